This design comes from an exercise in tuning for small area and a short achievable clock period on the open sky130 flow, not from production work. Where RTL was checked, it was by simulation tests only, not by an equivalence proof against the original. The runs stand in the order in which they began. Some may have run side by side, so a run need not build on the results above it, and the first need not be the original design. Not every run is shown, and edits may drop behaviour that the tests do not exercise. For runs 1 and 2, only the layout was checked, not whether the RTL still works. No activity file was given, so power comes from the tool's default toggle rates.

--- design/flow/config.mk ---
export PLATFORM = sky130hd
export DESIGN_NAME = pipeline
export DESIGN_NICKNAME = pipeline
export VERILOG_FILES = /design/flow/design.v
export SDC_FILE = /design/flow/constraint.sdc
export NUM_CORES = 4
export LEC_CHECK = 0
export CAP_MARGIN = 20
export CORE_MARGIN = 2
export CORE_UTILIZATION = 35
export SLEW_MARGIN = 20
--- design/flow/constraint.sdc ---
create_clock -name core_clock -period 12.5 [get_ports {clk}]
set_input_delay 2.5000 -clock core_clock [delete_from_list [all_inputs] [get_ports {clk}]]
set_output_delay 2.5000 -clock core_clock [all_outputs]
set_load 0.01 [all_outputs]
--- design/flow/design.v ---
`timescale 1ns / 1ps
module mux
	#(
		parameter B=32  
	)
	(
		input wire select,
		input wire [B-1:0] item_a,
		input wire [B-1:0] item_b,
		output wire [B-1:0] signal
   );
	assign signal = ( select == 0 )? item_a : item_b;
endmodule
`timescale 1ns / 1ps
module mux4
	#(
		parameter B=32
	)
	(
		input wire [1:0] sel,
		input wire [B-1:0] item_a,
		input wire [B-1:0] item_b,
		input wire [B-1:0] item_c,
		input wire [B-1:0] item_d,
		output wire [B-1:0] signal
    );
	assign signal = 	(sel == 2'b00) ? item_a :
							(sel == 2'b01) ? item_b :
							(sel == 2'b10) ? item_c :
							(sel == 2'b11) ? item_d :
							32'b11111111_11111111_11111111_11111111;
endmodule
`timescale 1ns / 1ps
module adder
	#(
		parameter B=32  
	)
	(
		input wire [B-1:0] value1,
		input wire [B-1:0] value2,
		output wire [B-1:0] result
   );
	assign result = value1 + value2;
endmodule
`timescale 1ns / 1ps
module sig_extend
	#(
		parameter B=16
	)
	(
		input [B-1:0] reg_in,
		output [31:0] reg_out
    );
	assign reg_out = {{(32-B){reg_in[B-1]}}, reg_in};
endmodule
`timescale 1ns / 1ps
module shift_left
	#(
		parameter B=32
	)
	(
    	input [B-1:0] shift_in,
		output [B-1:0] shift_out
    );
	assign shift_out = (shift_in << 2);
endmodule
`timescale 1ns / 1ps
module alu #(parameter B = 32)
	(
	input wire signed [B-1:0] op1,
	input wire signed [B-1:0] op2,
	input wire [3:0] alu_control,
	output wire [B-1:0] result,
	output wire zero
	);
	assign result = 	(alu_control == 4'b0000) ? op1 + op2 :  
							(alu_control == 4'b0001) ? op1 - op2 :  
							(alu_control == 4'b0010) ? op1 & op2 :  
							(alu_control == 4'b0011) ? op1 | op2 :  
							(alu_control == 4'b0100) ? op1 ^ op2 :  
							(alu_control == 4'b0101) ? ~(op1 | op2) :  
							(alu_control == 4'b0110) ? op1 < op2 :  
							(alu_control == 4'b0111) ? op1 << op2[10:6] :  
							(alu_control == 4'b1000) ? op1 >> op2[10:6] :  
							(alu_control == 4'b1001) ? {$signed(op1) >>> op2[10:6]} :  
							(alu_control == 4'b1010) ? op2 << op1 :  
							(alu_control == 4'b1011) ? op2 >> op1 :  
							(alu_control == 4'b1100) ? {$signed(op2) >>> op1} :  
							(alu_control == 4'b1101) ? {op2[15:0],16'b00000000_00000000} :  
							32'b11111111_11111111_11111111_11111111;
	assign zero = (result == 0) ? 1'b1 : 1'b0;
endmodule
`timescale 1ns / 1ps
module alu_control(
	input [5:0] ALUOp,
	input [5:0] funct,
	output wire [3:0] ALUcontrolOut
	);
	assign ALUcontrolOut = 	(ALUOp == 6'b000100) ? 4'b0001 :  
									(ALUOp == 6'b000101) ? 4'b0001 :  
									(ALUOp == 6'b001000) ? 4'b0000 :  
									(ALUOp == 6'b001010) ? 4'b0110 :  
									(ALUOp == 6'b001100) ? 4'b0010 :  
									(ALUOp == 6'b001101) ? 4'b0011 :  
									(ALUOp == 6'b001110) ? 4'b0100 :  
									(ALUOp == 6'b001111) ? 4'b1101 :  
									(ALUOp == 6'b100000) ? 4'b0000 :  
									(ALUOp == 6'b100001) ? 4'b0000 :  
									(ALUOp == 6'b100011) ? 4'b0000 :  
									(ALUOp == 6'b100100) ? 4'b0000 :  
									(ALUOp == 6'b100101) ? 4'b0000 :  
									(ALUOp == 6'b100111) ? 4'b0000 :  
									(ALUOp == 6'b101000) ? 4'b0000 :  
									(ALUOp == 6'b101001) ? 4'b0000 :  
									(ALUOp == 6'b101011) ? 4'b0000 :  
									(ALUOp == 6'b000011) ? 4'b0000 :  
									(	(funct == 6'b100000) ? 4'b0000 :  
										(funct == 6'b100010) ? 4'b0001 :  
										(funct == 6'b100100) ? 4'b0010 :  
										(funct == 6'b100101) ? 4'b0011 :  
										(funct == 6'b100110) ? 4'b0100 :  
										(funct == 6'b100111) ? 4'b0101 :  
										(funct == 6'b101010) ? 4'b0110 :  
										(funct == 6'b000000) ? 4'b0111 :  
										(funct == 6'b000010) ? 4'b1000 :  
										(funct == 6'b000011) ? 4'b1001 :  
										(funct == 6'b000100) ? 4'b1010 :  
										(funct == 6'b000110) ? 4'b1011 :  
										(funct == 6'b000111) ? 4'b1100 :  
										(funct == 6'b001001) ? 4'b0000 :  
										4'b1111);  
endmodule
`timescale 1ns / 1ps
module control_unit
	#(
		parameter B=32 	 
	)
	(
		input wire [5:0] opcode,
		input wire [5:0] func,
		output wire wb_RegWrite_out,
		output wire wb_MemtoReg_out,
		output wire m_Jump_out,
		output wire m_Branch_out,
		output wire m_BranchNot_out,
		output wire m_MemWrite_out,
		output wire ex_RegDst_out,
		output wire [5:0] ex_ALUOp_out,
		output wire ex_ALUSrc_out,
		output wire jr_jalr_out
    );
		wire [7:0] ex_ctrl_sgnl;    
		wire [4:0] mem_ctrl_sgnl;	 
		wire [1:0] wb_ctrl_sgnl;	 
		wire jr_jalr_sgnl;
		assign ex_ctrl_sgnl = 	
										(opcode == 6'b000_100) ? 8'b00010000 :  
										(opcode == 6'b000_101) ? 8'b00010100 :  
										(opcode == 6'b001_000) ? 8'b00100001 :  
										(opcode == 6'b001_010) ? 8'b00101001 :  
										(opcode == 6'b001_100) ? 8'b00110001 :  
										(opcode == 6'b001_101) ? 8'b00110101 :  
										(opcode == 6'b001_110) ? 8'b00111001 :  
										(opcode == 6'b001_111) ? 8'b00111101 :  
										(opcode == 6'b100_000) ? 8'b10000001 :  
										(opcode == 6'b100_001) ? 8'b10000101 :  
										(opcode == 6'b100_011) ? 8'b10001101 :  
										(opcode == 6'b100_100) ? 8'b10010001 :  
										(opcode == 6'b100_101) ? 8'b10010101 :  
										(opcode == 6'b100_111) ? 8'b10011101 :  
										(opcode == 6'b101_000) ? 8'b10100001 :  
										(opcode == 6'b101_001) ? 8'b10100101 :  
										(opcode == 6'b101_011) ? 8'b10101101 :  
										(opcode == 6'b000_010) ? 8'b00001010 :  
										(opcode == 6'b000_011) ? 8'b00001110 :  
										(	(func == 6'b000000) ? 8'b00000011 :  
											(func == 6'b000010) ? 8'b00000011 :  
											(func == 6'b000011) ? 8'b00000011 :  
											8'b00000010);
		assign mem_ctrl_sgnl = 	(opcode == 6'b000_000) ? (	(func == 6'b001000) ? 5'b00001 :	 
																			(func == 6'b001001) ? 5'b00001 :	 
																		  5'b00000) :  
										(opcode == 6'b000_100) ? 5'b00100 :  
										(opcode == 6'b000_101) ? 5'b00010 :  
										(opcode == 6'b001_000) ? 5'b00000 :  
										(opcode == 6'b001_010) ? 5'b00000 :  
										(opcode == 6'b001_100) ? 5'b00000 :  
										(opcode == 6'b001_101) ? 5'b00000 :  
										(opcode == 6'b001_110) ? 5'b00000 :  
										(opcode == 6'b001_111) ? 5'b00000 :  
										(opcode == 6'b100_000) ? 5'b10000 :  
										(opcode == 6'b100_001) ? 5'b10000 :  
										(opcode == 6'b100_011) ? 5'b10000 :  
										(opcode == 6'b100_100) ? 5'b10000 :  
										(opcode == 6'b100_101) ? 5'b10000 :  
										(opcode == 6'b100_111) ? 5'b10000 :  
										(opcode == 6'b101_000) ? 5'b01000 :  
										(opcode == 6'b101_001) ? 5'b01000 :  
										(opcode == 6'b101_011) ? 5'b01000 :  
										(opcode == 6'b000_010) ? 5'b00001 :  
										(opcode == 6'b000_011) ? 5'b00001 :  
										5'b00000;
		assign wb_ctrl_sgnl = 	(opcode == 6'b000_000) ? ((func == 6'b001000) ? 2'b00 :  
																		  2'b01) : 
										(opcode == 6'b000_100) ? 2'b00 :  
										(opcode == 6'b000_101) ? 2'b00 :  
										(opcode == 6'b001_000) ? 2'b01 :  
										(opcode == 6'b001_010) ? 2'b01 :  
										(opcode == 6'b001_100) ? 2'b01 :  
										(opcode == 6'b001_101) ? 2'b01 :  
										(opcode == 6'b001_110) ? 2'b01 :  
										(opcode == 6'b001_111) ? 2'b01 :  
										(opcode == 6'b100_000) ? 2'b11 :  
										(opcode == 6'b100_001) ? 2'b11 :  
										(opcode == 6'b100_011) ? 2'b11 :  
										(opcode == 6'b100_100) ? 2'b11 :  
										(opcode == 6'b100_101) ? 2'b11 :  
										(opcode == 6'b100_111) ? 2'b11 :  
										(opcode == 6'b101_000) ? 2'b00 :  
										(opcode == 6'b101_001) ? 2'b00 :  
										(opcode == 6'b101_011) ? 2'b00 :  
										(opcode == 6'b000_010) ? 2'b00 :  
										(opcode == 6'b000_011) ? 2'b01 :  
										2'b00;
		assign jr_jalr_sgnl = 	(opcode == 6'b000_000) ? ((func == 6'b001000) ? 1'b1 :	 
																		  (func == 6'b001001) ? 1'b1 :	 
																		  1'b0) :
										1'b0;
		assign ex_ALUOp_out = ex_ctrl_sgnl[7:2];
		assign ex_RegDst_out = ex_ctrl_sgnl[1];
		assign ex_ALUSrc_out = ex_ctrl_sgnl[0];
		assign m_MemWrite_out = mem_ctrl_sgnl[3];
		assign m_Branch_out = mem_ctrl_sgnl[2];
		assign m_BranchNot_out = mem_ctrl_sgnl[1];
		assign m_Jump_out = mem_ctrl_sgnl[0]; 
		assign wb_RegWrite_out = wb_ctrl_sgnl[0];
		assign wb_MemtoReg_out = wb_ctrl_sgnl[1];
		assign jr_jalr_out = jr_jalr_sgnl;
endmodule
`timescale 1ns / 1ps
module registers_memory
	#(
	parameter B=32,  
				 W=5	  
	)
	(
		input wire clk,	 
		input wire reset,
		input wire wr_en,	 
		input wire [W-1:0] w_addr, r_addr1, r_addr2,
		input wire [B-1:0] w_data,
		output wire [B-1:0] r_data1, r_data2,
		output wire [B-1:0] reg_0,
		output wire [B-1:0] reg_1,
		output wire [B-1:0] reg_2,
		output wire [B-1:0] reg_3,
		output wire [B-1:0] reg_4,
		output wire [B-1:0] reg_5,
		output wire [B-1:0] reg_6,
		output wire [B-1:0] reg_7,
		output wire [B-1:0] reg_8,
		output wire [B-1:0] reg_9,
		output wire [B-1:0] reg_10,
		output wire [B-1:0] reg_11,
		output wire [B-1:0] reg_12,
		output wire [B-1:0] reg_13,
		output wire [B-1:0] reg_14,
		output wire [B-1:0] reg_15,
		output wire [B-1:0] reg_16,
		output wire [B-1:0] reg_17,
		output wire [B-1:0] reg_18,
		output wire [B-1:0] reg_19,
		output wire [B-1:0] reg_20,
		output wire [B-1:0] reg_21,
		output wire [B-1:0] reg_22,
		output wire [B-1:0] reg_23,
		output wire [B-1:0] reg_24,
		output wire [B-1:0] reg_25,
		output wire [B-1:0] reg_26,
		output wire [B-1:0] reg_27,
		output wire [B-1:0] reg_28,
		output wire [B-1:0] reg_29,
		output wire [B-1:0] reg_30,
		output wire [B-1:0] reg_31
   );
	reg [B-1:0] array_reg [0:31];
	integer i;
	always @(negedge clk)
	begin 		
			if (reset)
				begin
					for (i=0;i<32;i=i+1)
					begin
						array_reg[i] <= 0;
					end
				end
			else if (wr_en)
				array_reg[w_addr] <= w_data;
	end
	assign r_data1 = array_reg[r_addr1];
	assign r_data2 = array_reg[r_addr2];
	assign reg_0 = array_reg[0];
	assign reg_1 = array_reg[1];
	assign reg_2 = array_reg[2];
	assign reg_3 = array_reg[3];
	assign reg_4 = array_reg[4];
	assign reg_5 = array_reg[5];
	assign reg_6 = array_reg[6];
	assign reg_7 = array_reg[7];
	assign reg_8 = array_reg[8];
	assign reg_9 = array_reg[9];
	assign reg_10 = array_reg[10];
	assign reg_11 = array_reg[11];
	assign reg_12 = array_reg[12];
	assign reg_13 = array_reg[13];
	assign reg_14 = array_reg[14];
	assign reg_15 = array_reg[15];
	assign reg_16 = array_reg[16];
	assign reg_17 = array_reg[17];
	assign reg_18 = array_reg[18];
	assign reg_19 = array_reg[19];
	assign reg_20 = array_reg[20];
	assign reg_21 = array_reg[21];
	assign reg_22 = array_reg[22];
	assign reg_23 = array_reg[23];
	assign reg_24 = array_reg[24];
	assign reg_25 = array_reg[25];
	assign reg_26 = array_reg[26];
	assign reg_27 = array_reg[27];
	assign reg_28 = array_reg[28];
	assign reg_29 = array_reg[29];
	assign reg_30 = array_reg[30];
	assign reg_31 = array_reg[31];
endmodule
`timescale 1ns / 1ps
module instruction_decode
	#(
		parameter B=32, 	 
		parameter W=5		 
	)
	(
		input wire clk,
		input wire reset,
		input wire RegWrite,					 
		input wire [B-1:0] alu_result_EX,
		input wire ForwardAD,
		input wire ForwardBD,
		input wire [B-1:0] instruction,
		input wire [W-1:0] address_write,			 
		input wire [B-1:0] data_write,			 
		input wire [B-1:0] pc_incrementado,
		input wire [B-1:0] reg_muxes_b,		 
		output wire [B-1:0] reg_data1,					 
		output wire [B-1:0] reg_data2,					 
		output wire [B-1:0] sgn_extend_data_imm,		 
		output wire [W-1:0] rd,
		output wire [W-1:0] rt,
		output wire [W-1:0] rs,
		output wire [B-1:0] pc_jump,
		output wire [B-1:0] addResult_Pc_Branch_D,		 
		output wire wb_RegWrite_out,
		output wire wb_MemtoReg_out,
		output wire branch_out,
		output wire branch_taken_out,
		output wire jump_out,
		output wire m_MemWrite_out,
		output wire ex_RegDst_out,
		output wire [5:0] ex_ALUOp_out,
		output wire ex_ALUSrc_out,
		output wire [5:0] opcode_out,
		output wire [5:0] func_out,
		output wire [B-1:0] reg_0,
		output wire [B-1:0] reg_1,
		output wire [B-1:0] reg_2,
		output wire [B-1:0] reg_3,
		output wire [B-1:0] reg_4,
		output wire [B-1:0] reg_5,
		output wire [B-1:0] reg_6,
		output wire [B-1:0] reg_7,
		output wire [B-1:0] reg_8,
		output wire [B-1:0] reg_9,
		output wire [B-1:0] reg_10,
		output wire [B-1:0] reg_11,
		output wire [B-1:0] reg_12,
		output wire [B-1:0] reg_13,
		output wire [B-1:0] reg_14,
		output wire [B-1:0] reg_15,
		output wire [B-1:0] reg_16,
		output wire [B-1:0] reg_17,
		output wire [B-1:0] reg_18,
		output wire [B-1:0] reg_19,
		output wire [B-1:0] reg_20,
		output wire [B-1:0] reg_21,
		output wire [B-1:0] reg_22,
		output wire [B-1:0] reg_23,
		output wire [B-1:0] reg_24,
		output wire [B-1:0] reg_25,
		output wire [B-1:0] reg_26,
		output wire [B-1:0] reg_27,
		output wire [B-1:0] reg_28,
		output wire [B-1:0] reg_29,
		output wire [B-1:0] reg_30,
		output wire [B-1:0] reg_31
    );
	wire jump;
	wire jr_jalr_out;
	wire [B-1:0] data1;
	wire [B-1:0] data2;
	wire [B-1:0] mux_reg1_out;
	wire [B-1:0] mux_reg2_out;
	wire comparador;
	wire branch_signal;
	wire branchNot_signal;
	assign branch_out = branch_signal | branchNot_signal;
	assign opcode_out = instruction[31:26];
	assign func_out = instruction[5:0];
	control_unit cu ( 
						  .opcode(instruction[31:26]),
						  .func(instruction[5:0]),
						  .wb_RegWrite_out(wb_RegWrite_out),
						  .wb_MemtoReg_out(wb_MemtoReg_out),
						  .m_Jump_out(jump),
						  .m_Branch_out(branch_signal),
						  .m_BranchNot_out(branchNot_signal),
						  .m_MemWrite_out(m_MemWrite_out),
						  .ex_RegDst_out(ex_RegDst_out),
						  .ex_ALUOp_out(ex_ALUOp_out),
						  .ex_ALUSrc_out(ex_ALUSrc_out),
						  .jr_jalr_out(jr_jalr_out)
						  );
	registers_memory rb (.clk(clk),
								.reset(reset),
								.wr_en(RegWrite),
								.r_addr1(instruction[25:21]), 
								.r_addr2(instruction[20:16]), 
								.w_addr(address_write), .w_data(data_write), 
								.r_data1(data1), 
								.r_data2(data2),
								.reg_0(reg_0),
								.reg_1(reg_1),
								.reg_2(reg_2),
								.reg_3(reg_3),
								.reg_4(reg_4),
								.reg_5(reg_5),
								.reg_6(reg_6),
								.reg_7(reg_7),
								.reg_8(reg_8),
								.reg_9(reg_9),
								.reg_10(reg_10),
								.reg_11(reg_11),
								.reg_12(reg_12),
								.reg_13(reg_13),
								.reg_14(reg_14),
								.reg_15(reg_15),
								.reg_16(reg_16),
								.reg_17(reg_17),
								.reg_18(reg_18),
								.reg_19(reg_19),
								.reg_20(reg_20),
								.reg_21(reg_21),
								.reg_22(reg_22),
								.reg_23(reg_23),
								.reg_24(reg_24),
								.reg_25(reg_25),
								.reg_26(reg_26),
								.reg_27(reg_27),
								.reg_28(reg_28),
								.reg_29(reg_29),
								.reg_30(reg_30),
								.reg_31(reg_31)
								);
	sig_extend sig(.reg_in(instruction[15:0]), 		 
						.reg_out(sgn_extend_data_imm));	 
	assign rt = instruction[20:16];
	assign rs = instruction[25:21];
	wire [W-1:0] rdaux;
	assign rdaux = instruction[15:11];
	assign jump_out = jump;
	wire [B-1:0] pc_j;
	wire [B-1:0] shiftLeftOut;
	shift_left shiftModule(
    	.shift_in(instruction),
		.shift_out(shiftLeftOut)
    );
	assign pc_j = {pc_incrementado[31:28], shiftLeftOut[27:0]};
	wire Forward;	
	wire [31:0] jump_forwarded;
	assign Forward = (ForwardAD == 1'b1 | ForwardBD == 1'b1)? 1'b1:1'b0;
	mux jr_forwarded(
		.select(Forward),
		.item_a(data1),
		.item_b(alu_result_EX),  
		.signal(jump_forwarded)
	);
	mux j_or_jr(
		.select(jr_jalr_out),
		.item_a(pc_j),
		.item_b(jump_forwarded),  
		.signal(pc_jump)
	);
	mux pc_or_data1(
		.select(jump),
		.item_a(data1),
		.item_b(pc_incrementado),
		.signal(reg_data1)
	);
	mux four_or_data2(
		.select(jump),
		.item_a(data2),
		.item_b(32'b00000000_00000000_00000000_00000100),
		.signal(reg_data2)
	);
	wire sel;
	assign sel = jump&(~jr_jalr_out);
	mux #(5) rd_or_31(
		.select(sel),
		.item_a(rdaux),
		.item_b(5'b11111),  
		.signal(rd)
	);
	mux mux_reg_1(
		.select(ForwardAD),
		.item_a(reg_data1),
		.item_b(reg_muxes_b),
		.signal(mux_reg1_out)
	);
	mux mux_reg_2(
		.select(ForwardBD),
		.item_a(reg_data2),
		.item_b(reg_muxes_b),
		.signal(mux_reg2_out)
	);
	wire [B-1:0] shiftLeftOutBranch;
	shift_left shiftModuleBranch(
    	.shift_in(sgn_extend_data_imm),
		.shift_out(shiftLeftOutBranch)
    );
	adder #(32) adderModule(
		.value1(pc_incrementado),
		.value2(shiftLeftOutBranch),
		.result(addResult_Pc_Branch_D)
	);
	assign comparador = (mux_reg1_out == mux_reg2_out) ? 1'b1 : 1'b0;
	wire and_BEQ;
	assign and_BEQ = branch_signal & comparador;
	wire and_BNE; 
	assign and_BNE = branchNot_signal & (~comparador);
	assign branch_taken_out = (and_BEQ | and_BNE);  
endmodule
`timescale 1ns / 1ps
module Hazard_unit(
	input wire [4:0] RsE,			 
	input wire [4:0] RtE,			 
	input wire [4:0] WriteRegM,		
	input wire [4:0] WriteRegWB,
	input wire RegWriteM,	
	input wire RegWriteWB,
	output reg [1:0] ForwardAE,
	output reg [1:0] ForwardBE,
	input wire [4:0] RsD,	 
	input wire [4:0] RtD,	 
	input wire MemtoRegEX,	 
	output reg stallF,
	output reg stallD,
	output reg flushIDEX,
	input wire [5:0] Opcode,
	input wire [5:0] Func,
	output reg flushIFID,
	input wire [4:0] WriteRegEX,
	input wire MemtoRegM,
	input wire RegWriteE,
	input wire branch_ID,		
	input wire branch_taken_ID,
	output reg ForwardAD,
	output reg ForwardBD
   );
	reg lwstall;
	reg branchstall;
	always@(*)
	begin
	lwstall = ((RtE == RsD) | (RtE == RtD)) & MemtoRegEX;
	branchstall = (branch_ID & RegWriteE & (WriteRegEX == RsD | WriteRegEX == RtD)) | 
					  (branch_ID & MemtoRegM & (WriteRegM == RsD | WriteRegM == RtD));
	stallF = (lwstall | branchstall);
	stallD = (lwstall | branchstall);
	flushIDEX = (lwstall | branchstall);
	end
	always@(*)
	begin
		if ((RsE != 5'b00000) & (RsE == WriteRegM) & RegWriteM)
			ForwardAE = 2'b10;
		else if ((RsE != 5'b00000) & (RsE == WriteRegWB) & RegWriteWB)
			ForwardAE = 2'b01;
		else 
			ForwardAE = 2'b00;
		if ((RtE != 5'b00000) & (RtE == WriteRegM) & RegWriteM)
			ForwardBE = 2'b10;
		else if ((RtE != 5'b00000) & (RtE == WriteRegWB) & RegWriteWB)
			ForwardBE = 2'b01;
		else 
			ForwardBE = 2'b00;
	end
	always@(*)
	begin
		if ((Opcode == 6'b000010) |  
			(Opcode == 6'b000011) |  
			(((Opcode == 6'b000100) |(Opcode == 6'b000101)) & branch_taken_ID)|  
			(Opcode == 6'b000000 & Func == 6'b001000)  | 
			(Opcode == 6'b000000 & Func == 6'b001001) ) 
			flushIFID = 1'b1;
		else
			flushIFID = 1'b0;
		if (stallD == 1'b1)		 
			flushIFID = 1'b0;
	end
	always@(*)
	begin
		if ((RsD != 0) & (RsD == WriteRegM | WriteRegEX) & RegWriteM)
			ForwardAD = 1'b1;
		else 
			ForwardAD = 1'b0;
		if ((RtD != 0) & (RtD == WriteRegM | WriteRegEX) & RegWriteM)
			ForwardBD = 1'b1;
		else 
			ForwardBD = 1'b0;
	end
endmodule
`timescale 1ns / 1ps
module PC_counter
	#(
		parameter B=32  
	)
	(
	input wire clk,
	input wire reset,
	input wire ena,
	input wire disa,
	input wire [B-1:0] pc_branch,  
	input wire [B-1:0] pc_jump,
	input wire PCSrc, 				 
	input wire jump,
	output wire [B-1:0] pc_out,
	output wire [B-1:0] pc_incrementado
   );
	reg [B-1:0] pc;	 
	adder add (
		.value1(pc),
		.value2(4),
		.result(pc_incrementado)
		);
	always@(posedge clk)
			if (reset) 
				pc <= 0;		 
			else
				if (ena)
					begin
					if (disa == 1)
						pc <= pc; 
					else
						begin
							if (PCSrc == 1) pc <= pc_branch;
							else if (jump == 1) pc <= pc_jump;
							else pc <= pc_incrementado;			 
						end
					end
	assign pc_out = pc;
endmodule
`timescale 1ns / 1ps
module latch_IF_ID
	#(
	parameter B=32	 
   )
	(
	input wire clk,
	input wire reset,
	input wire ena,
	input wire disa,
	input wire flush,
	input wire [B-1:0]pc_incrementado_in,
	input wire [B-1:0]instruction_in,
	output reg [B-1:0]pc_incrementado_out,
	output reg [B-1:0]instruction_out
	);
	reg [B-1:0] instr_reg;
	reg [B-1:0] pc_next_reg;
	always @(posedge clk)
	begin
		if (reset)
			begin
			pc_incrementado_out <= 0;
			instruction_out <=0;
			end
		else
			if(ena)
				begin
				if(disa)
					begin
					pc_next_reg <= pc_next_reg;
					instr_reg <= instr_reg;
					end
				else if (flush)
					begin
					pc_incrementado_out <= pc_incrementado_out;
					instruction_out <= 0;
					end
				else
					begin
					instruction_out <= instruction_in;
					pc_incrementado_out <= pc_incrementado_in;
					end
				end
	end
endmodule
`timescale 1ns / 1ps
module latch_ID_EX
	#(
	parameter B=32,W=5
   )
	(
	input wire clk,
	input wire reset,
	input wire ena,
	input wire flush,
	input wire [B-1:0] pc_next_in,
	input wire [B-1:0] r_data1_in,
	input wire [B-1:0] r_data2_in,
	input wire [B-1:0] sign_ext_in,
	input wire [W-1:0] inst_25_21_in, 
	input wire [W-1:0] inst_20_16_in,
	input wire [W-1:0] inst_15_11_in,
	output wire [B-1:0] pc_next_out,
	output wire [B-1:0] r_data1_out,
	output wire [B-1:0] r_data2_out,
	output wire [B-1:0] sign_ext_out,
	output wire [W-1:0] inst_25_21_out, 
	output wire [W-1:0] inst_20_16_out,
	output wire [W-1:0] inst_15_11_out,
	input wire wb_RegWrite_in,
	input wire wb_MemtoReg_in,
	input wire m_MemWrite_in,
	input wire ex_RegDst_in,
	input wire [5:0] ex_ALUOp_in,
	input wire ex_ALUSrc_in,
	input wire [5:0] opcode_in,
	output wire wb_RegWrite_out,
	output wire wb_MemtoReg_out,
	output wire m_MemWrite_out,
	output wire ex_RegDst_out,
	output wire [5:0] ex_ALUOp_out,
	output wire ex_ALUSrc_out,
	output wire [5:0] opcode_out
	);
	reg [B-1:0] pc_next_reg;
	reg signed [B-1:0] r_data1_reg;
	reg signed [B-1:0] r_data2_reg;
	reg [B-1:0] sign_ext_reg;
	reg [W-1:0] inst_25_21_reg; 
	reg [W-1:0] inst_20_16_reg;
	reg [W-1:0] inst_15_11_reg;
	reg wb_RegWrite_reg;
	reg wb_MemtoReg_reg;
	reg m_MemWrite_reg;
	reg ex_RegDst_reg;
	reg [5:0] ex_ALUOp_reg;
	reg ex_ALUSrc_reg;
	reg [5:0] opcode_reg;
	always @(posedge clk)
	begin
		if (reset)
			begin
				pc_next_reg <= 0;
				r_data1_reg <= 0;
				r_data2_reg <= 0;
				sign_ext_reg <= 0;
				inst_25_21_reg <= 5'b00000; 
				inst_20_16_reg <= 5'b00000;
				inst_15_11_reg <= 5'b00000;
				wb_RegWrite_reg <= 0;
				wb_MemtoReg_reg <= 0;
				m_MemWrite_reg <= 0;
				ex_RegDst_reg <= 0;
				ex_ALUOp_reg <= 0;
				ex_ALUSrc_reg <= 0;
				opcode_reg <= 0;
			end
		else
			if(ena==1'b1)
				if (flush)
					begin
					pc_next_reg <= 0;
					r_data1_reg <= 0;
					r_data2_reg <= 0;
					sign_ext_reg <= 0;
					inst_25_21_reg <= 5'b00000; 
					inst_20_16_reg <= 5'b00000;
					inst_15_11_reg <= 5'b00000;
					wb_RegWrite_reg <= 0;
					wb_MemtoReg_reg <= 0;
					m_MemWrite_reg <= 0;
					ex_RegDst_reg <= 0;
					ex_ALUOp_reg <= 0;
					ex_ALUSrc_reg <= 0;
					opcode_reg <= 0;
					end
				else
					begin
					pc_next_reg <= pc_next_in;
					r_data1_reg <= r_data1_in;
					r_data2_reg <= r_data2_in;
					sign_ext_reg <= sign_ext_in;
					inst_25_21_reg <= inst_25_21_in; 
					inst_20_16_reg <= inst_20_16_in;
					inst_15_11_reg <= inst_15_11_in;
					wb_RegWrite_reg <= wb_RegWrite_in;
					wb_MemtoReg_reg <= wb_MemtoReg_in;
					m_MemWrite_reg <= m_MemWrite_in;
					ex_RegDst_reg <= ex_RegDst_in;
					ex_ALUOp_reg <= ex_ALUOp_in;
					ex_ALUSrc_reg <= ex_ALUSrc_in;
					opcode_reg <= opcode_in;
					end
	end
	assign pc_next_out = pc_next_reg;
	assign r_data1_out = r_data1_reg;
	assign r_data2_out = r_data2_reg;
	assign sign_ext_out = sign_ext_reg;
	assign inst_25_21_out = inst_25_21_reg; 
	assign inst_20_16_out = inst_20_16_reg;
	assign inst_15_11_out = inst_15_11_reg;
	assign wb_RegWrite_out = wb_RegWrite_reg;
	assign wb_MemtoReg_out = wb_MemtoReg_reg;
	assign m_MemWrite_out = m_MemWrite_reg;
	assign ex_RegDst_out = ex_RegDst_reg;
	assign ex_ALUOp_out = ex_ALUOp_reg;
	assign ex_ALUSrc_out = ex_ALUSrc_reg;
	assign opcode_out = opcode_reg;
endmodule
`timescale 1ns / 1ps
module latch_EX_MEM
	#(
	parameter B=32, W=5
   )
	(
	input wire clk,
	input wire reset,
	input wire ena,
	input wire [B-1:0] alu_result_in,
	input wire [B-1:0] r_data2_in,
	input wire [W-1:0] mux_RegDst_in,
	output wire [B-1:0]alu_result_out,
	output wire [B-1:0]r_data2_out,
	output wire [W-1:0]mux_RegDst_out,
	input wire wb_RegWrite_in,
	input wire wb_MemtoReg_in,
	input wire m_MemWrite_in,
	input [5:0] opcode_in,
	output wire wb_RegWrite_out,
	output wire wb_MemtoReg_out,
	output wire m_MemWrite_out,
	output wire [5:0] opcode_out
	);
	reg [B-1:0] alu_result_reg;
	reg [B-1:0] r_data2_reg;
	reg [W-1:0] mux_RegDst_reg;
	reg wb_RegWrite_reg;
	reg wb_MemtoReg_reg;
	reg m_MemWrite_reg;
	reg [5:0] opcode_reg;
	always @(posedge clk)
	begin
		if (reset)
		begin
			alu_result_reg <= 0;
			r_data2_reg <= 0;
			mux_RegDst_reg <= 0;
			wb_RegWrite_reg <= 0;
			wb_MemtoReg_reg <= 0;
			m_MemWrite_reg <= 0;
			opcode_reg <= 0;
		end
		else
			if(ena==1'b1)
			begin
				alu_result_reg <= alu_result_in;
				r_data2_reg <= r_data2_in;
				mux_RegDst_reg <= mux_RegDst_in;
				wb_RegWrite_reg <= wb_RegWrite_in;
				wb_MemtoReg_reg <= wb_MemtoReg_in;
				m_MemWrite_reg <= m_MemWrite_in;
				opcode_reg <= opcode_in;
			end
	end
	assign alu_result_out = alu_result_reg;
	assign r_data2_out = r_data2_reg;
	assign mux_RegDst_out = mux_RegDst_reg;
	assign wb_RegWrite_out = wb_RegWrite_reg;
	assign wb_MemtoReg_out = wb_MemtoReg_reg;
	assign m_MemWrite_out = m_MemWrite_reg;
	assign opcode_out = opcode_reg;
endmodule
`timescale 1ns / 1ps
module latch_MEM_WB
	#(
	parameter B=32, W=5
	)
	(
	input wire clk,
	input wire reset,
	input wire ena,
	input wire [B-1:0] read_data_in,
	input wire [B-1:0] alu_result_in,
	input wire [W-1:0] mux_RegDst_in,
	output wire [B-1:0] read_data_out,
	output wire [B-1:0] alu_result_out,
	output wire [W-1:0] mux_RegDst_out,
	input wire wb_RegWrite_in,
	input wire wb_MemtoReg_in,
	output wire wb_RegWrite_out,
	output wire wb_MemtoReg_out
   );
	reg [B-1:0]read_data_reg;
	reg [B-1:0]alu_result_reg;
	reg [W-1:0]mux_RegDst_reg;
	reg wb_RegWrite_reg;
	reg wb_MemtoReg_reg;
	always @(posedge clk)
	begin
		if (reset)
		begin
			read_data_reg <= 0;
			alu_result_reg <= 0;
			mux_RegDst_reg <= 0;
			wb_RegWrite_reg <= 0;
			wb_MemtoReg_reg <= 0;
		end
		else
			if(ena==1'b1)
			begin
				read_data_reg <= read_data_in;
				alu_result_reg <= alu_result_in;
				mux_RegDst_reg <= mux_RegDst_in;
				wb_RegWrite_reg <= wb_RegWrite_in;
				wb_MemtoReg_reg <= wb_MemtoReg_in;
			end
	end
	assign read_data_out = read_data_reg;
	assign alu_result_out = alu_result_reg;
	assign mux_RegDst_out = mux_RegDst_reg;
	assign wb_RegWrite_out = wb_RegWrite_reg;
	assign wb_MemtoReg_out = wb_MemtoReg_reg;
endmodule
`timescale 1ns / 1ps
module third_step(
		input wire aluSrc,		
		input wire [5:0] ALUOp,	
		input wire regDst,
		input wire [1:0] ForwardAE,
		input wire [1:0] ForwardBE,		
		input wire [31:0] reg1,
		input wire [31:0] reg2,
		input wire [31:0] signExtend,
		input wire [4:0] regDst1,
		input wire [4:0] regDst2,
		input wire [31:0] reg_muxes_b,
		input wire [31:0] reg_muxes_d,
		output wire [31:0] aluResult,
		output wire [31:0] reg2Out,
		output wire [4:0] muxRegDstOut
    );
	mux #(5) muxRegDst (
		.select(regDst),
		.item_a(regDst1), 
		.item_b(regDst2), 
		.signal(muxRegDstOut)
	);
	wire [31:0] ALUoperator1;
	mux4 mux_reg1
		(
			.sel(ForwardAE),
			.item_a(reg1),
			.item_b(reg_muxes_b),
			.item_c(reg_muxes_d),
			.item_d(32'b0),
			.signal(ALUoperator1)
		);
	wire [31:0] ALUoperator2;
	mux4 mux_reg2
		(
			.sel(ForwardBE),
			.item_a(reg2),
			.item_b(reg_muxes_b),
			.item_c(reg_muxes_d),
			.item_d(32'b0),
			.signal(ALUoperator2)
		);
	wire [31:0] muxAluSrc2Out;
	mux muxAluSrc2 (
		.select(aluSrc),
		.item_a(ALUoperator2), 
		.item_b(signExtend), 
		.signal(muxAluSrc2Out)
	);
	wire [3:0] ALUcontrolOut;
	alu_control aluControl (
		.ALUOp(ALUOp),  
		.funct(signExtend[5:0]),
		.ALUcontrolOut(ALUcontrolOut)
	);
	alu aluModule (
		.op1(ALUoperator1),
		.op2(muxAluSrc2Out),
		.alu_control(ALUcontrolOut),
		.result(aluResult),
		.zero()
	);
	wire [31:0] shiftLeftOut;
	assign reg2Out = ALUoperator2;
endmodule
`timescale 1ns / 1ps
module data_access
	#(
		parameter B=32,  
		parameter W=5	 
	)
	(
		input wire clk,
		input wire [B-1:0] addr_in,
		input wire [B-1:0] write_data,
		input wire [5:0] opcode,
		input wire mem_write,
		output wire [B-1:0] data_out,
		output wire [B-1:0] dmem_addr,
		output wire [B-1:0] dmem_wdata,
		output wire dmem_we,
		input wire [B-1:0] dmem_rdata
    );
		wire [3:0] we;
		assign we[3]=mem_write;
		assign we[2]=mem_write;
		assign we[1]=mem_write;
		assign we[0]=mem_write;
		wire [B-1:0] sb;
		wire [B-1:0] sh;
		sig_extend #(8) sb_sign
		(
			.reg_in(write_data[7:0]),
			.reg_out(sb)
		);
		sig_extend sh_sign
		(
			.reg_in(write_data[15:0]),
			.reg_out(sh)
		);
		wire [B-1:0] write_data_mem;
		mux4 mux_store 
		(
			.sel(opcode[1:0]),
			.item_a(sb),
			.item_b(sh),
			.item_c({B{1'b0}}),
			.item_d(write_data),
			.signal(write_data_mem)
		);
		wire [B-1:0] data_mem;
		assign dmem_addr = addr_in;
		assign dmem_wdata = write_data_mem;
		assign dmem_we = mem_write;
		assign data_mem = dmem_rdata;
		wire [B-1:0] lb;
		wire [B-1:0] lh;
		wire [B-1:0] lbu;
		wire [B-1:0] lhu;
		wire [B-1:0] l;
		wire [B-1:0] lu;
		sig_extend #(8) lb_sign
		(
			.reg_in(data_mem[7:0]),
			.reg_out(lb)
		);
		sig_extend lh_sign
		(
			.reg_in(data_mem[15:0]),
			.reg_out(lh)
		);
		assign lbu = {{(24){1'b0}}, data_mem[7:0]};
		assign lhu = {{(16){1'b0}}, data_mem[15:0]};
		mux4 mux_l
		(
			.sel(opcode[1:0]),
			.item_a(lb),
			.item_b(lh),
			.item_c({B{1'b0}}),
			.item_d(data_mem),
			.signal(l)
		);
		mux4 mux_lu
		(
			.sel(opcode[1:0]),
			.item_a(lbu),
			.item_b(lhu),
			.item_c({B{1'b0}}),
			.item_d(data_mem),
			.signal(lu)
		);
		mux mux_data_out
		(
			.select(opcode[2]),
			.item_a(l),
			.item_b(lu),
			.signal(data_out)
		);
endmodule
`timescale 1ns / 1ps
module write_back
	#(
	parameter B=32, D=5
	)
	(
	input wire[B-1:0]mem_data,
	input wire[B-1:0]ALU_data,
	input wire MemtoReg,
	output wire [B-1:0] data_out
   );
	mux wb_mux (
	.select(MemtoReg),
	.item_a(ALU_data),
	.item_b(mem_data),
	.signal(data_out)
	);
endmodule
`timescale 1ns / 1ps
module pipeline
	#(
		parameter B=32,  
		parameter W=5
	)
	(
		input wire clk,
		input wire reset,
		input wire ena,
		output wire [B-1:0] imem_addr,
		input wire [B-1:0] imem_data,
		output wire [B-1:0] dmem_addr,
		output wire [B-1:0] dmem_wdata,
		output wire dmem_we,
		input wire [B-1:0] dmem_rdata,
		output wire [B-1:0] reg_0,
		output wire [B-1:0] reg_1,
		output wire [B-1:0] reg_2,
		output wire [B-1:0] reg_3,
		output wire [B-1:0] reg_4,
		output wire [B-1:0] reg_5,
		output wire [B-1:0] reg_6,
		output wire [B-1:0] reg_7,
		output wire [B-1:0] reg_8,
		output wire [B-1:0] reg_9,
		output wire [B-1:0] reg_10,
		output wire [B-1:0] reg_11,
		output wire [B-1:0] reg_12,
		output wire [B-1:0] reg_13,
		output wire [B-1:0] reg_14,
		output wire [B-1:0] reg_15,
		output wire [B-1:0] reg_16,
		output wire [B-1:0] reg_17,
		output wire [B-1:0] reg_18,
		output wire [B-1:0] reg_19,
		output wire [B-1:0] reg_20,
		output wire [B-1:0] reg_21,
		output wire [B-1:0] reg_22,
		output wire [B-1:0] reg_23,
		output wire [B-1:0] reg_24,
		output wire [B-1:0] reg_25,
		output wire [B-1:0] reg_26,
		output wire [B-1:0] reg_27,
		output wire [B-1:0] reg_28,
		output wire [B-1:0] reg_29,
		output wire [B-1:0] reg_30,
		output wire [B-1:0] reg_31
    );
   wire [W-1:0] instruction_25_21_IDEX;  
   wire [W-1:0] instruction_20_16_IDEX;  
   wire wb_RegWrite_EXMEM;
   wire wb_RegWrite_MEMWB;
   wire [W-1:0] reg_dest_addr_MEMWB;
   wire [W-1:0] reg_dest_addr_EXMEM;
   wire [W-1:0] reg_dest_addr_EX;
	wire [W-1:0] instruction_25_21_ID;     
   wire [W-1:0] instruction_20_16_ID;     
	wire branch_ID;
	wire branch_taken_ID;
	wire wb_RegWrite_IDEX;
	wire wb_MemtoReg_EXMEM;
	wire wb_MemtoReg_IDEX;
   wire [5:0] opcode_ID;
	wire [5:0] func_ID;
   wire [1:0] ForwardAE_HZ;
   wire [1:0] ForwardBE_HZ;
   wire stallF_HZ;
   wire stallD_HZ;
   wire flushIDEX_HZ;
	wire flushIFID_HZ;
	wire ForwardAD_HZ;
	wire ForwardBD_HZ;
	Hazard_unit HU(
		 .RsE(instruction_25_21_IDEX),
		 .RtE(instruction_20_16_IDEX),
		 .RsD(instruction_25_21_ID),
		 .RtD(instruction_20_16_ID),
		 .WriteRegM(reg_dest_addr_EXMEM),
		 .WriteRegWB(reg_dest_addr_MEMWB),
		 .Opcode(opcode_ID),  
		 .Func(func_ID),
		 .branch_ID(branch_ID),
		 .branch_taken_ID(branch_taken_ID),
		 .WriteRegEX(reg_dest_addr_EX),
		 .MemtoRegM(wb_MemtoReg_EXMEM),
		 .RegWriteE(wb_RegWrite_IDEX),
		 .RegWriteM(wb_RegWrite_EXMEM),
		 .RegWriteWB(wb_RegWrite_MEMWB),
		 .MemtoRegEX(wb_MemtoReg_IDEX),
		 .ForwardAE(ForwardAE_HZ),
		 .ForwardBE(ForwardBE_HZ),
		 .stallF(stallF_HZ),
		 .stallD(stallD_HZ),
		 .flushIDEX(flushIDEX_HZ),
		 .flushIFID(flushIFID_HZ),
		 .ForwardAD(ForwardAD_HZ),
		 .ForwardBD(ForwardBD_HZ)
   );
	wire jump_ID;
	wire [B-1:0] pc_jump_ID;
	wire [B-1:0] pc_Branch_ID;
	wire [B-1:0] pc_incrementado_PC;  
	wire [B-1:0] pc_PC;					 
	PC_counter PC(
		.clk(clk),
		.reset(reset),
		.ena(ena),
		.disa(stallF_HZ),
		.pc_branch(pc_Branch_ID),  
		.pc_jump(pc_jump_ID),
		.PCSrc(branch_taken_ID), 				 
		.jump(jump_ID),
		.pc_out(pc_PC),					 
		.pc_incrementado(pc_incrementado_PC)	 
   );
	wire [B-1:0] instruction_IF;		 
	assign imem_addr = pc_PC;
	assign instruction_IF = imem_data;
	wire [B-1:0] pc_incrementado_IFID;
	wire [B-1:0] instruction_IFID;
	latch_IF_ID IF_ID(
		.clk(clk),
		.reset(reset),
		.ena(ena),
		.flush(flushIFID_HZ),  
		.disa(stallD_HZ),
		.pc_incrementado_in(pc_incrementado_PC),
		.instruction_in(instruction_IF),
		.pc_incrementado_out(pc_incrementado_IFID),
		.instruction_out(instruction_IFID)
	);
	wire [B-1:0] data_to_write_WB;
	wire [B-1:0] alu_result_EXMEM;  
	wire [B-1:0] alu_result_EX;
	wire [B-1:0] reg_data1_ID;
	wire [B-1:0] reg_data2_ID;
	wire [B-1:0] sgn_extend_ID;
	wire [W-1:0] instruction_15_11_ID;  
	wire wb_RegWrite_ID;
	wire wb_MemtoReg_ID;
	wire m_BranchNot_ID;
	wire m_MemRead_ID;
	wire m_MemWrite_ID;
	wire ex_RegDst_ID;
	wire [5:0] ex_ALUOp_ID;
	wire ex_ALUSrc_ID;
	instruction_decode ID(
		.clk(clk),
		.reset(reset),
		.RegWrite(wb_RegWrite_MEMWB),
		.ForwardAD(ForwardAD_HZ),
		.ForwardBD(ForwardBD_HZ),
		.alu_result_EX(alu_result_EX),
		.reg_muxes_b(alu_result_EXMEM),
		.instruction(instruction_IFID),
		.pc_incrementado(pc_incrementado_IFID),
		.address_write(reg_dest_addr_MEMWB),
		.data_write(data_to_write_WB),
		.wb_RegWrite_out(wb_RegWrite_ID),
		.wb_MemtoReg_out(wb_MemtoReg_ID),
		.jump_out(jump_ID),
		.branch_taken_out(branch_taken_ID),
		.branch_out(branch_ID),
		.m_MemWrite_out(m_MemWrite_ID),
		.ex_RegDst_out(ex_RegDst_ID),
		.ex_ALUOp_out(ex_ALUOp_ID),
		.ex_ALUSrc_out(ex_ALUSrc_ID),
		.opcode_out(opcode_ID),
		.func_out(func_ID),
		.reg_data1(reg_data1_ID),
		.reg_data2(reg_data2_ID),
		.sgn_extend_data_imm(sgn_extend_ID),
		.rd(instruction_15_11_ID),
		.rt(instruction_20_16_ID),
		.rs(instruction_25_21_ID),
		.pc_jump(pc_jump_ID),
		.addResult_Pc_Branch_D(pc_Branch_ID),
		.reg_0(reg_0),
		.reg_1(reg_1),
		.reg_2(reg_2),
		.reg_3(reg_3),
		.reg_4(reg_4),
		.reg_5(reg_5),
		.reg_6(reg_6),
		.reg_7(reg_7),
		.reg_8(reg_8),
		.reg_9(reg_9),
		.reg_10(reg_10),
		.reg_11(reg_11),
		.reg_12(reg_12),
		.reg_13(reg_13),
		.reg_14(reg_14),
		.reg_15(reg_15),
		.reg_16(reg_16),
		.reg_17(reg_17),
		.reg_18(reg_18),
		.reg_19(reg_19),
		.reg_20(reg_20),
		.reg_21(reg_21),
		.reg_22(reg_22),
		.reg_23(reg_23),
		.reg_24(reg_24),
		.reg_25(reg_25),
		.reg_26(reg_26),
		.reg_27(reg_27),
		.reg_28(reg_28),
		.reg_29(reg_29),
		.reg_30(reg_30),
		.reg_31(reg_31)
    );
	wire m_MemWrite_IDEX;
	wire ex_RegDst_IDEX;
	wire [5:0] ex_ALUOp_IDEX;
	wire ex_ALUSrc_IDEX;
	wire [5:0] opcode_IDEX;
	wire [B-1:0] pc_incrementado_IDEX;
	wire [B-1:0] reg_data1_IDEX;
	wire [B-1:0] reg_data2_IDEX;
	wire [B-1:0] sgn_extend_IDEX;
	wire [W-1:0] instruction_15_11_IDEX;
	latch_ID_EX ID_EX(
		.clk(clk),
		.reset(reset),
		.ena(ena),
		.flush(flushIDEX_HZ),
		.wb_RegWrite_in(wb_RegWrite_ID),
		.wb_MemtoReg_in(wb_MemtoReg_ID),
		.m_MemWrite_in(m_MemWrite_ID),
		.ex_RegDst_in(ex_RegDst_ID),
		.ex_ALUOp_in(ex_ALUOp_ID),
		.ex_ALUSrc_in(ex_ALUSrc_ID),
		.opcode_in(opcode_ID),
		.pc_next_in(pc_incrementado_IFID),
		.r_data1_in(reg_data1_ID),
		.r_data2_in(reg_data2_ID),
		.sign_ext_in(sgn_extend_ID),
		.inst_25_21_in(instruction_25_21_ID),
		.inst_20_16_in(instruction_20_16_ID),
		.inst_15_11_in(instruction_15_11_ID),
		.wb_RegWrite_out(wb_RegWrite_IDEX),
		.wb_MemtoReg_out(wb_MemtoReg_IDEX),
		.m_MemWrite_out(m_MemWrite_IDEX),
		.ex_RegDst_out(ex_RegDst_IDEX),
		.ex_ALUOp_out(ex_ALUOp_IDEX),
		.ex_ALUSrc_out(ex_ALUSrc_IDEX),
		.opcode_out(opcode_IDEX),
		.pc_next_out(pc_incrementado_IDEX),
		.r_data1_out(reg_data1_IDEX),
		.r_data2_out(reg_data2_IDEX),
		.sign_ext_out(sgn_extend_IDEX),
		.inst_25_21_out(instruction_25_21_IDEX),
		.inst_20_16_out(instruction_20_16_IDEX),
		.inst_15_11_out(instruction_15_11_IDEX)
	);
	wire zero_EX;
	wire [B-1:0] reg_data2_EX;
	third_step EX(
		.aluSrc(ex_ALUSrc_IDEX),
		.ALUOp(ex_ALUOp_IDEX),
		.regDst(ex_RegDst_IDEX),
		.reg1(reg_data1_IDEX),
		.reg2(reg_data2_IDEX),
		.signExtend(sgn_extend_IDEX),
		.regDst1(instruction_20_16_IDEX),
		.regDst2(instruction_15_11_IDEX),
		.reg_muxes_b(data_to_write_WB),
		.reg_muxes_d(alu_result_EXMEM),
		.ForwardAE(ForwardAE_HZ),
		.ForwardBE(ForwardBE_HZ),
		.aluResult(alu_result_EX),
		.reg2Out(reg_data2_EX),
		.muxRegDstOut(reg_dest_addr_EX)
    );
	wire [B-1:0] reg_data2_EXMEM;
	wire m_MemWrite_EXMEM;
	wire [5:0] opcode_EXMEM;
	latch_EX_MEM EX_MEM(
		.clk(clk),
		.reset(reset),
		.ena(ena),
		.alu_result_in(alu_result_EX),
		.r_data2_in(reg_data2_EX),
		.mux_RegDst_in(reg_dest_addr_EX),
		.wb_RegWrite_in(wb_RegWrite_IDEX),
		.wb_MemtoReg_in(wb_MemtoReg_IDEX),
		.m_MemWrite_in(m_MemWrite_IDEX),
		.opcode_in(opcode_IDEX),
		.alu_result_out(alu_result_EXMEM),
		.r_data2_out(reg_data2_EXMEM),
		.mux_RegDst_out(reg_dest_addr_EXMEM),
		.wb_RegWrite_out(wb_RegWrite_EXMEM),
		.wb_MemtoReg_out(wb_MemtoReg_EXMEM),
		.m_MemWrite_out(m_MemWrite_EXMEM),
		.opcode_out(opcode_EXMEM)
	);
	wire [B-1:0] data_MEM;
	data_access MEM(
		.clk(clk),
		.mem_write(m_MemWrite_EXMEM),
		.opcode(opcode_EXMEM),
		.addr_in(alu_result_EXMEM),
		.write_data(reg_data2_EXMEM),
		.data_out(data_MEM),
		.dmem_addr(dmem_addr),
		.dmem_wdata(dmem_wdata),
		.dmem_we(dmem_we),
		.dmem_rdata(dmem_rdata)
    );
	wire [B-1:0] data_MEMWB;
	wire [B-1:0] alu_result_MEMWB;
	wire wb_MemtoReg_MEMWB;
	latch_MEM_WB MEM_WB(
		.clk(clk),
		.reset(reset),
		.ena(ena),
		.read_data_in(data_MEM),
		.alu_result_in(alu_result_EXMEM),
		.mux_RegDst_in(reg_dest_addr_EXMEM),
		.wb_RegWrite_in(wb_RegWrite_EXMEM),
		.wb_MemtoReg_in(wb_MemtoReg_EXMEM),
		.read_data_out(data_MEMWB),
		.alu_result_out(alu_result_MEMWB),
		.mux_RegDst_out(reg_dest_addr_MEMWB),
		.wb_RegWrite_out(wb_RegWrite_MEMWB),
		.wb_MemtoReg_out(wb_MemtoReg_MEMWB)
	);
	write_back WB(
		.mem_data(data_MEMWB),
		.ALU_data(alu_result_MEMWB),
		.MemtoReg(wb_MemtoReg_MEMWB),
		.data_out(data_to_write_WB)
	);
endmodule
--- design/flow/run.sh ---
#!/bin/bash
# synth_recipe.tcl (not shown) runs the flow's synth.tcl, then flattens the netlist and writes it again
# the make line also repeats each setting of config.mk as NAME=value (left out here)
make -C /OpenROAD-flow-scripts/flow DESIGN_CONFIG=/design/flow/config.mk WORK_HOME=/design/flow/orfs CLKGATE_MAP_FILE= SYNTH_SCRIPT=/design/flow/synth_recipe.tcl finish
==> flow_summary.ini, run 1 <==
[cells_and_area]
layout-drive-gt1-share_pct = 14.5
largest_register_ffs = 1024
seq_area_um2 = 37800
layout-area-overhead-vs-synth_pct = 29.9
multi_input_area_um2 = 45800
layout.nets = 10600
num-fill-cells = 23500

[logic_synthesis]
yosysMostFrequentCell = nor2_1
synthCells = 8478
ys_seq_area_share_pct = 43.6
yosysWarnings = 7
synth_fp_nets = 8674
ys_ff_latch = 1374
synth_area_leader_cell = edfxtp_1
syn_area_um2 = 86500
ys_async_sr_fraction_pct = 0
synth_cell_types = 104
ys_top_cells_by_area = edfxtp_1, mux4_2, dfxtp_1
syn_area_per_cell_um2 = 10.2
synth_ff_type = edfxtp_1
synth_common_cells = nor2_1, edfxtp_1, clkbuf_1
synth.top_cell.area_share_pct = 35.5
synth_edf_count = 1024

[global_route]
antenna_found_initial = 39
grt_pass1_wl_mm = 802
grt_usage_pct = 47.3
grt_pass1_vias = 87600
grt_overflow = 0
grt_max_degree = 91

[power]
powerDensity_nw_per_um2 = 157
power_frac_comb_pct = 34.0
p_sw_share_pct = 43.0
vdd_drop_max_mv = 0.143
p_switching_mw = 7.59
power_frac_clock_pct = 35.0
seq_power_share_pct = 31.1
power_leakage_nw = 42.9
p_int_mw = 10.1
power_mw = 17.6

[floorplan]
die_w_um = 501
initial_core_util_pct = 35.2
num_rows = 182
coreArea_um2 = 246000
fp.dieArea_um2 = 251000
die_h_um = 501
ios = 1188

[sta]
finalSetupViolCount = 0
worst_slew_pin_slew_ns = 1.34
skew_ns = 0.0650
finalHoldViolCount = 0
layout_setup_ws_ns = 0.883
finalMaxSlewViolations = 0
grt_setup_unrepaired = no
slew_headroom_pct = 10.0
setup-tns-final_ns = 0
holdWs_ns = 0.474

[place]
gp_congestion = 1.08
detailed_place_hpwl_mm = 467
io_buffers = 1187
pre_cts_ws_ns = 1.08

[critical_path]
critical_path_class = reg2reg
start_kind = flop
path_cells = mux4_2, mux4_2, mux2i_1, o21ai_0, o22a_1, a21oi_1, a2bb2oi_1, nand3_1, a22o_1, a311o_2, buf_4, o21ai_0, nor3_1, a2111oi_0
cp_max_fo = 25
worst-path-buf-inv = 1
cp-end-kind = flop
path_delay_family = compound AO/OA/AOI/OAI gates
max_stage_delay_ns = 0.81
crit_slowest_cell = mux2i_1
crit_required_ns = 13.23
arrival_ns = 12.35

[detailed_routing]
ant_nets = 0
routed_wl_mm = 615
routedWlPerCell_um = 44.7
drc_errors = 0
vias = 92800
initialDrtViolationCount = 15200
via_per_inst = 6.74
first_pass_iters = 9

[clocking]
postCtsHoldBufs = 0
htreeDepth = 4
clock_sinks = 1374
cts.path.max_buffers = 3
cts_resized = 0
cts_root_buf = clkbuf_16
cts.clk_slew.worst_paths_ns = 0.07
postCtsSetupBuffers = 0
cts_tree = yes
cts_buffers = 153
clock_latency_ns = 0.85

[job]
maxCapViolCount = 0

[min_path]
hp-class = reg2reg

[run_status]
outcome = finished clean
[final cells by class]
| cell class | count | share of cell area, % |
|---|---|---|
| sequential | 1374 | 33.6 |
| multi-input combinational | 6128 | 40.8 |
| inverter | 142 | 0.478 |
| clock buffer | 165 | 3.49 |
| antenna | 20 | 0.0445 |
| timing repair buffer | 1584 | 13.5 |
| tap | 3220 | 3.59 |
| clock inverter | 1139 | 4.50 |
[cells in the final DEF (no fill, tap or decap), types with 42 or more instances in the layout]
master	instances
nor2_1	1661
clkdlybuf4s50_1	1185
inv_1	1177
edfxtp_1	1024
mux4_2	559
a21oi_1	461
nand2_1	415
buf_4	372
dfxtp_1	341
nand3_1	332
o21ai_0	313
nor3_1	181
mux2i_1	171
clkbuf_16	153
o22ai_1	151
ha_1	126
a22oi_1	123
a211oi_1	117
o211ai_1	105
xnor2_1	100
a221oi_1	87
a21o_1	84
a31oi_1	73
a22o_1	64
xor2_1	61
nor4_1	56
and3_1	44
a311oi_1	42
[worst reg2reg max path, cell delays in order (launching register included)]
cell       delay (ns)
edfxtp_1         0.44
mux4_2           0.58
mux4_2           0.49
mux2i_1          0.81
o21ai_0          0.40
o22a_1           0.30
a21oi_1          0.15
a2bb2oi_1        0.25
nand3_1          0.13
a22o_1           0.21
a311o_2          0.46
buf_4            0.28
o21ai_0          0.30
nor3_1           0.09
a2111oi_0        0.39
[cells by family after synthesis]
kind of cell	count (synthesis)	synth area share (%)
compound gates	2002	15.6
flops	1374	43.6
fa+ha+maj	130	1.90
xor+xnor	161	1.63
buf+inv	976	4.60
mux	801	17.4
simple gates	3034	15.2
[through the flow]
step	instances	cell area (µm²)	utilization (%)
floorplan	8478	86500	-
global placement	12400	103000	42.0
detailed placement	12400	103000	42.0
CTS	13800	112000	45.7
global route	13800	112000	45.7
finish	13800	112000	45.7
[power by group through the flow]
| stage | logic, mW | clock network [mW] | registers (mW) |
|---|---|---|---|
| 2_1_floorplan | 2.72 | 0.484 | 5.42 |
| 3_3_place_gp | 5.69 | 0.484 | 5.51 |
| 3_5_place_dp | 5.68 | 0.484 | 5.52 |
| 4_1_cts | 5.70 | 6.15 | 5.46 |
| 5_1_grt | 5.99 | 6.54 | 5.47 |
| 6_report | 5.99 | 6.17 | 5.48 |
[final timing paths]
check / start / end / slack (ns) / depth (start not counted)
worst max-delay path: ID.rb.array_reg[8][0] / PC.pc[2] / 0.88 / 14
worst min-delay path: ID_EX.inst_15_11_reg[3] / ID_EX.inst_15_11_reg[3] / 0.47 / 2
worst max register to register: ID.rb.array_reg[8][0] / PC.pc[2] / 0.88 / 14
worst min register to register: ID_EX.inst_15_11_reg[3] / ID_EX.inst_15_11_reg[3] / 0.47 / 2
[routing by layer]
layer  GRT usage, %  vias up  share of wire (%)
met1           51.8    46100                 32
met2           69.2     8384                 42
met5              0        -              0.024
li1               -    36000                  -
met3           19.3     2283                 14
met4           44.3       22                 12
==> run 2, diff against run 1 <==
==> design/flow/design.v (replaced) <==
`timescale 1ns / 1ps
module pipeline
	#(
		parameter B=32,
		parameter W=5
	)
	(
		input wire clk,
		input wire reset,
		input wire ena,
		output wire [B-1:0] imem_addr,
		input wire [B-1:0] imem_data,
		output wire [B-1:0] dmem_addr,
		output wire [B-1:0] dmem_wdata,
		output wire dmem_we,
		input wire [B-1:0] dmem_rdata,
		output wire [B-1:0] reg_0,
		output wire [B-1:0] reg_1,
		output wire [B-1:0] reg_2,
		output wire [B-1:0] reg_3,
		output wire [B-1:0] reg_4,
		output wire [B-1:0] reg_5,
		output wire [B-1:0] reg_6,
		output wire [B-1:0] reg_7,
		output wire [B-1:0] reg_8,
		output wire [B-1:0] reg_9,
		output wire [B-1:0] reg_10,
		output wire [B-1:0] reg_11,
		output wire [B-1:0] reg_12,
		output wire [B-1:0] reg_13,
		output wire [B-1:0] reg_14,
		output wire [B-1:0] reg_15,
		output wire [B-1:0] reg_16,
		output wire [B-1:0] reg_17,
		output wire [B-1:0] reg_18,
		output wire [B-1:0] reg_19,
		output wire [B-1:0] reg_20,
		output wire [B-1:0] reg_21,
		output wire [B-1:0] reg_22,
		output wire [B-1:0] reg_23,
		output wire [B-1:0] reg_24,
		output wire [B-1:0] reg_25,
		output wire [B-1:0] reg_26,
		output wire [B-1:0] reg_27,
		output wire [B-1:0] reg_28,
		output wire [B-1:0] reg_29,
		output wire [B-1:0] reg_30,
		output wire [B-1:0] reg_31
	);
	reg  [31:0] pc_reg;
	reg         pc_sel;           
	reg  [31:0] instr_D;
	reg  [31:0] r1_E, r2_E;
	reg  [15:0] imm_E;
	reg  [4:0]  rt_E, dest_E;
	reg         fA_E, fB_E;       
	reg         RegWrite_E, MemtoReg_E, MemWrite_E, ALUSrc_E;
	reg  [3:0]  aluc_E;           
	reg  [2:0]  op_E;             
	reg  [31:0] alu_M, sd_M;
	reg  [4:0]  dest_M;
	reg         RegWrite_M, MemtoReg_M, MemWrite_M;
	reg  [2:0]  op_M;
	reg  [31:0] rf [0:31];
	wire [31:0] pc = pc_sel ? alu_M : pc_reg;
	assign imem_addr = pc;
	wire [31:0] pc4 = pc + 32'd4;
	wire [5:0] op = instr_D[31:26];
	wire [5:0] fn = instr_D[5:0];
	wire [4:0] rs = instr_D[25:21];
	wire [4:0] rt = instr_D[20:16];
	wire [4:0] rdf = instr_D[15:11];
	wire isR     = (op == 6'b000000);
	wire is_j    = (op == 6'b000010);
	wire is_jal  = (op == 6'b000011);
	wire is_beq  = (op == 6'b000100);
	wire is_bne  = (op == 6'b000101);
	wire jr_jalr = isR & ((fn == 6'b001000) | (fn == 6'b001001));
	wire jump    = jr_jalr | is_j | is_jal;
	wire branch  = is_beq | is_bne;
	reg listed, ALUSrc_D, RegWrite_D, MemtoReg_D, MemWrite_D;
	always @* begin
		listed = 1'b1; ALUSrc_D = 1'b1; RegWrite_D = 1'b0; MemtoReg_D = 1'b0; MemWrite_D = 1'b0;
		case (op)
			6'h04, 6'h05:                      ALUSrc_D = 1'b0;
			6'h08, 6'h0A, 6'h0C, 6'h0D, 6'h0E, 6'h0F: RegWrite_D = 1'b1;
			6'h20, 6'h21, 6'h23, 6'h24, 6'h25, 6'h27: begin RegWrite_D = 1'b1; MemtoReg_D = 1'b1; end
			6'h28, 6'h29, 6'h2B:               MemWrite_D = 1'b1;
			6'h02:                             ALUSrc_D = 1'b0;
			6'h03:                     begin ALUSrc_D = 1'b0; RegWrite_D = 1'b1; end
			default: begin
				listed = 1'b0;
				ALUSrc_D = (fn == 6'h00) | (fn == 6'h02) | (fn == 6'h03);
				RegWrite_D = isR & (fn != 6'h08);
			end
		endcase
	end
	wire RegDst_D = listed ? (is_j | is_jal) : 1'b1;
	reg [3:0] aluc_D;
	always @* begin
		case (op)
			6'h04, 6'h05: aluc_D = 4'd1;
			6'h08:        aluc_D = 4'd0;
			6'h0A:        aluc_D = 4'd6;
			6'h0C:        aluc_D = 4'd2;
			6'h0D:        aluc_D = 4'd3;
			6'h0E:        aluc_D = 4'd4;
			6'h0F:        aluc_D = 4'd13;
			6'h20, 6'h21, 6'h23, 6'h24, 6'h25, 6'h27,
			6'h28, 6'h29, 6'h2B, 6'h03: aluc_D = 4'd0;
			default:
				case (fn)
					6'h20: aluc_D = 4'd0;
					6'h22: aluc_D = 4'd1;
					6'h24: aluc_D = 4'd2;
					6'h25: aluc_D = 4'd3;
					6'h26: aluc_D = 4'd4;
					6'h27: aluc_D = 4'd5;
					6'h2A: aluc_D = 4'd6;
					6'h00: aluc_D = 4'd7;
					6'h02: aluc_D = 4'd8;
					6'h03: aluc_D = 4'd9;
					6'h04: aluc_D = 4'd10;
					6'h06: aluc_D = 4'd11;
					6'h07: aluc_D = 4'd12;
					6'h09: aluc_D = 4'd0;
					default: aluc_D = 4'd15;
				endcase
		endcase
	end
	wire [31:0] data1 = rf[rs];
	wire [31:0] data2 = rf[rt];
	wire FAD = (rs != 5'd0) & ((rs == dest_M) | dest_E[0]) & RegWrite_M;
	wire FBD = (rt != 5'd0) & ((rt == dest_M) | dest_E[0]) & RegWrite_M;
	wire [31:0] cmpA = FAD ? alu_M : data1;
	wire [31:0] cmpB = FBD ? alu_M : data2;
	wire eq = (cmpA == cmpB);
	wire taken = (is_beq & eq) | (is_bne & ~eq);
	wire [31:0] se_D = {{16{instr_D[15]}}, instr_D[15:0]};
	wire [31:0] br_target = pc + {se_D[29:0], 2'b00};
	wire [31:0] pc_j = {pc[31:28], instr_D[25:0], 2'b00};
	wire lwstall = ((rt_E == rs) | (rt_E == rt)) & MemtoReg_E;
	wire branchstall = branch & ((RegWrite_E & ((dest_E == rs) | (dest_E == rt))) |
	                             (MemtoReg_M & ((dest_M == rs) | (dest_M == rt))));
	wire stall = lwstall | branchstall;
	wire flushIFID = ~stall & (jump | taken);
	wire [31:0] reg_data1 = jump ? pc : data1;
	wire [31:0] reg_data2 = jump ? 32'd4 : data2;
	wire [4:0]  rd_D = (jump & ~jr_jalr) ? 5'd31 : rdf;
	wire [4:0]  dest_D = RegDst_D ? rd_D : rt;
	wire [31:0] wd_M;
	wire pfA = (rs != 5'd0) & (rs == dest_M) & RegWrite_M;
	wire pfB = (rt != 5'd0) & (rt == dest_M) & RegWrite_M;
	wire fA_D = (rs != 5'd0) & (rs == dest_E) & RegWrite_E;
	wire fB_D = (rt != 5'd0) & (rt == dest_E) & RegWrite_E;
	wire [31:0] A = fA_E ? alu_M : r1_E;
	wire [31:0] Bv = fB_E ? alu_M : r2_E;
	wire [31:0] se_E = {{16{imm_E[15]}}, imm_E};
	wire [31:0] op2 = ALUSrc_E ? se_E : Bv;
	wire [3:0]  aluc = aluc_E ^ 4'b0111;
	wire do_sub = (aluc == 4'd1) | (aluc == 4'd6);
	wire [31:0] addb = do_sub ? ~op2 : op2;
	wire [31:0] sum = A + addb + {31'd0, do_sub};
	wire slt = (A[31] ^ op2[31]) ? A[31] : sum[31];
	wire sh_var   = (aluc == 4'd10) | (aluc == 4'd11) | (aluc == 4'd12);
	wire sh_left  = (aluc == 4'd7) | (aluc == 4'd10);
	wire sh_arith = (aluc == 4'd9) | (aluc == 4'd12);
	wire [31:0] sh_val = sh_var ? op2 : A;
	wire [4:0]  sh_amt = sh_var ? A[4:0] : op2[10:6];
	wire        sh_big = sh_var & (|A[31:5]);
	wire        sh_fill = sh_arith & sh_val[31];
	reg  [31:0] sh_in, sh_rev;
	integer k;
	always @* for (k = 0; k < 32; k = k + 1) sh_in[k] = sh_left ? sh_val[31-k] : sh_val[k];
	wire [63:0] sh_ext = {{32{sh_fill}}, sh_in};
	wire [31:0] sh_r0 = sh_ext[sh_amt +: 32];
	wire [31:0] sh_r = sh_big ? {32{sh_fill}} : sh_r0;
	always @* for (k = 0; k < 32; k = k + 1) sh_rev[k] = sh_left ? sh_r[31-k] : sh_r[k];
	reg [31:0] alu_E;
	always @* begin
		case (aluc)
			4'd0, 4'd1: alu_E = sum;
			4'd2:  alu_E = A & op2;
			4'd3:  alu_E = A | op2;
			4'd4:  alu_E = A ^ op2;
			4'd5:  alu_E = ~(A | op2);
			4'd6:  alu_E = {31'd0, slt};
			4'd7, 4'd8, 4'd9, 4'd10, 4'd11, 4'd12: alu_E = sh_rev;
			4'd13: alu_E = {op2[15:0], 16'd0};
			default: alu_E = 32'hFFFFFFFF;
		endcase
	end
	reg [31:0] sd_E;
	always @* begin
		case (op_E[1:0])
			2'b00: sd_E = {{24{Bv[7]}}, Bv[7:0]};
			2'b01: sd_E = {{16{Bv[15]}}, Bv[15:0]};
			2'b10: sd_E = 32'd0;
			default: sd_E = Bv;
		endcase
	end
	assign dmem_addr = alu_M;
	assign dmem_wdata = sd_M;
	assign dmem_we = MemWrite_M;
	reg [31:0] ld;
	always @* begin
		case (op_M[1:0])
			2'b00: ld = {{24{dmem_rdata[7] & ~op_M[2]}}, dmem_rdata[7:0]};
			2'b01: ld = {{16{dmem_rdata[15] & ~op_M[2]}}, dmem_rdata[15:0]};
			2'b10: ld = 32'd0;
			default: ld = dmem_rdata;
		endcase
	end
	assign wd_M = MemtoReg_M ? ld : alu_M;
	always @(posedge clk) begin
		if (reset) begin
			pc_reg <= 32'd0;
			pc_sel <= 1'b0;
		end else if (ena) begin
			if (stall) begin
				pc_reg <= pc;
				pc_sel <= 1'b0;
			end else if (taken) begin
				pc_reg <= br_target;
				pc_sel <= 1'b0;
			end else if (jump) begin
				pc_reg <= jr_jalr ? data1 : pc_j;
				pc_sel <= jr_jalr & (FAD | FBD);
			end else begin
				pc_reg <= pc4;
				pc_sel <= 1'b0;
			end
		end
	end
	always @(posedge clk) begin
		if (reset)
			instr_D <= 32'd0;
		else if (ena & ~stall)
			instr_D <= flushIFID ? 32'd0 : imem_data;
	end
	always @(posedge clk) begin
		if (reset | (ena & stall)) begin
			r1_E <= 32'd0; r2_E <= 32'd0; imm_E <= 16'd0;
			rt_E <= 5'd0; dest_E <= 5'd0; fA_E <= 1'b0; fB_E <= 1'b0;
			RegWrite_E <= 1'b0; MemtoReg_E <= 1'b0; MemWrite_E <= 1'b0; ALUSrc_E <= 1'b0;
			aluc_E <= 4'd0; op_E <= 3'd0;
		end else if (ena) begin
			r1_E <= pfA ? wd_M : reg_data1;
			r2_E <= pfB ? wd_M : reg_data2;
			imm_E <= instr_D[15:0];
			rt_E <= rt; dest_E <= dest_D; fA_E <= fA_D; fB_E <= fB_D;
			RegWrite_E <= RegWrite_D; MemtoReg_E <= MemtoReg_D; MemWrite_E <= MemWrite_D;
			ALUSrc_E <= ALUSrc_D; aluc_E <= aluc_D ^ 4'b0111; op_E <= op[2:0];
		end
	end
	always @(posedge clk) begin
		if (reset) begin
			alu_M <= 32'd0; dest_M <= 5'd0;
			RegWrite_M <= 1'b0; MemtoReg_M <= 1'b0; MemWrite_M <= 1'b0; op_M <= 3'd0;
		end else if (ena) begin
			alu_M <= alu_E; dest_M <= dest_E;
			RegWrite_M <= RegWrite_E; MemtoReg_M <= MemtoReg_E; MemWrite_M <= MemWrite_E; op_M <= op_E;
		end
	end
	always @(posedge clk)
		if (ena) sd_M <= sd_E;
	genvar gi;
	generate
		for (gi = 0; gi < 32; gi = gi + 1) begin : g_rf
			always @(posedge clk or posedge reset) begin
				if (reset)
					rf[gi] <= 32'd0;
				else if (ena & RegWrite_M & (dest_M == gi))
					rf[gi] <= wd_M;
			end
		end
	endgenerate
	assign reg_0 = rf[0];
	assign reg_1 = rf[1];
	assign reg_2 = rf[2];
	assign reg_3 = rf[3];
	assign reg_4 = rf[4];
	assign reg_5 = rf[5];
	assign reg_6 = rf[6];
	assign reg_7 = rf[7];
	assign reg_8 = rf[8];
	assign reg_9 = rf[9];
	assign reg_10 = rf[10];
	assign reg_11 = rf[11];
	assign reg_12 = rf[12];
	assign reg_13 = rf[13];
	assign reg_14 = rf[14];
	assign reg_15 = rf[15];
	assign reg_16 = rf[16];
	assign reg_17 = rf[17];
	assign reg_18 = rf[18];
	assign reg_19 = rf[19];
	assign reg_20 = rf[20];
	assign reg_21 = rf[21];
	assign reg_22 = rf[22];
	assign reg_23 = rf[23];
	assign reg_24 = rf[24];
	assign reg_25 = rf[25];
	assign reg_26 = rf[26];
	assign reg_27 = rf[27];
	assign reg_28 = rf[28];
	assign reg_29 = rf[29];
	assign reg_30 = rf[30];
	assign reg_31 = rf[31];
endmodule
==> design/flow/flow/run.sh (new file) <==
#!/bin/bash
# Own flow: the standard layout (standard.sh, unchanged synthesis), with
#  - port buffers of the smallest buffer cell (buf_1) instead of the default pick,
#  - a larger setup-repair margin, so that repair_timing keeps improving the
#    critical paths beyond the 12.5 ns clock (the SDC is not changed).
# The make output goes to flow_make.log in the work folder; ORFS writes each
# tool's own log under orfs/logs/.
set -euo pipefail
export BUFFER_PORTS_ARGS="-buffer_cell sky130_fd_sc_hd__buf_1"
export SETUP_SLACK_MARGIN=8
bash standard.sh > flow_make.log 2>&1
==> design/flow/standard.sh (new file) <==
#!/bin/bash
# synth_recipe.tcl (not shown) runs the flow's synth.tcl, then flattens the netlist and writes it again
# the make line also repeats each setting of config.mk as NAME=value (left out here)
make -C /OpenROAD-flow-scripts/flow DESIGN_CONFIG=/design/flow/config.mk WORK_HOME=/design/flow/orfs CLKGATE_MAP_FILE= SYNTH_SCRIPT=/design/flow/synth_recipe.tcl "${@:-finish}"
--- a/design/flow/config.mk
+++ b/design/flow/config.mk
@@ -7,5 +7,5 @@
 export LEC_CHECK = 0
 export CAP_MARGIN = 20
 export CORE_MARGIN = 2
-export CORE_UTILIZATION = 35
+export CORE_UTILIZATION = 50
 export SLEW_MARGIN = 20
removed: design/flow/run.sh
==> run 2 against run 1 <==
  * The flow now stops in global routing (5_1_grt)
  * Area after synthesis fell by 14%
  * Synthesized cell count rose by 7.2%
==> flow_summary.ini, run 2 <==
[logic_synthesis]
syn_area_um2 = 74400
synth_cell_types = 95
synth_area_leader_cell = dfrtp_1
synth_common_cells = nand2_1, o21ai_0, dfrtp_1
synth.top_cell.area_share_pct = 34.4
synth_ff_type = dfrtp_1
synthCells = 9085
syn_area_per_cell_um2 = 8.19
yosysWarnings = 2
synth_edf_count = 32
ys_seq_area_share_pct = 41.5
yosysMostFrequentCell = nand2_1
ys_async_sr_fraction_pct = 80.6
ys_top_cells_by_area = dfrtp_1, o21ai_0, nand2_1
synth_fp_nets = 9280
ys_ff_latch = 1271

[floorplan]
initial_core_util_pct = 50.3
num_rows = 141
die_w_um = 390
ios = 1188
die_h_um = 390

[clocking]
cts_root_buf = clkbuf_16
htreeDepth = 4
cts.path.max_buffers = 3
cts_buffers = 136
clock_sinks = 1271

[place]
detailed_place_hpwl_mm = 395
gp_congestion = 1.18
io_buffers = 1187

[run_status]
outcome = stopped before the end
stop_stage = global routing (5_1_grt)
stop_error = [ERROR GRT-0232] Routing congestion too high. Check the congestion heatmap in the GUI.

[global_route]
grt_max_degree = 172
grt_overflow = 3
grt_usage_pct = 79.1
## run 2: cell count changes after synthesis, moves of 529 or more
| cell | before | now |
|---|---|---|
| o21ai_0 | 318 | 1265 |
| edfxtp_1 | 1024 | 32 |
| nand3_1 | 332 | 931 |
| nand2_1 | 449 | 1377 |
| mux4_2 | 559 | 30 |
| nor2_1 | 1673 | 393 |
| dfrtp_1 | 0 | 1024 |
## run 2: power groups by stage
stage | clock network [mW] | registers (mW) | logic [mW]
2_1_floorplan | 0 | 4.44 | 1.55
3_3_place_gp | 0 | 4.56 | 2.68
4_1_cts | 4.23 | 4.49 | 3.13
3_5_place_dp | 0 | 4.56 | 2.72
## run 2: layer usage
layer	global-route usage, %	overflow
met5	34.4	0
met1	81.9	1
met4	79.6	1
met2	90.9	1
met3	65.1	0
## run 2: repair_timing
action                                   CTS
resized for setup                        739
hold buffers                               0
gates cloned                              54
endpoints found under the setup margin  1018
setup buffers                            407
pin swaps                                155
## run 2: logic make-up after synthesis
logic type               after synthesis  synth area share, %
adder cells (fa/ha/maj)              128                 2.17
XOR/XNOR                             166                 1.96
multiplexers                         281                 4.38
AND/OR/NAND/NOR                     3581                 22.7
AO/OA/AOI/OAI                       2611                 21.8
flip-flops                          1271                 41.5
buffers and inverters               1047                 5.48
## run 2: through the flow
stage          std cells  hold WS, ns  util (%)  setup slack (ns)  instance area [µm²]
3_5_place_dp       11600        0.452      54.8              4.40                81000
2_1_floorplan       9085        0.437         -              6.79                74600
3_3_place_gp       11600        0.447      54.7              4.46                80900
4_1_cts            12300        0.484      63.3              7.08                93600
## run 2: how the worst max path moves through the flow
stage	to	depth (start not counted)	start
after detailed placement	flop	21	instr_D[25]
after floorplan	flop	8	reset
after CTS	flop	25	instr_D[17]
after global placement	flop	20	instr_D[25]
==> run 3, diff against run 2 <==
--- a/design/flow/design.v
+++ b/design/flow/design.v
@@ -48,8 +48,8 @@
 		output wire [B-1:0] reg_31
 	);
 	reg  [31:0] pc_reg;
-	reg         pc_sel;           
 	reg  [31:0] instr_D;
+	reg  [31:0] rs_oh, rt_oh;     
 	reg  [31:0] r1_E, r2_E;
 	reg  [15:0] imm_E;
 	reg  [4:0]  rt_E, dest_E;
@@ -60,9 +60,10 @@
 	reg  [31:0] alu_M, sd_M;
 	reg  [4:0]  dest_M;
 	reg         RegWrite_M, MemtoReg_M, MemWrite_M;
-	reg  [2:0]  op_M;
+	reg  [31:0] wdec_M;           
+	reg         ws_mid, ws_hi, ws_b7, ws_h15;   
 	reg  [31:0] rf [0:31];
-	wire [31:0] pc = pc_sel ? alu_M : pc_reg;
+	wire [31:0] pc = pc_reg;
 	assign imem_addr = pc;
 	wire [31:0] pc4 = pc + 32'd4;
 	wire [5:0] op = instr_D[31:26];
@@ -128,13 +129,22 @@
 				endcase
 		endcase
 	end
-	wire [31:0] data1 = rf[rs];
-	wire [31:0] data2 = rf[rt];
+	reg [31:0] data1, data2;
+	integer ri;
+	always @* begin
+		data1 = 32'd0;
+		data2 = 32'd0;
+		for (ri = 0; ri < 32; ri = ri + 1) begin
+			data1 = data1 | (rf[ri] & {32{rs_oh[ri]}});
+			data2 = data2 | (rf[ri] & {32{rt_oh[ri]}});
+		end
+	end
 	wire FAD = (rs != 5'd0) & ((rs == dest_M) | dest_E[0]) & RegWrite_M;
 	wire FBD = (rt != 5'd0) & ((rt == dest_M) | dest_E[0]) & RegWrite_M;
-	wire [31:0] cmpA = FAD ? alu_M : data1;
-	wire [31:0] cmpB = FBD ? alu_M : data2;
-	wire eq = (cmpA == cmpB);
+	wire eq_dd = (data1 == data2);
+	wire eq_ad = (alu_M == data2);
+	wire eq_da = (data1 == alu_M);
+	wire eq = FAD ? (FBD | eq_ad) : (FBD ? eq_da : eq_dd);
 	wire taken = (is_beq & eq) | (is_bne & ~eq);
 	wire [31:0] se_D = {{16{instr_D[15]}}, instr_D[15:0]};
 	wire [31:0] br_target = pc + {se_D[29:0], 2'b00};
@@ -202,41 +212,37 @@
 	assign dmem_addr = alu_M;
 	assign dmem_wdata = sd_M;
 	assign dmem_we = MemWrite_M;
-	reg [31:0] ld;
-	always @* begin
-		case (op_M[1:0])
-			2'b00: ld = {{24{dmem_rdata[7] & ~op_M[2]}}, dmem_rdata[7:0]};
-			2'b01: ld = {{16{dmem_rdata[15] & ~op_M[2]}}, dmem_rdata[15:0]};
-			2'b10: ld = 32'd0;
-			default: ld = dmem_rdata;
-		endcase
-	end
-	assign wd_M = MemtoReg_M ? ld : alu_M;
+	wire ws_b7x  = ws_b7 & dmem_rdata[7];
+	wire ws_h15x = ws_h15 & dmem_rdata[15];
+	genvar gj;
+	generate
+		for (gj = 0; gj < 32; gj = gj + 1) begin : g_wd
+			if (gj < 8)
+				assign wd_M[gj] = MemtoReg_M ? dmem_rdata[gj] : alu_M[gj];
+			else if (gj < 16)
+				assign wd_M[gj] = (~MemtoReg_M & alu_M[gj]) | (ws_mid & dmem_rdata[gj]) | ws_b7x;
+			else
+				assign wd_M[gj] = (~MemtoReg_M & alu_M[gj]) | (ws_hi & dmem_rdata[gj]) | ws_b7x | ws_h15x;
+		end
+	endgenerate
+	wire [31:0] pc_jump = jr_jalr ? ((FAD | FBD) ? alu_E : data1) : pc_j;
 	always @(posedge clk) begin
-		if (reset) begin
+		if (reset)
 			pc_reg <= 32'd0;
-			pc_sel <= 1'b0;
-		end else if (ena) begin
-			if (stall) begin
-				pc_reg <= pc;
-				pc_sel <= 1'b0;
-			end else if (taken) begin
-				pc_reg <= br_target;
-				pc_sel <= 1'b0;
-			end else if (jump) begin
-				pc_reg <= jr_jalr ? data1 : pc_j;
-				pc_sel <= jr_jalr & (FAD | FBD);
-			end else begin
-				pc_reg <= pc4;
-				pc_sel <= 1'b0;
-			end
-		end
+		else if (ena & ~stall)
+			pc_reg <= taken ? br_target : (jump ? pc_jump : pc4);
 	end
+	wire [31:0] instr_F = flushIFID ? 32'd0 : imem_data;
 	always @(posedge clk) begin
-		if (reset)
+		if (reset) begin
 			instr_D <= 32'd0;
-		else if (ena & ~stall)
-			instr_D <= flushIFID ? 32'd0 : imem_data;
+			rs_oh <= 32'd1;
+			rt_oh <= 32'd1;
+		end else if (ena & ~stall) begin
+			instr_D <= instr_F;
+			rs_oh <= 32'd1 << instr_F[25:21];
+			rt_oh <= 32'd1 << instr_F[20:16];
+		end
 	end
 	always @(posedge clk) begin
 		if (reset | (ena & stall)) begin
@@ -256,10 +262,16 @@
 	always @(posedge clk) begin
 		if (reset) begin
 			alu_M <= 32'd0; dest_M <= 5'd0;
-			RegWrite_M <= 1'b0; MemtoReg_M <= 1'b0; MemWrite_M <= 1'b0; op_M <= 3'd0;
+			RegWrite_M <= 1'b0; MemtoReg_M <= 1'b0; MemWrite_M <= 1'b0;
+			wdec_M <= 32'd0; ws_mid <= 1'b0; ws_hi <= 1'b0; ws_b7 <= 1'b0; ws_h15 <= 1'b0;
 		end else if (ena) begin
 			alu_M <= alu_E; dest_M <= dest_E;
-			RegWrite_M <= RegWrite_E; MemtoReg_M <= MemtoReg_E; MemWrite_M <= MemWrite_E; op_M <= op_E;
+			RegWrite_M <= RegWrite_E; MemtoReg_M <= MemtoReg_E; MemWrite_M <= MemWrite_E;
+			wdec_M <= {32{RegWrite_E}} & (32'd1 << dest_E);
+			ws_mid <= MemtoReg_E & op_E[0];                       
+			ws_hi  <= MemtoReg_E & op_E[1];                       
+			ws_b7  <= MemtoReg_E & ~op_E[0] & ~op_E[2];           
+			ws_h15 <= MemtoReg_E & op_E[0] & ~op_E[1] & ~op_E[2];  
 		end
 	end
 	always @(posedge clk)
@@ -270,7 +282,7 @@
 			always @(posedge clk or posedge reset) begin
 				if (reset)
 					rf[gi] <= 32'd0;
-				else if (ena & RegWrite_M & (dest_M == gi))
+				else if (ena & wdec_M[gi])
 					rf[gi] <= wd_M;
 			end
 		end
--- a/design/flow/config.mk
+++ b/design/flow/config.mk
@@ -7,5 +7,5 @@
 export LEC_CHECK = 0
 export CAP_MARGIN = 20
 export CORE_MARGIN = 2
-export CORE_UTILIZATION = 50
+export CORE_UTILIZATION = 40
 export SLEW_MARGIN = 20
==> run 3 against run 2 <==
  * Now clean on timing, DRC and antenna
  * Area after synthesis down 1.4%
  * Synthesized cell count decreased by 8.1%
==> flow_summary.ini, run 3 <==
[clocking]
cts_root_buf = clkbuf_16
clock_latency_ns = 0.91
clock_sinks = 1367
cts_buffers = 156
postCtsHoldBufs = 0
htreeDepth = 4
cts.clk_slew.worst_paths_ns = 0.06
cts.path.max_buffers = 3
cts_tree = yes

[logic_synthesis]
synth_fp_nets = 8548
yosysWarnings = 2
synthSimpleGateAreaFrac_pct = 15.2
synth_ff_type = dfrtp_1
ys_async_sr_fraction_pct = 74.9
synth_edf_count = 32
ys_seq_area_share_pct = 44.7
synthCells = 8353
synth_cell_types = 102
synth_common_cells = nor2_1, a21oi_1, a22oi_1
synth_area_leader_cell = dfrtp_1
yosysMostFrequentCell = nor2_1
ys_ff_latch = 1367
synth_top_family_by_area = compound AO/OA/AOI/OAI gates
ys_top_cells_by_area = dfrtp_1, a22oi_1, a21oi_1
synth_compound_area_share_pct = 26.5
syn_area_per_cell_um2 = 8.78
synth.top_cell.area_share_pct = 34.9
synth_xor_area_share_pct = 2.29
synthMuxAreaShare_pct = 4.10
syn_area_um2 = 73400
synthAdderAreaFrac_pct = 2.20

[power]
power_leakage_nw = 39.1
powerDensity_nw_per_um2 = 161
vdd_drop_max_mv = 0.129

[critical_path]
cp-end-kind = flop
critical_path_class = reg2reg
path_depth = 23
start_kind = flop
r2r-end = rs_oh[15]
crit_path_start = rs_oh[11]
crit_slowest_cell = dfxtp_2
arrival_ns = 5.87
worst-path-buf-inv = 11
worst_setup_path_endpoint = rs_oh[15]
cpMostUsedCell = buf_6
max_stage_delay_ns = 0.71
r2r-start = rs_oh[11]
r2r_slack_ns = 7.34
cp_max_fo = 25
r2r_cells = 23
crit_required_ns = 13.20
path_delay_family = buffers and inverters
path_cells = buf_6, a22oi_1, nand4_1, nor4_4, buf_6, xor2_1, a2111oi_4, nand4_1, buf_6, o311ai_4, nor3b_4, buf_12, nor2_4, buf_12, buf_6, buf_12, buf_8, buf_16, buf_4, nor4b_4, buf_6, nand4_1, a21oi_1

[sta]
timing.final.crit_share_pct = 41.3
period_needed_ns = 5.16
setup-tns-final_ns = 0
timing.fmax_mhz = 194
finalSetupViolCount = 0
skew_ns = 0.0543
worst_slew_pin_slew_ns = 1.26
grt_setup_unrepaired = yes
slew_headroom_pct = 15.8
finalMaxSlewViolations = 0
finalHoldViolCount = 0
holdWs_ns = 0.487

[cells_and_area]
layout.nets = 9736
layout-drive-gt1-share_pct = 15.9
layout_common_cells = nor2_1, a21oi_1, buf_1, dfrtp_1, a22oi_1
largest_register_ffs = 1024
final_common_cell = nor2_1
num-fill-cells = 17100
layout-area-overhead-vs-synth_pct = 28.2
instances_no_fill = 12100

[min_path]
hp-class = reg2reg

[detailed_routing]
routedWlPerCell_um = 49.1
initialDrtViolationCount = 17700
routed_wl_mm = 594
via_per_inst = 7.53
vias = 91200
first_pass_iters = 12
drc_errors = 0
ant_nets = 0

[place]
place_inst = 11400
io_buffers = 1187
detailed_place_hpwl_mm = 398
gp_congestion = 1.09

[job]
maxCapViolCount = 0

[global_route]
grt_max_degree = 104
antenna_found_initial = 52
grt_usage_pct = 61.1
grt_pass1_vias = 80800
grt_overflow = 0
grt_pass1_wl_mm = 768

[floorplan]
initial_core_util_pct = 40.2
ios = 1188
num_rows = 157
coreArea_um2 = 183000
die_h_um = 432
die_w_um = 432
fp.dieArea_um2 = 187000

[run_status]
outcome = finished clean
==> run 3: logic make-up after synthesis <==
| kind of cell | Yosys count |
|---|---|
| AOI/OAI and AO/OA | 3020 |
| and+or+nand+nor | 2469 |
| DFF | 1367 |
| buffers and inverters | 923 |
| muxes | 254 |
| xor gates and xnor gates | 192 |
| adders and majority gates | 128 |
==> run 3: metal layers <==
metal  part of all wire [%]  global-route usage, %
met4                     13                   58.8
met3                     16                   33.3
met5                   0.38                   10.1
met2                     38                   80.7
met1                     32                   67.6
==> run 3: worst min path at each step <==
stage / startpoint / endpoint / slack (ns) / cells after the start
floorplan: r2_E[2] / r2_E[2] / 0.44 / 2
global placement: fA_E / fA_E / 0.45 / 2
detailed placement: fA_E / fA_E / 0.45 / 2
CTS: fA_E / fA_E / 0.48 / 2
global route: fA_E / fA_E / 0.51 / 2
finish: fA_E / fA_E / 0.49 / 2
==> run 3: what timing repair did <==
| action | CTS | global route |
|---|---|---|
| setup endpoints to repair | 1311 | 719 |
| pin swaps | 133 | 119 |
| resized for setup | 633 | 209 |
| buffers inserted | 236 | 94 |
| gates cloned | 33 | 2 |
| endpoints found under the hold margin | 0 | 0 |
==> run 3: area by class of cell <==
class | instances | area, µm² | area share [%]
diodes | 60 | 150 | 0.160
clock buffers | 219 | 4500 | 4.79
clock inverters | 71 | 1040 | 1.10
inverters | 118 | 478 | 0.508
multi-input cells | 6066 | 40000 | 42.6
flip-flops and latches | 1367 | 33100 | 35.1
well taps | 2385 | 2980 | 3.17
repair buffers | 1832 | 11800 | 12.6
==> run 3: where the power goes <==
group          switching [mW]  internal [mW]  total [mW]
sequential              0.799           4.71        5.51
combinational            3.05           1.53        4.58
clock                    2.17           2.90        5.06
==> run 3: worst min-delay path: stages, from the launching register on <==
cell and delay, ns:
dfxtp_2 0.33, nand2_1 0.06, a21oi_1 0.05
==> run 3: metrics by stage <==
stage               setup WS [ns]  cell area [µm²]  utilization (%)  total power, mW
floorplan                    6.33            73400                -             7.06
CTS                          7.65            92200             50.5             14.6
global placement             5.90            80800             44.2             9.23
global route                 7.43            93900             51.4             15.3
detailed placement           6.05            80900             44.3             9.24
finish                       7.34            94000             51.5             15.2
==> run 4, diff against run 3 <==
--- a/design/flow/design.v
+++ b/design/flow/design.v
@@ -48,14 +48,17 @@
 		output wire [B-1:0] reg_31
 	);
 	reg  [31:0] pc_reg;
+	reg         pc_sel;           
 	reg  [31:0] instr_D;
 	reg  [31:0] rs_oh, rt_oh;     
+	reg         bubble;           
 	reg  [31:0] r1_E, r2_E;
 	reg  [15:0] imm_E;
 	reg  [4:0]  rt_E, dest_E;
 	reg         fA_E, fB_E;       
 	reg         RegWrite_E, MemtoReg_E, MemWrite_E, ALUSrc_E;
-	reg  [3:0]  aluc_E;           
+	reg         do_sub_E, sh_var_E, sh_left_E, sh_arith_E;
+	reg         r_sum_E, r_and_E, r_or_E, r_xor_E, r_nor_E, r_slt_E, r_sh_E, r_lui_E, r_ones_E;
 	reg  [2:0]  op_E;             
 	reg  [31:0] alu_M, sd_M;
 	reg  [4:0]  dest_M;
@@ -63,7 +66,7 @@
 	reg  [31:0] wdec_M;           
 	reg         ws_mid, ws_hi, ws_b7, ws_h15;   
 	reg  [31:0] rf [0:31];
-	wire [31:0] pc = pc_reg;
+	wire [31:0] pc = pc_sel ? alu_M : pc_reg;
 	assign imem_addr = pc;
 	wire [31:0] pc4 = pc + 32'd4;
 	wire [5:0] op = instr_D[31:26];
@@ -97,38 +100,29 @@
 		endcase
 	end
 	wire RegDst_D = listed ? (is_j | is_jal) : 1'b1;
-	reg [3:0] aluc_D;
-	always @* begin
-		case (op)
-			6'h04, 6'h05: aluc_D = 4'd1;
-			6'h08:        aluc_D = 4'd0;
-			6'h0A:        aluc_D = 4'd6;
-			6'h0C:        aluc_D = 4'd2;
-			6'h0D:        aluc_D = 4'd3;
-			6'h0E:        aluc_D = 4'd4;
-			6'h0F:        aluc_D = 4'd13;
-			6'h20, 6'h21, 6'h23, 6'h24, 6'h25, 6'h27,
-			6'h28, 6'h29, 6'h2B, 6'h03: aluc_D = 4'd0;
-			default:
-				case (fn)
-					6'h20: aluc_D = 4'd0;
-					6'h22: aluc_D = 4'd1;
-					6'h24: aluc_D = 4'd2;
-					6'h25: aluc_D = 4'd3;
-					6'h26: aluc_D = 4'd4;
-					6'h27: aluc_D = 4'd5;
-					6'h2A: aluc_D = 4'd6;
-					6'h00: aluc_D = 4'd7;
-					6'h02: aluc_D = 4'd8;
-					6'h03: aluc_D = 4'd9;
-					6'h04: aluc_D = 4'd10;
-					6'h06: aluc_D = 4'd11;
-					6'h07: aluc_D = 4'd12;
-					6'h09: aluc_D = 4'd0;
-					default: aluc_D = 4'd15;
-				endcase
-		endcase
-	end
+	wire [3:0] aluc_fn =
+		(fn == 6'h20) ? 4'd0 :
+		(fn == 6'h22) ? 4'd1 :
+		(fn == 6'h24) ? 4'd2 :
+		(fn == 6'h25) ? 4'd3 :
+		(fn == 6'h26) ? 4'd4 :
+		(fn == 6'h27) ? 4'd5 :
+		(fn == 6'h2A) ? 4'd6 :
+		(fn == 6'h00) ? 4'd7 :
+		(fn == 6'h02) ? 4'd8 :
+		(fn == 6'h03) ? 4'd9 :
+		(fn == 6'h04) ? 4'd10 :
+		(fn == 6'h06) ? 4'd11 :
+		(fn == 6'h07) ? 4'd12 :
+		(fn == 6'h09) ? 4'd0 : 4'd15;
+	wire [3:0] aluc_D =
+		(is_beq | is_bne) ? 4'd1 :
+		(op == 6'h0A) ? 4'd6 :
+		(op == 6'h0C) ? 4'd2 :
+		(op == 6'h0D) ? 4'd3 :
+		(op == 6'h0E) ? 4'd4 :
+		(op == 6'h0F) ? 4'd13 :
+		((op == 6'h08) | MemtoReg_D | MemWrite_D | is_jal) ? 4'd0 : aluc_fn;
 	reg [31:0] data1, data2;
 	integer ri;
 	always @* begin
@@ -154,8 +148,10 @@
 	                             (MemtoReg_M & ((dest_M == rs) | (dest_M == rt))));
 	wire stall = lwstall | branchstall;
 	wire flushIFID = ~stall & (jump | taken);
-	wire [31:0] reg_data1 = jump ? pc : data1;
-	wire [31:0] reg_data2 = jump ? 32'd4 : data2;
+	wire [31:0] rd1 = bubble ? rf[0] : data1;
+	wire [31:0] rd2 = bubble ? rf[0] : data2;
+	wire [31:0] reg_data1 = jump ? pc : rd1;
+	wire [31:0] reg_data2 = jump ? 32'd4 : rd2;
 	wire [4:0]  rd_D = (jump & ~jr_jalr) ? 5'd31 : rdf;
 	wire [4:0]  dest_D = RegDst_D ? rd_D : rt;
 	wire [31:0] wd_M;
@@ -167,14 +163,13 @@
 	wire [31:0] Bv = fB_E ? alu_M : r2_E;
 	wire [31:0] se_E = {{16{imm_E[15]}}, imm_E};
 	wire [31:0] op2 = ALUSrc_E ? se_E : Bv;
-	wire [3:0]  aluc = aluc_E ^ 4'b0111;
-	wire do_sub = (aluc == 4'd1) | (aluc == 4'd6);
+	wire do_sub = do_sub_E;
 	wire [31:0] addb = do_sub ? ~op2 : op2;
 	wire [31:0] sum = A + addb + {31'd0, do_sub};
 	wire slt = (A[31] ^ op2[31]) ? A[31] : sum[31];
-	wire sh_var   = (aluc == 4'd10) | (aluc == 4'd11) | (aluc == 4'd12);
-	wire sh_left  = (aluc == 4'd7) | (aluc == 4'd10);
-	wire sh_arith = (aluc == 4'd9) | (aluc == 4'd12);
+	wire sh_var   = sh_var_E;
+	wire sh_left  = sh_left_E;
+	wire sh_arith = sh_arith_E;
 	wire [31:0] sh_val = sh_var ? op2 : A;
 	wire [4:0]  sh_amt = sh_var ? A[4:0] : op2[10:6];
 	wire        sh_big = sh_var & (|A[31:5]);
@@ -186,20 +181,16 @@
 	wire [31:0] sh_r0 = sh_ext[sh_amt +: 32];
 	wire [31:0] sh_r = sh_big ? {32{sh_fill}} : sh_r0;
 	always @* for (k = 0; k < 32; k = k + 1) sh_rev[k] = sh_left ? sh_r[31-k] : sh_r[k];
-	reg [31:0] alu_E;
-	always @* begin
-		case (aluc)
-			4'd0, 4'd1: alu_E = sum;
-			4'd2:  alu_E = A & op2;
-			4'd3:  alu_E = A | op2;
-			4'd4:  alu_E = A ^ op2;
-			4'd5:  alu_E = ~(A | op2);
-			4'd6:  alu_E = {31'd0, slt};
-			4'd7, 4'd8, 4'd9, 4'd10, 4'd11, 4'd12: alu_E = sh_rev;
-			4'd13: alu_E = {op2[15:0], 16'd0};
-			default: alu_E = 32'hFFFFFFFF;
-		endcase
-	end
+	wire [31:0] alu_E =
+		({32{r_sum_E}} & sum) |
+		({32{r_and_E}} & (A & op2)) |
+		({32{r_or_E}}  & (A | op2)) |
+		({32{r_xor_E}} & (A ^ op2)) |
+		({32{r_nor_E}} & ~(A | op2)) |
+		({32{r_slt_E}} & {31'd0, slt}) |
+		({32{r_sh_E}}  & sh_rev) |
+		({32{r_lui_E}} & {op2[15:0], 16'd0}) |
+		{32{r_ones_E}};
 	reg [31:0] sd_E;
 	always @* begin
 		case (op_E[1:0])
@@ -225,38 +216,63 @@
 				assign wd_M[gj] = (~MemtoReg_M & alu_M[gj]) | (ws_hi & dmem_rdata[gj]) | ws_b7x | ws_h15x;
 		end
 	endgenerate
-	wire [31:0] pc_jump = jr_jalr ? ((FAD | FBD) ? alu_E : data1) : pc_j;
 	always @(posedge clk) begin
-		if (reset)
+		if (reset) begin
 			pc_reg <= 32'd0;
-		else if (ena & ~stall)
-			pc_reg <= taken ? br_target : (jump ? pc_jump : pc4);
+			pc_sel <= 1'b0;
+		end else if (ena) begin
+			if (stall) begin
+				pc_reg <= pc;
+				pc_sel <= 1'b0;
+			end else begin
+				pc_reg <= taken ? br_target : (jump ? (jr_jalr ? data1 : pc_j) : pc4);
+				pc_sel <= jr_jalr & (FAD | FBD);
+			end
+		end
 	end
-	wire [31:0] instr_F = flushIFID ? 32'd0 : imem_data;
 	always @(posedge clk) begin
 		if (reset) begin
 			instr_D <= 32'd0;
-			rs_oh <= 32'd1;
-			rt_oh <= 32'd1;
+			bubble <= 1'b1;
 		end else if (ena & ~stall) begin
-			instr_D <= instr_F;
-			rs_oh <= 32'd1 << instr_F[25:21];
-			rt_oh <= 32'd1 << instr_F[20:16];
+			instr_D <= flushIFID ? 32'd0 : imem_data;
+			bubble <= flushIFID;
 		end
 	end
+	always @(posedge clk)
+		if (ena & ~stall) begin
+			rs_oh <= 32'd1 << imem_data[25:21];
+			rt_oh <= 32'd1 << imem_data[20:16];
+		end
 	always @(posedge clk) begin
 		if (reset | (ena & stall)) begin
 			r1_E <= 32'd0; r2_E <= 32'd0; imm_E <= 16'd0;
 			rt_E <= 5'd0; dest_E <= 5'd0; fA_E <= 1'b0; fB_E <= 1'b0;
 			RegWrite_E <= 1'b0; MemtoReg_E <= 1'b0; MemWrite_E <= 1'b0; ALUSrc_E <= 1'b0;
-			aluc_E <= 4'd0; op_E <= 3'd0;
+			op_E <= 3'd0;
+			do_sub_E <= 1'b0; sh_var_E <= 1'b0; sh_left_E <= 1'b1; sh_arith_E <= 1'b0;
+			r_sum_E <= 1'b0; r_and_E <= 1'b0; r_or_E <= 1'b0; r_xor_E <= 1'b0; r_nor_E <= 1'b0;
+			r_slt_E <= 1'b0; r_sh_E <= 1'b1; r_lui_E <= 1'b0; r_ones_E <= 1'b0;
 		end else if (ena) begin
 			r1_E <= pfA ? wd_M : reg_data1;
 			r2_E <= pfB ? wd_M : reg_data2;
 			imm_E <= instr_D[15:0];
 			rt_E <= rt; dest_E <= dest_D; fA_E <= fA_D; fB_E <= fB_D;
 			RegWrite_E <= RegWrite_D; MemtoReg_E <= MemtoReg_D; MemWrite_E <= MemWrite_D;
-			ALUSrc_E <= ALUSrc_D; aluc_E <= aluc_D ^ 4'b0111; op_E <= op[2:0];
+			ALUSrc_E <= ALUSrc_D; op_E <= op[2:0];
+			do_sub_E   <= (aluc_D == 4'd1) | (aluc_D == 4'd6);
+			sh_var_E   <= (aluc_D == 4'd10) | (aluc_D == 4'd11) | (aluc_D == 4'd12);
+			sh_left_E  <= (aluc_D == 4'd7) | (aluc_D == 4'd10);
+			sh_arith_E <= (aluc_D == 4'd9) | (aluc_D == 4'd12);
+			r_sum_E  <= (aluc_D == 4'd0) | (aluc_D == 4'd1);
+			r_and_E  <= (aluc_D == 4'd2);
+			r_or_E   <= (aluc_D == 4'd3);
+			r_xor_E  <= (aluc_D == 4'd4);
+			r_nor_E  <= (aluc_D == 4'd5);
+			r_slt_E  <= (aluc_D == 4'd6);
+			r_sh_E   <= (aluc_D >= 4'd7) & (aluc_D <= 4'd12);
+			r_lui_E  <= (aluc_D == 4'd13);
+			r_ones_E <= (aluc_D == 4'd14) | (aluc_D == 4'd15);
 		end
 	end
 	always @(posedge clk) begin
==> run 4 against run 3 <==
  * Still clean on timing, DRC and antenna
  * Cell count down 0.58%
  * Setup slack improved by 0.42 ns
  * Die area is 1.4% higher
  * Cell area is 2.9% lower
  * Register-to-register slack improved by 0.45 ns
  * Synthesized cell count increased by 0.26%
  * Count of clock-buffer cells in the layout decreased by 2
  * Via count decreased by 1.7%
  * Clock skew shrank 0.0078 ns
  * Area after synthesis increased by 1.4%
  * Flip-flop and latch count up 7
  * Largest power group unchanged
==> flow_summary.ini, run 4 <==
[detailed_routing]
initialDrtViolationCount = 16800
vias = 89700
ant_nets = 0
routedWlPerCell_um = 48.5
drc_errors = 0
first_pass_iters = 12
via_per_inst = 7.45
routed_wl_mm = 584

[logic_synthesis]
ys_top_cells_by_area = dfrtp_1, a22oi_1, a21oi_1
synth_common_cells = nor2_1, a21oi_1, a22oi_1
ys_async_sr_fraction_pct = 74.5
ys_ff_latch = 1374
synth_cell_types = 84
synth_area_leader_cell = dfrtp_1
syn_area_per_cell_um2 = 8.88
synth.top_cell.area_share_pct = 34.4
synth_edf_count = 96
ys_seq_area_share_pct = 45.1
yosysMostFrequentCell = nor2_1
syn_area_um2 = 74400
synth_ff_type = dfrtp_1
yosysWarnings = 2
synth_fp_nets = 8568
synthCells = 8375

[critical_path]
start_kind = flop
critical_path_class = reg2out
crit_required_ns = 10.00
crit_slowest_cell = dfxtp_4
path_cells = buf_12, buf_16, mux2i_4, clkinvlp_4, buf_6
arrival_ns = 2.24
max_stage_delay_ns = 0.47
cp_max_fo = 7
cp-end-kind = primary output

[power]
vdd_drop_max_mv = 0.135
p_switching_mw = 6.82
p_sw_share_pct = 42.1
seq_power_share_pct = 36.6
powerDensity_nw_per_um2 = 177
power_frac_clock_pct = 30.8
power_mw = 16.2
power_leakage_nw = 38.7
power_frac_comb_pct = 32.7
p_int_mw = 9.37

[place]
gp_congestion = 1.09
io_buffers = 1187
placed_cell_area_um2 = 82300
place_inst = 11600
detailed_place_hpwl_mm = 417
pre_cts_ws_ns = 5.93

[clocking]
cts.path.max_buffers = 3
postCtsHoldBufs = 0
cts_buffers = 153
cts.clk_slew.worst_paths_ns = 0.06
htreeDepth = 4
cts_tree = yes
clock_latency_ns = 0.87
clock_sinks = 1374
cts_root_buf = clkbuf_16

[floorplan]
coreArea_um2 = 185000
fp.dieArea_um2 = 189000
initial_core_util_pct = 40.2
die_h_um = 435
die_w_um = 435
ios = 1188
num_rows = 158

[sta]
worst_slew_pin_slew_ns = 1.27
layout_setup_ws_ns = 7.76
timing.fmax_mhz = 211
finalSetupViolCount = 0
skew_ns = 0.0466
grt_setup_unrepaired = yes
finalMaxSlewViolations = 0
timing.final.crit_share_pct = 37.9
slew_headroom_pct = 15.0
period_needed_ns = 4.74
finalHoldViolCount = 0
setup-tns-final_ns = 0
holdWs_ns = 0.476

[cells_and_area]
final_common_cell = nor2_1
instances_no_fill = 12000
layout_common_cells = nor2_1, a21oi_1, buf_1, a22oi_1, dfrtp_1
layout-area-overhead-vs-synth_pct = 22.8
layout.nets = 9599
final_area_um2 = 91400
num-fill-cells = 17700
final_util_pct = 49.4
largest_register_ffs = 1024
layout-drive-gt1-share_pct = 12.5

[run_status]
outcome = finished clean

[min_path]
hp-class = reg2reg

[global_route]
grt_max_degree = 141
grt_overflow = 0
grt_usage_pct = 59.1
grt_pass1_vias = 81200
antenna_found_initial = 61
grt_pass1_wl_mm = 763

[job]
maxCapViolCount = 0
run 4: cell count changes after synthesis, sizes merged, moves of 22 or more:
cell,delta
dfxtp,-57
nand3,-34
edfxtp,+64
xor2,-23
o21ai,-30
o211ai,-47
a21oi,-68
inv,+28
or3,-22
buf,-127
clkbuf,+122
mux2i,+97
run 4: kinds of logic (layout without fill, tap and decap cells):
logic type,count (synthesis),in the layout,share of synthesized area [%]
AO/OA/AOI/OAI,2933,2934,25.5
XOR/XNOR,174,174,2.05
adder cells (fa/ha/maj),127,127,2.15
buffers and inverters,946,2097,4.87
flip-flops,1374,1374,45.1
multiplexers,368,369,5.61
other,0,39,0
AND/OR/NAND/NOR,2453,2454,14.6
run 4: path summary, 6_finish.rpt:
path | cells after the start | slack, ns | end | start
max in group asynchronous | 5 | 8.19 | rf[9][5] | reset
hold / removal | 2 | 0.48 | r_ones_E | r_ones_E
setup reg to reg | 13 | 7.79 | alu_M[27] | fB_E
setup / recovery | 5 | 7.76 | imem_addr[23] | pc_sel
min in group asynchronous | 2 | 2.15 | rf[9][21] | reset
hold reg to reg | 2 | 0.48 | r_ones_E | r_ones_E
run 4: power by group through the flow:
| stage | Combinational [mW] | Clock, mW | Sequential, mW |
|---|---|---|---|
| floorplan | 2.33 | 0 | 5.34 |
| global placement | 4.59 | 0 | 5.85 |
| detailed placement | 4.64 | 0 | 5.85 |
| CTS | 4.85 | 4.93 | 5.77 |
| global route | 5.33 | 5.11 | 5.83 |
| finish | 5.29 | 4.98 | 5.92 |
run 4: critical path: cells and delay by family, from the launching register on:
| kind | cells | cell delay, ns |
|---|---|---|
| DFF | 1 | 0.47 |
| buffers and inverters | 4 | 0.65 |
| muxes | 1 | 0.26 |
run 4: layout make-up:
class | count | area, µm² | share of cell area [%]
well taps | 2480 | 3100 | 3.40
clock inverters | 61 | 928 | 1.02
repair inverters | 1 | 5.00 | 0.00548
repair buffers | 1672 | 9410 | 10.3
flip-flops and latches | 1374 | 33700 | 36.8
diodes | 39 | 97.6 | 0.107
inverters | 146 | 602 | 0.659
multi-input cells | 6058 | 39100 | 42.8
clock buffers | 217 | 4470 | 4.90
run 4: repair_timing:
item	4_1_cts	5_1_grt
setup buffers	101	53
pin swaps	14	34
endpoints found under the setup margin	658	375
gates cloned	13	3
resized for setup	334	162
run 4: layer usage:
metal,wire length [µm],up-vias,global-route usage [%]
met2,229000,9338,81.3
met1,191000,44100,65.8
met4,75700,50,57.6
li1,-,33000,-
met5,873,-,2.44
met3,88300,3279,28.1
==> run 5, diff against run 4 <==
--- a/design/flow/design.v
+++ b/design/flow/design.v
@@ -48,15 +48,15 @@
 		output wire [B-1:0] reg_31
 	);
 	reg  [31:0] pc_reg;
-	reg         pc_sel;           
 	reg  [31:0] instr_D;
 	reg  [31:0] rs_oh, rt_oh;     
 	reg         bubble;           
 	reg  [31:0] r1_E, r2_E;
-	reg  [15:0] imm_E;
+	reg  [31:0] addb_E;           
 	reg  [4:0]  rt_E, dest_E;
 	reg         fA_E, fB_E;       
-	reg         RegWrite_E, MemtoReg_E, MemWrite_E, ALUSrc_E;
+	reg         fBo_E;            
+	reg         RegWrite_E, MemtoReg_E, MemWrite_E;
 	reg         do_sub_E, sh_var_E, sh_left_E, sh_arith_E;
 	reg         r_sum_E, r_and_E, r_or_E, r_xor_E, r_nor_E, r_slt_E, r_sh_E, r_lui_E, r_ones_E;
 	reg  [2:0]  op_E;             
@@ -66,7 +66,7 @@
 	reg  [31:0] wdec_M;           
 	reg         ws_mid, ws_hi, ws_b7, ws_h15;   
 	reg  [31:0] rf [0:31];
-	wire [31:0] pc = pc_sel ? alu_M : pc_reg;
+	wire [31:0] pc = pc_reg;
 	assign imem_addr = pc;
 	wire [31:0] pc4 = pc + 32'd4;
 	wire [5:0] op = instr_D[31:26];
@@ -158,15 +158,17 @@
 	wire pfA = (rs != 5'd0) & (rs == dest_M) & RegWrite_M;
 	wire pfB = (rt != 5'd0) & (rt == dest_M) & RegWrite_M;
 	wire fA_D = (rs != 5'd0) & (rs == dest_E) & RegWrite_E;
+	wire [31:0] r2pf = pfB ? wd_M : reg_data2;
+	wire sub_D = (aluc_D == 4'd1) | (aluc_D == 4'd6);
 	wire fB_D = (rt != 5'd0) & (rt == dest_E) & RegWrite_E;
 	wire [31:0] A = fA_E ? alu_M : r1_E;
 	wire [31:0] Bv = fB_E ? alu_M : r2_E;
-	wire [31:0] se_E = {{16{imm_E[15]}}, imm_E};
-	wire [31:0] op2 = ALUSrc_E ? se_E : Bv;
 	wire do_sub = do_sub_E;
-	wire [31:0] addb = do_sub ? ~op2 : op2;
+	wire [31:0] addb = fBo_E ? (alu_M ^ {32{do_sub}}) : addb_E;
+	wire [31:0] op2 = addb;
+	wire op2_31 = addb[31] ^ do_sub;
 	wire [31:0] sum = A + addb + {31'd0, do_sub};
-	wire slt = (A[31] ^ op2[31]) ? A[31] : sum[31];
+	wire slt = (A[31] ^ op2_31) ? A[31] : sum[31];
 	wire sh_var   = sh_var_E;
 	wire sh_left  = sh_left_E;
 	wire sh_arith = sh_arith_E;
@@ -216,19 +218,12 @@
 				assign wd_M[gj] = (~MemtoReg_M & alu_M[gj]) | (ws_hi & dmem_rdata[gj]) | ws_b7x | ws_h15x;
 		end
 	endgenerate
+	wire [31:0] pc_jump = jr_jalr ? ((FAD | FBD) ? alu_E : data1) : pc_j;
 	always @(posedge clk) begin
-		if (reset) begin
+		if (reset)
 			pc_reg <= 32'd0;
-			pc_sel <= 1'b0;
-		end else if (ena) begin
-			if (stall) begin
-				pc_reg <= pc;
-				pc_sel <= 1'b0;
-			end else begin
-				pc_reg <= taken ? br_target : (jump ? (jr_jalr ? data1 : pc_j) : pc4);
-				pc_sel <= jr_jalr & (FAD | FBD);
-			end
-		end
+		else if (ena & ~stall)
+			pc_reg <= taken ? br_target : (jump ? pc_jump : pc4);
 	end
 	always @(posedge clk) begin
 		if (reset) begin
@@ -246,21 +241,22 @@
 		end
 	always @(posedge clk) begin
 		if (reset | (ena & stall)) begin
-			r1_E <= 32'd0; r2_E <= 32'd0; imm_E <= 16'd0;
+			r1_E <= 32'd0; r2_E <= 32'd0; addb_E <= 32'd0; fBo_E <= 1'b0;
 			rt_E <= 5'd0; dest_E <= 5'd0; fA_E <= 1'b0; fB_E <= 1'b0;
-			RegWrite_E <= 1'b0; MemtoReg_E <= 1'b0; MemWrite_E <= 1'b0; ALUSrc_E <= 1'b0;
+			RegWrite_E <= 1'b0; MemtoReg_E <= 1'b0; MemWrite_E <= 1'b0;
 			op_E <= 3'd0;
 			do_sub_E <= 1'b0; sh_var_E <= 1'b0; sh_left_E <= 1'b1; sh_arith_E <= 1'b0;
 			r_sum_E <= 1'b0; r_and_E <= 1'b0; r_or_E <= 1'b0; r_xor_E <= 1'b0; r_nor_E <= 1'b0;
 			r_slt_E <= 1'b0; r_sh_E <= 1'b1; r_lui_E <= 1'b0; r_ones_E <= 1'b0;
 		end else if (ena) begin
 			r1_E <= pfA ? wd_M : reg_data1;
-			r2_E <= pfB ? wd_M : reg_data2;
-			imm_E <= instr_D[15:0];
+			r2_E <= r2pf;
+			addb_E <= (ALUSrc_D ? se_D : r2pf) ^ {32{sub_D}};
+			fBo_E <= fB_D & ~ALUSrc_D;
 			rt_E <= rt; dest_E <= dest_D; fA_E <= fA_D; fB_E <= fB_D;
 			RegWrite_E <= RegWrite_D; MemtoReg_E <= MemtoReg_D; MemWrite_E <= MemWrite_D;
-			ALUSrc_E <= ALUSrc_D; op_E <= op[2:0];
-			do_sub_E   <= (aluc_D == 4'd1) | (aluc_D == 4'd6);
+			op_E <= op[2:0];
+			do_sub_E   <= sub_D;
 			sh_var_E   <= (aluc_D == 4'd10) | (aluc_D == 4'd11) | (aluc_D == 4'd12);
 			sh_left_E  <= (aluc_D == 4'd7) | (aluc_D == 4'd10);
 			sh_arith_E <= (aluc_D == 4'd9) | (aluc_D == 4'd12);
==> run 5 against run 4 <==
  * Critical endpoint is now pc_reg[6]
  * Maximum frequency rose by 1.8%
  * Highest routed layer unchanged
  * Clock power shrank 1%
  * Largest cell class unchanged
  * First-iteration DRC count up 9.9%
  * Area after synthesis increased by 0.42%
  * Sequential power barely moved
  * Routed wire length down 3.2%
  * Cell count shrank 0.50%
==> flow_summary.ini, run 5 <==
[logic_synthesis]
synth_fp_nets = 8560
yosysMostFrequentCell = nor2_1
synthCells = 8396
synth_common_cells = nor2_1, a21oi_1, a22oi_1
synth.top_cell.area_share_pct = 34.3
syn_area_per_cell_um2 = 8.90
synth_area_leader_cell = dfrtp_1
synth_cell_types = 90
syn_area_um2 = 74700
synth_edf_count = 96
ys_seq_area_share_pct = 45.4
ys_ff_latch = 1389
synth_ff_type = dfrtp_1
yosysWarnings = 2
ys_async_sr_fraction_pct = 73.7
ys_top_cells_by_area = dfrtp_1, a22oi_1, a21oi_1

[global_route]
grt_max_degree = 164
grt_usage_pct = 56.4
antenna_found_initial = 37
grt_overflow = 0
grt_pass1_wl_mm = 733
grt_pass1_vias = 80000

[clocking]
cts.clk_slew.worst_paths_ns = 0.06
clock_latency_ns = 0.86
cts_root_buf = clkbuf_16
cts.path.max_buffers = 3
cts_buffers = 157
postCtsHoldBufs = 0
cts_tree = yes
clock_sinks = 1389
htreeDepth = 4

[critical_path]
r2r_slack_ns = 7.84
critical_path_class = reg2reg
path_cells = buf_8, a22oi_1, nand4_1, nor4_4, buf_6, xor2_1, nor4_2, nand4_1, o32ai_4, buf_12, mux2_4, nor2_4, buf_12, clkbuf_16, a311oi_1
cp-end-kind = flop
cp_max_fo = 29
start_kind = flop
crit_slowest_cell = nor4_4
max_stage_delay_ns = 0.63
arrival_ns = 5.35
crit_required_ns = 13.19

[cells_and_area]
layout.nets = 9510
final_util_pct = 48.9
num-fill-cells = 17900
layout-drive-gt1-share_pct = 11.4
final_common_cell = nor2_1
largest_register_ffs = 1024
instances_no_fill = 12000
layout_common_cells = nor2_1, a21oi_1, buf_1, a22oi_1, dfrtp_1
layout-area-overhead-vs-synth_pct = 21.3

[sta]
finalHoldViolCount = 0
timing.fmax_mhz = 215
finalMaxSlewViolations = 0
worst_slew_pin_slew_ns = 1.27
skew_ns = 0.0366
slew_headroom_pct = 15.3
grt_setup_unrepaired = yes
period_needed_ns = 4.66
finalSetupViolCount = 0
setup-tns-final_ns = 0
layout_setup_ws_ns = 7.84
timing.final.crit_share_pct = 37.2

[power]
power_leakage_nw = 37.6
powerDensity_nw_per_um2 = 181
vdd_drop_max_mv = 0.113

[detailed_routing]
routed_wl_mm = 566
vias = 89800
via_per_inst = 7.49
initialDrtViolationCount = 18400
ant_nets = 0
drc_errors = 0
first_pass_iters = 15
routedWlPerCell_um = 47.2

[floorplan]
ios = 1188
fp.dieArea_um2 = 190000
num_rows = 158
die_h_um = 436
initial_core_util_pct = 40.3
die_w_um = 436
coreArea_um2 = 185000

[place]
detailed_place_hpwl_mm = 388
gp_congestion = 1.12
io_buffers = 1187
place_inst = 11500
pre_cts_ws_ns = 5.99

[job]
maxCapViolCount = 0

[run_status]
outcome = finished clean

[min_path]
hp-class = reg2reg
run 5: cell types whose count changed in the layout (fill, tap and decap cells not counted), moves of 41 or more:
cell / delta
nor2_1: +59
nand2_1: -77
a21oi_1: +68
a211oi_1: +117
buf_4: -59
xor2_1: +41
run 5: worst max-delay path: cells and delay by family, from the launching register on:
kind                      cells  cell delay, ns
muxes                         1            0.36
xor gates and xnor gates      1            0.09
DFF                           1            0.61
AOI/OAI and AO/OA             3            0.71
buffers and inverters         5            1.11
and+or+nand+nor               5            1.51
run 5: logic make-up after synthesis:
family                   after synthesis  synth area share, %
multiplexers                         333                 5.08
AND/OR/NAND/NOR                     2404                 14.3
buffers and inverters                932                 4.84
adder cells (fa/ha/maj)               98                 1.67
AO/OA/AOI/OAI                       3011                 26.1
XOR/XNOR                             229                 2.68
flip-flops                          1389                 45.4
run 5: what timing repair did:
action | 4_1_cts | 5_1_grt
setup buffers | 60 | 67
gates resized for setup | 228 | 134
gates cloned | 9 | 20
pin swaps | 29 | 32
hold endpoints to repair | 0 | 0
endpoints found under the setup margin | 1263 | 332
run 5: routing by layer:
layer	wire (µm)	up-vias	global-route usage (%)
met4	74000	36	53.8
li1	-	33000	-
met2	213000	9734	74.0
met5	1530	-	5.57
met3	94500	3494	30.6
met1	183000	43500	63.4
run 5: layout make-up:
type,count,area [µm²],share of cell area (%)
multi-input cells,6090,39200,43.2
flip-flops and latches,1389,34000,37.5
repair buffers,1610,8570,9.45
clock buffers,220,4570,5.04
well taps,2480,3100,3.42
clock inverters,70,802,0.885
inverters,98,385,0.425
diodes,31,77.6,0.0856
run 5: final timing paths:
kind | from | to | depth (start not counted)
max in group asynchronous | reset | rf[13][23] | 6
min in group asynchronous | reset | rf[0][20] | 3
worst min-delay path | r2_E[8] | r2_E[8] | 2
worst min register to register | r2_E[8] | r2_E[8] | 2
worst max register to register | rs_oh[11] | pc_reg[6] | 15
worst max-delay path | rs_oh[11] | pc_reg[6] | 15
run 5: stage by stage:
step	total power, mW	area (µm²)	hold WS, ns
after floorplan	7.96	74800	0.441
after global placement	10.7	82100	0.465
after detailed placement	10.7	82100	0.477
after CTS	15.7	89100	0.486
after global routing	16.5	90600	0.508
final	16.4	90700	0.494
run 5: power by group:
group,leakage (nW),switching [mW],internal [mW],total (mW)
Combinational,17.6,3.85,1.74,5.59
Clock,2.62,2.13,2.80,4.93
Sequential,17.3,0.991,4.90,5.90
==> run 6, diff against run 5 <==
==> design/flow/flow/run.sh (replaced) <==
#!/bin/bash
# Own flow: the standard layout (standard.sh, unchanged synthesis), with
#  - port buffers of the smallest buffer cell (buf_1) instead of the default pick,
#  - a larger setup-repair margin, so that repair_timing keeps improving the
#    critical paths beyond the 12.5 ns clock (the SDC is not changed),
#  - clock tree synthesis without dummy loads (ORFS's default arguments
#    otherwise).
# The make output goes to flow_make.log in the work folder; ORFS writes each
# tool's own log under orfs/logs/.
set -euo pipefail
export BUFFER_PORTS_ARGS="-buffer_cell sky130_fd_sc_hd__buf_1"
export SETUP_SLACK_MARGIN=8
export CTS_ARGS="-sink_clustering_enable -repair_clock_nets -dont_use_dummy_load"
bash standard.sh > flow_make.log 2>&1
==> run 6 against run 5 <==
  * Maximum frequency grew 0.26%
  * Clock skew increased by 0.026 ns
  * Setup slack improved by 0.012 ns
  * Non-clock buffer count rose by 3
  * Critical endpoint unchanged
  * Largest cell class unchanged
==> flow_summary.ini, run 6 <==
[run_status]
outcome = finished clean

[clocking]
clock_sinks = 1389
cts_tree = yes
cts.path.max_buffers = 3
postCtsHoldBufs = 0
htreeDepth = 4
cts_buffers = 157
clock_latency_ns = 0.89
cts.clk_slew.worst_paths_ns = 0.05
cts_root_buf = clkbuf_16

[min_path]
min_delay_path_depth = 2
hp-class = reg2reg

[detailed_routing]
first_pass_iters = 14
wl_met3_mm = 94.1
ant_nets = 0
met1_length_mm = 183
routed_wl_mm = 564
routedWlPerCell_um = 47.5
via_per_inst = 7.52
drc_errors = 0
initialDrtViolationCount = 18300
top_layer = met5
vias = 89300
met2_length_mm = 212

[critical_path]
start_kind = flop
crit_path_start = rs_oh[21]
worst_setup_path_endpoint = pc_reg[6]
critical_path_class = reg2reg
cp_max_fo = 30
arrival_ns = 5.35
r2r-start = rs_oh[21]
r2r_slack_ns = 7.86
cp-end-kind = flop
crit_required_ns = 13.20
r2r_cells = 14
r2r-end = pc_reg[6]

[logic_synthesis]
yosysWarnings = 2
synth_ff_type = dfrtp_1
synth_fp_nets = 8560
syn_area_per_cell_um2 = 8.90
ys_seq_area_share_pct = 45.4
synth_edf_count = 96
synth_area_leader_cell = dfrtp_1
synth_cell_types = 90
synth_common_cells = nor2_1, a21oi_1, a22oi_1
ys_async_sr_fraction_pct = 73.7
syn_area_um2 = 74700
ys_top_cells_by_area = dfrtp_1, a22oi_1, a21oi_1
ys_ff_latch = 1389
synth.top_cell.area_share_pct = 34.3
synthCells = 8396
yosysMostFrequentCell = nor2_1

[place]
detailed_place_hpwl_mm = 388
pre_cts_ws_ns = 5.99
io_buffers = 1187
gp_congestion = 1.12

[cells_and_area]
final_common_cell = nor2_1
multi_input_area_um2 = 39300
layout.nets = 9511
largest_register_ffs = 1024
layout-area-overhead-vs-synth_pct = 19.7
seq_area_um2 = 34000
num-fill-cells = 18000
layout-drive-gt1-share_pct = 10.7
layout_common_cells = nor2_1, a21oi_1, buf_1, a22oi_1, dfrtp_1

[sta]
slew_headroom_pct = 6.35
timing.final.crit_share_pct = 37.1
finalSetupViolCount = 0
grt_setup_unrepaired = yes
finalMaxSlewViolations = 0
worst_slew_pin_slew_ns = 1.39
timing.fmax_mhz = 215
layout_setup_ws_ns = 7.86
skew_ns = 0.0629
period_needed_ns = 4.64
finalHoldViolCount = 0
setup-tns-final_ns = 0

[global_route]
grt_usage_pct = 56.3
grt_pass1_vias = 79900
antenna_found_initial = 42
grt_overflow = 0
grt_pass1_wl_mm = 732
grt_max_degree = 164

[floorplan]
fp.dieArea_um2 = 190000
ios = 1188
die_h_um = 436
coreArea_um2 = 185000
die_w_um = 436
initial_core_util_pct = 40.3
num_rows = 158

[power]
power_leakage_nw = 36.9
vdd_drop_max_mv = 0.129
powerDensity_nw_per_um2 = 174

[job]
maxCapViolCount = 0
## run 6: what timing repair did
item,in CTS,in global routing
buffers inserted,55,74
gates cloned,9,19
setup endpoints to repair,1264,337
resized for setup,227,179
pin swaps,28,57
## run 6: power by group
group / switching, mW / internal [mW] / leakage [nW] / total (mW)
Combinational: 3.85 / 1.75 / 17.7 / 5.60
Clock: 1.88 / 2.19 / 1.93 / 4.07
Sequential: 0.991 / 4.91 / 17.3 / 5.90
## run 6: metal layers
layer | global-route usage (%) | up-vias
met5 | 4.33 | -
li1 | - | 32900
met1 | 63.0 | 43100
met4 | 53.4 | 38
met2 | 73.9 | 9819
met3 | 31.4 | 3407
## run 6: stage by stage
stage               power, mW  util (%)  area, µm²  instances  hold slack (ns)
finish                   15.6      48.2      89400      11900            0.487
global route             15.7      48.2      89300      11800            0.506
CTS                      14.8      47.3      87700      11700            0.485
detailed placement       10.7      44.3      82100      11500            0.477
global placement         10.7      44.3      82100      11500            0.465
floorplan                7.96         -      74800       8396            0.441
## run 6: logic make-up after synthesis
group / count (synthesis) / share of synthesized area (%)
XOR/XNOR: 229 / 2.68
AND/OR/NAND/NOR: 2404 / 14.3
multiplexers: 333 / 5.08
AO/OA/AOI/OAI: 3011 / 26.1
buffers and inverters: 932 / 4.84
adder cells (fa/ha/maj): 98 / 1.67
flip-flops: 1389 / 45.4
## run 6: layout make-up
type                            count  area share [%]
Multi-Input combinational cell   6088            43.9
Sequential cell                  1389            38.0
Timing Repair Buffer             1613            9.65
Clock buffer                      157            4.39
Tap cell                         2480            3.47
Inverter                           98           0.431
Antenna cell                       47           0.132
## run 6: worst min path at each step
stage	startpoint	endpoint	slack, ns
finish	addb_E[10]	addb_E[10]	0.49
global route	r2_E[6]	r2_E[6]	0.51
CTS	r2_E[27]	r2_E[27]	0.48
detailed placement	ws_h15	ws_h15	0.48
global placement	ws_h15	ws_h15	0.47
floorplan	ws_h15	ws_h15	0.44
## run 6: worst max-delay path, stage by stage (launching register included)
cell and delay [ns]:
edfxtp_1 0.56, buf_6 0.32, a22oi_1 0.28, nand4_1 0.17, nor4_4 1.11, xor2_1 0.15
nor2_1 0.13, nand4_1 0.19, o32ai_4 0.29, buf_12 0.18, mux2_4 0.38, nor2_4 0.15
buf_12 0.17, buf_12 0.16, a311oi_1 0.09

[what the ideal ports hide]
Ports are ideal in the flow. The routed layouts listed here were re-timed in OpenROAD.
Step 1 assumes that a clkbuf_16 drives the clock port and a buf_2 every other input.
Step 2 also shifts input and output timing later by t, the mid clock arrival at the registers, as if the neighbouring blocks saw the same clock.
Three values: no drivers, after step 1, after step 2; two values: the first two.
| run | shift t [ns] | setup WS [ns] | pins driven straight from the clock port |
|---|---|---|---|
| run 3 | 0.987 | 7.338 / 7.338 / 6.980 | 1 |
| run 4 | 0.954 | 7.762 / 7.654 / 7.083 | 1 |
| run 5 | 0.950 | 7.844 / 7.826 / 7.005 | 1 |
| run 6 | 0.962 | 7.857 / 7.779 / 7.001 | 1 |
After both steps every run listed still meets setup and hold. For run 6, which loses most, drivers alone change the setup slack by -0.078 ns; drivers and shift together by -0.856 ns.
